Source: an optimization exercise on an open RTL-to-GDS flow (aim: small area, a short achievable clock period and few clock cycles per item). Production flows keep margins and buffers that such runs may drop.
At most, simulation tests tie the RTL to the original design; equivalence was not proved.
The runs stand in the order in which they began. Some may have run side by side, so a run need not build on the results above it, and the first need not be the original design.
Some runs may be left out. An edit can pass the tests and still lose a function that they never use.
No functional check of the RTL was part of run 15.

==> flow/design.v <==
`timescale 1ns/1ps
module mult_serial #(parameter NA = 112, NB = 8, N = NA+NB)(
input  logic [NA-1:0] A,
input  logic [NB-1:0] B,
output logic [N-1:0]  P
);
assign P = A * B;
endmodule
`timescale 1ns/1ps
module exponentiation (
input logic clock,
input logic reset,
input logic start,
input logic [7:0] X,
input logic [3:0] Y,
output logic end_expo,
output logic [127:0] resultado
);
logic [119:0] S;
logic [7:0]   xr;
logic [3:0]   cnt;
logic         busy;
logic         load;
logic [119:0] prod;
assign load = start & ~busy;
mult_serial #(.NA(112), .NB(8)) MULT1 (.A(S[111:0]), .B(xr), .P(prod));
always_ff @(posedge clock or posedge reset) begin
    if (reset) begin
        busy     <= 1'b0;
        end_expo <= 1'b0;
        cnt      <= 4'd0;
    end else begin
        end_expo <= 1'b0;
        if (load) begin
            cnt <= Y - 4'd1;
            if (Y <= 4'd1 || X <= 8'd1) end_expo <= 1'b1;
            else                        busy     <= 1'b1;
        end else if (busy) begin
            cnt <= cnt - 4'd1;
            if (cnt == 4'd1) begin
                busy     <= 1'b0;
                end_expo <= 1'b1;
            end
        end
    end
end
always_ff @(posedge clock) begin
    if (load) begin
        xr <= X;
        S  <= (Y == 4'd0) ? 120'd1 : {112'd0, X};
    end else begin
        S  <= prod;
    end
end
assign resultado = {8'd0, S};
endmodule
==> flow/run.sh <==
#!/bin/bash
# synth_recipe.tcl (not shown) runs the flow's synth.tcl, then flattens the netlist and writes it again
# the make line also repeats each setting of config.mk as NAME=value (left out here)
make -C /OpenROAD-flow-scripts/flow DESIGN_CONFIG=/design/flow/config.mk WORK_HOME=/design/flow/orfs CLKGATE_MAP_FILE= SYNTH_SCRIPT=/design/flow/synth_recipe.tcl finish
==> flow/config.mk <==
export PLATFORM = sky130hd
export DESIGN_NAME = exponentiation
export DESIGN_NICKNAME = exponentiation
export VERILOG_FILES = /design/flow/design.v
export SDC_FILE = /design/flow/constraint.sdc
export NUM_CORES = 4
export LEC_CHECK = 0
export CAP_MARGIN = 20
export CORE_MARGIN = 2
export CORE_UTILIZATION = 40
export SLEW_MARGIN = 20
==> flow/constraint.sdc <==
create_clock -name core_clock -period 5.5 [get_ports {clock}]
set_input_delay 1.1000 -clock core_clock [delete_from_list [all_inputs] [get_ports {clock}]]
set_output_delay 1.1000 -clock core_clock [all_outputs]
set_load 0.01 [all_outputs]
==> flow_summary.toml, run 1 <==
[outcome]
outcome = "finished with violations"
violatedChecks = "setup timing"

[floorplan]
die-height_um = 289
start_util_pct = 40.3
die_area_mm2 = 0.0833
ios = 144
die_w_um = 289
core_area_mm2 = 0.0804
num_rows = 104

[layout]
stdcell_area_mm2 = 0.0427
final_layout_size_suffix_gt1_share_pct = 23.8
antennaDiodeCount = 0
layout.cells.non_filler = 5401
finalNetCount = 5148
area_delta_synth_final_pct = 31.7

[sta]
rsz0062_at_grt = "true"
max_freq_mhz = 172
setup_ws_ns = -0.325
fin_crit_ns = 5.82
tightest_slew_ns = 0.699
slew-limit-headroom_pct = 53.4
setup_viol = 50
hold_violations = 0
maxSlewViolCount = 0
timing.hold.ws_ns = 0.546
finClkSkew_ns = 0.0149
fin_crit_sh_pct = 106

[route]
postRouteAntennaNets = 0
wl_um = 103000
wl_per_cell_um = 19.0
firstDrtPassIters = 5
drt_iter0_drc = 1782
num_vias = 27900
drc_errors = 0
viasPerCell = 5.17

[clocking]
numCtsBuffers = 17
clock_sinks = 134
clk-insertion-delay-late_ns = 0.47
cts.clk_slew.worst_paths_ns = 0.07
htree_levels = 4
root_buffer = "clkbuf_16"
clk_path_buf_depth = 2
cts_tree = "done"

[yosys]
synth_edf_count = 8
netlist_instances = 3672
synth_top_family_by_area = "adder cells"
yosys.area_share.simple_pct = 24.2
async_flop_share_pct = 4.48
seq_area_frac_synth_pct = 8.62
synth_area_per_cell_um2 = 8.83
synthXorXnorAreaFrac_pct = 2.46
syn_area_mm2 = 0.0324
synth_compound_area_share_pct = 10.1
ys.flop_type = "dfxtp_1"
synth_mux_area_share_pct = 0.162
ys_types = 83
yosys.area_share.adder_pct = 46.3
yosysWarningCount = 1
ys_ff_latch = 134

[worst_setup_path]
slowest_delay_ns = 0.52
critical_path_class = "flop to flop"
reg2reg_from = "xr[5]"
crit_top_cell = "fa_1"
cp_max_fo = 6
cp-start-kind = "flop"
cp-startpoint = "xr[5]"
crit_slowest_cell = "fa_1"
r2r_slack_ns = -0.32
critPathRequiredTime_ns = 5.85
cp-end-kind = "flop"
path_cells = "buf_8 -> buf_8 -> buf_16 -> and2_1 -> fa_1 -> fa_1 -> fa_1 -> inv_2 -> fa_1 -> inv_2 -> ha_4 -> a21oi_1 -> buf_4 -> o211ai_1 -> a21oi_2 -> o211ai_1 -> nand2_1 -> a21oi_2 -> o211ai_1 -> buf_4 -> a211oi_4 -> buf_4 -> o211a_1 -> nor3b_2"
r2r_cells = 24
critPathArrivalTime_ns = 6.18
crit_end = "S[113]"
reg2reg_to = "S[113]"

[global_routing]
grt_pass1_vias = 29800
antenna_found_initial = 2
grt-ovfl-total = 0
grt_pass1_wl_um = 165000
grt_start_max_net_pins = 57
grt_util_all_layers_pct = 25.2

[job]
maxCapViolCount = 0

[hold_path]
hold_path.class = "flop to flop"

[placed_design]
placed_area_mm2 = 0.0391
port_buffers = 135
gp_congestion = 0.905
dp_hpwl_um = 78000
place_inst = 5282
layer usage:
layer / part of all wire, % / vias to the layer above / global-route usage (%)
li1: - / 12800 / -
met1: 44 / 14300 / 34.9
met2: 49 / 723 / 42.4
met3: 5.0 / 129 / 2.96
met4: 2.0 / 4 / 5.85
met5: 0.022 / - / 0
cell type report:
type / instances / area, um^2
fillers: 7354 / 37700
inverters: 494 / 1860
flip-flops and latches: 134 / 2790
well taps: 1060 / 1330
clock buffers: 25 / 559
multi-input cells: 2861 / 28800
repair buffers: 821 / 7300
clock inverters: 6 / 57.6
how the worst min path moves through the flow:
| stage | start | end | slack [ns] | cells past startpoint |
|---|---|---|---|---|
| after global routing | cnt[0] | cnt[0] | 0.56 | 1 |
| after CTS | cnt[0] | cnt[0] | 0.54 | 1 |
| after global placement | cnt[0] | cnt[0] | 0.53 | 1 |
| after detailed placement | cnt[0] | cnt[0] | 0.53 | 1 |
| after floorplan | cnt[0] | cnt[0] | 0.49 | 1 |
| final | cnt[0] | cnt[0] | 0.55 | 1 |
through the flow:
stage | utilization, % | TNS (ns) | setup WS, ns
CTS | 51.8 | -4.26 | -0.280
global placement | 48.6 | -17.87 | -0.797
finish | 53.1 | -6.95 | -0.325
global route | 53.1 | -18.35 | -0.524
floorplan | - | 0 | 0.107
detailed placement | 48.6 | -20.99 | -0.814
sequential cells by signal, indices dropped and copies added, names as in the netlist:
register	count
busy	1
end_expo	1
cnt	4
xr	8
S	120
cell families after synthesis:
kind of cell | Yosys count
DFF | 134
buffers and inverters | 684
xor gates and xnor gates | 91
muxes | 5
AOI/OAI and AO/OA | 508
adders and majority gates | 804
other | 1
and+or+nand+nor | 1445
synth_stat cells, types with 46 or more instances:
master      n  share of area [%]
nand4_1    57                1.1
inv_1     493                5.7
dfxtp_1   120                7.4
fa_1      660                 41
o21ai_0    94                1.5
a21o_1     71                1.6
clkbuf_1  158                1.8
a21oi_1   179                2.8
nor3_1     46               0.71
nor2_1    180                2.1
nand2_1   285                3.3
xnor2_1    52                1.4
and2_1    758                 15
ha_1      144                5.6
critical path, delay by kind of cell, from the launching register on:
kind	cells	cell delay, ns
buf+inv	8	1.06
simple gates	3	0.40
flops	1	0.39
fa+ha+maj	5	2.26
compound gates	8	1.57
cell usage in the layout, fill, tap and decap left out, types with 40 or more instances in the layout:
master,netlist,routed
nand4_1,57,57
buf_6,0,41
a21oi_1,179,125
fa_1,660,641
o21ai_0,94,52
xnor2_1,52,40
ha_1,144,101
a21oi_2,1,43
buf_4,12,601
dfxtp_1,120,120
and2_1,758,731
ha_4,0,43
clkdlybuf4s50_1,0,135
nor2_1,180,172
a21o_1,71,70
nand2_1,285,271
inv_1,493,480
repair_timing:
item	4_1_cts	5_1_grt
hold buffers	0	0
gates cloned	13	1
pin swaps	138	120
endpoints found under the setup margin	77	79
buffers inserted	41	38
gates resized for setup	279	188
Testbench counts, summed over its fixed seeds: cycles 2,496, items 384.
Power of run 1 is left out: the tool's default activity adds up to more than one toggle a clock period on the data nets, which glitch-free logic cannot reach.
==> inputs of run 2 (changes only) <==
==> flow/design.v (replaced) <==
`timescale 1ns/1ps
module mult_serial #(parameter W = 40, N = W + 8) (
input  logic [W-1:0] A,
input  logic [7:0]   cin,
input  logic [3:0]   one, two, neg,
input  logic         top,
output logic [N-1:0] P
);
logic [N-1:0] r [0:5];
logic [W:0]   m [0:3];
localparam logic [N-1:0] K = -((N'(1) << (W+1)) + (N'(1) << (W+3)) + (N'(1) << (W+5)) + (N'(1) << (W+7)));
always_comb begin
    for (int i = 0; i < 4; i++) begin
        m[i] = (({1'b0, A} & {(W+1){one[i]}}) | ({A, 1'b0} & {(W+1){two[i]}})) ^ {(W+1){neg[i]}};
        r[i] = '0;
        r[i][2*i +: W+2] = {~neg[i], m[i]};
        if (i > 0) r[i][2*i-2] = neg[i-1];
    end
    r[4] = '0;
    r[4][N-1:8] = A & {W{top}};
    r[4][6] = neg[3];
    r[5] = K | N'(cin);
end
function automatic logic [2*N-1:0] csa(input logic [N-1:0] x, y, z);
    logic [N-1:0] s, cy;
    s  = x ^ y ^ z;
    cy = (x & y) | (x & z) | (y & z);
    csa = {cy[N-2:0], 1'b0, s};
endfunction
logic [N-1:0] s1, c1, s2, c2, s3, c3, s4, c4;
logic [2*N-1:0] t1, t2, t3, t4;
assign t1 = csa(r[0], r[1], r[2]);
assign t2 = csa(r[3], r[4], r[5]);
assign {c1, s1} = t1;
assign {c2, s2} = t2;
assign t3 = csa(s1, c1, s2);
assign {c3, s3} = t3;
assign t4 = csa(s3, c3, c2);
assign {c4, s4} = t4;
assign P = s4 + c4;
endmodule
`timescale 1ns/1ps
module exponentiation #(parameter W = 40, NC = 3) (
input logic clock,
input logic reset,
input logic start,
input logic [7:0] X,
input logic [3:0] Y,
output logic end_expo,
output logic [127:0] resultado
);
logic [W-1:0]  C [0:NC-1];       
logic [NC-1:0] sel;              
logic [3:0]    one, two, neg;    
logic          top;
logic [7:0]    carry;
logic [3:0]    cnt;              
logic          busy;
logic          load, triv, last;
logic [W-1:0]  a;
logic [W+7:0]  r;
logic [NC-1:0] upper_zero;       
logic [8:0]    xe;
assign load = start & ~busy;
assign triv = (Y <= 4'd1) || (X <= 8'd1);
assign xe   = {X, 1'b0};
always_comb begin
    a = '0;
    for (int i = 0; i < NC; i++)
        a = a | (C[i] & {W{sel[i]}});
end
always_comb begin
    upper_zero[NC-1] = 1'b1;
    for (int i = NC-2; i >= 0; i--)
        upper_zero[i] = upper_zero[i+1] & (C[i+1] == '0);
end
assign last = |(sel & upper_zero);
mult_serial #(.W(W)) MULT1 (.A(a), .cin(carry), .one(one), .two(two), .neg(neg), .top(top), .P(r));
always_ff @(posedge clock or posedge reset) begin
    if (reset) begin
        busy     <= 1'b0;
        end_expo <= 1'b0;
        cnt      <= 4'd0;
        sel      <= '0;
    end else begin
        end_expo <= 1'b0;
        if (load) begin
            cnt <= Y - 4'd1;
            sel <= 1;
            if (triv) end_expo <= 1'b1;
            else      busy     <= 1'b1;
        end else if (busy) begin
            if (last) begin
                sel <= 1;
                cnt <= cnt - 4'd1;
                if (cnt == 4'd1) begin
                    busy     <= 1'b0;
                    end_expo <= 1'b1;
                end
            end else begin
                sel <= sel << 1;
            end
        end
    end
end
always_ff @(posedge clock) begin
    if (load) begin
        for (int i = 0; i < 4; i++) begin
            one[i] <= xe[2*i+1] ^ xe[2*i];
            two[i] <= (xe[2*i+2] & ~xe[2*i+1] & ~xe[2*i]) | (~xe[2*i+2] & xe[2*i+1] & xe[2*i]);
            neg[i] <= xe[2*i+2];
        end
        top   <= X[7];
        carry <= 8'd0;
    end else if (busy) begin
        carry <= last ? 8'd0 : r[W+7:W];
    end
end
always_ff @(posedge clock) begin
    for (int i = 0; i < NC; i++) begin
        if (load) begin
            C[i] <= '0;
            if (i == 0) C[i][7:0] <= (Y == 4'd0) ? 8'd1 : X;
        end else if (busy) begin
            if (sel[i]) C[i] <= r[W-1:0];
            if (i > 0 && sel[i-1] && last) C[i][7:0] <= r[W+7:W];
        end
    end
end
always_comb begin
    resultado = '0;
    for (int i = 0; i < NC; i++)
        resultado[i*W +: W] = C[i];
end
endmodule
==> flow_summary.toml, run 2 <==
[outcome]
outcome = "finished with violations"
violatedChecks = "setup timing"

[worst_setup_path]
slowest_delay_ns = 0.55
crit_top_cell = "buf_4"
critPathRequiredTime_ns = 5.79
cp-start-kind = "flop"
cp_max_fo = 10
critical_path_class = "flop to flop"
worst-path-buf-inv = 9
critPathArrivalTime_ns = 6.23
cp-end-kind = "flop"
crit_slowest_cell = "fa_1"
crit_family = "adder cells"

[layout]
area_delta_synth_final_pct = 40.8
largest_reg_flops = 120
largest-register = "C"
final_layout_size_suffix_gt1_share_pct = 27.5
most-common-layout-cells = "buf_4, inv_1, xnor2_1, nand2_1, a22oi_1"
finalNetCount = 2489
final_common_cell = "buf_4"
layout.cells.non_filler = 2780
antennaDiodeCount = 0
largestRegisters = "C (120), carry (8)"

[floorplan]
die_area_mm2 = 0.0406
die-height_um = 202
num_rows = 72
core_area_mm2 = 0.0386
ios = 144
die_w_um = 202
start_util_pct = 40.5

[sta]
tightest_slew_ns = 1.10
hold_violations = 0
max_freq_mhz = 168
rsz0062_at_grt = "true"
tns_ns = -6.03
setup_ws_ns = -0.437
setup_viol = 37
fin_crit_ns = 5.94
finClkSkew_ns = 0.0149
timing.hold.ws_ns = 0.477
maxSlewViolCount = 0
slew-limit-headroom_pct = 26.3
fin_crit_sh_pct = 108

[yosys]
synth_top_area_cell = "fa_1"
yosysWarningCount = 6
synth_area_leaders = "fa_1, dfxtp_1, xnor2_1, a22oi_1, ha_1"
synth_top_area_share_pct = 15.8
async_flop_share_pct = 6.04
seq_area_frac_synth_pct = 20.7
netlist_instances = 1817
syn_area_mm2 = 0.0156
synth_top_cells_by_count = "inv_1, a22oi_1, nand2_1, xnor2_1, fa_1"
synth.most_common_cell = "inv_1"
ys_types = 66
synth_area_per_cell_um2 = 8.59
ys_ff_latch = 149
synth_edf_count = 20
ys.flop_type = "dfxtp_1"

[clocking]
root_buffer = "clkbuf_16"
htree_levels = 4
numCtsBuffers = 17
clk_path_buf_depth = 2
cts_hold_buf = 0
cts.clk_slew.worst_paths_ns = 0.07
clk-insertion-delay-late_ns = 0.44
cts_tree = "done"
clock_sinks = 149

[route]
wl_per_cell_um = 20.8
wl_um = 57800
firstDrtPassIters = 5
num_vias = 15600
drc_errors = 0
viasPerCell = 5.62
drt_iter0_drc = 1296
postRouteAntennaNets = 0

[global_routing]
grt_pass1_wl_um = 89700
grt_util_all_layers_pct = 28.0
grt_pass1_vias = 15800
antenna_found_initial = 0
grt_start_max_net_pins = 36
grt-ovfl-total = 0

[hold_path]
hold_path.class = "flop to flop"

[placed_design]
port_buffers = 135
place_inst = 2716
dp_hpwl_um = 45000
gp_congestion = 1.03

[job]
maxCapViolCount = 0
-- run 2: cell count changes after synthesis, sizes merged, moves of 50 or more --
cell,before,now
nand4,58,8
nor2,180,40
fa,660,123
nand2,286,197
xnor2,52,188
and2,758,42
a22o,3,78
clkbuf,159,99
inv,494,237
a21oi,181,75
a22oi,2,201
o21ai,98,45
-- run 2: final cells by class --
class	count	area (um^2)
clock buffer	19	475
multi-input combinational	1321	12100
fill	3511	16600
sequential	149	3230
timing repair buffer	523	4450
inverter	237	890
tap	518	648
clock inverter	13	140
-- run 2: logic make-up after synthesis --
group                      share of synthesized area (%)
DFF                                                 20.7
muxes                                              0.265
other                                             0.0240
adders and majority gates                           24.0
xor gates and xnor gates                            12.1
AOI/OAI and AO/OA                                   23.7
buffers and inverters                               8.71
and+or+nand+nor                                     10.5
-- run 2: final timing paths --
check                           end  startpoint  slack (ns)  cells after the start
min in group asynchronous      busy       reset        0.95                      2
setup reg to reg            C[2][5]      sel[1]       -0.44                     27
hold reg to reg            carry[0]    carry[0]        0.48                      2
setup / recovery            C[2][5]      sel[1]       -0.44                     27
hold / removal             carry[0]    carry[0]        0.48                      2
max in group asynchronous    sel[1]       reset        4.26                      2
-- run 2: stage by stage --
step | setup slack (ns) | instance area (um^2) | util, %
after floorplan | 0.0255 | 15800 | -
after global placement | -0.651 | 20100 | 52.2
after detailed placement | -0.679 | 20100 | 52.2
after CTS | -0.353 | 21400 | 55.6
after global routing | -0.584 | 22000 | 57.0
final | -0.437 | 22000 | 57.0
-- run 2: what timing repair did --
action	4_1_cts	5_1_grt
pin swaps	46	30
setup buffers	22	10
resized for setup	119	93
endpoints found under the setup margin	80	82
-- run 2: worst register-to-register path, delay by kind of cell (launching register included) --
kind	cells	cell delay [ns]
XOR/XNOR	2	0.33
adder cells (fa/ha/maj)	4	1.80
buffers and inverters	9	1.32
flip-flops	1	0.42
AND/OR/NAND/NOR	2	0.25
AO/OA/AOI/OAI	10	1.70
-- run 2: per-layer routing --
metal | vias up | track usage, % | part of all wire, %
met5 | - | 0 | 0
met4 | 0 | 14.4 | 4.8
met3 | 130 | 3.35 | 6.1
met2 | 665 | 45.9 | 47
met1 | 7716 | 36.5 | 42
li1 | 7108 | - | -
Testbench counts for the RTL of run 2, summed over its fixed seeds: cycles 3,498, items 384.
Power of run 2 is left out for the same reason.
==> inputs of run 3 (changes only) <==
--- a/flow/design.v
+++ b/flow/design.v
@@ -57,7 +57,8 @@
 logic [3:0]    cnt;              
 logic          busy;
 logic          load, triv, last;
-logic [W-1:0]  a;
+logic [W-1:0]  a;                
+logic [W-1:0]  a_next;
 logic [W+7:0]  r;
 logic [NC-1:0] upper_zero;       
 logic [8:0]    xe;
@@ -65,16 +66,20 @@
 assign triv = (Y <= 4'd1) || (X <= 8'd1);
 assign xe   = {X, 1'b0};
 always_comb begin
-    a = '0;
-    for (int i = 0; i < NC; i++)
-        a = a | (C[i] & {W{sel[i]}});
-end
-always_comb begin
     upper_zero[NC-1] = 1'b1;
     for (int i = NC-2; i >= 0; i--)
         upper_zero[i] = upper_zero[i+1] & (C[i+1] == '0);
 end
 assign last = |(sel & upper_zero);
+always_comb begin
+    a_next = '0;
+    if (last) begin
+        a_next = sel[0] ? r[W-1:0] : C[0];
+    end else begin
+        for (int i = 0; i < NC-1; i++)
+            a_next = a_next | (C[i+1] & {W{sel[i]}});
+    end
+end
 mult_serial #(.W(W)) MULT1 (.A(a), .cin(carry), .one(one), .two(two), .neg(neg), .top(top), .P(r));
 always_ff @(posedge clock or posedge reset) begin
     if (reset) begin
@@ -112,8 +117,10 @@
         end
         top   <= X[7];
         carry <= 8'd0;
+        a     <= {{(W-8){1'b0}}, X};
     end else if (busy) begin
         carry <= last ? 8'd0 : r[W+7:W];
+        a     <= a_next;
     end
 end
 always_ff @(posedge clock) begin
==> flow_summary.toml, run 3 <==
[yosys]
ys.flop_type = "dfxtp_1"
seq_area_frac_synth_pct = 23.6
async_flop_share_pct = 4.76
synth.most_common_cell = "inv_1"
synth_top_area_cell = "dfxtp_1"
synth_area_per_cell_um2 = 8.57
syn_area_mm2 = 0.0174
synth_area_leaders = "dfxtp_1, fa_1, xnor2_1, a22oi_1, ha_1"
netlist_instances = 2036
yosysWarningCount = 6
ys_ff_latch = 189
synth_top_area_share_pct = 17.4
synth_edf_count = 28
ys_types = 67
synth_top_cells_by_count = "inv_1, xnor2_1, a22oi_1, nand2_1, dfxtp_1"

[worst_setup_path]
critical_path_class = "flop to flop"
critPathArrivalTime_ns = 5.70
cp-end-kind = "flop"
path_cells = "buf_4 -> a22oi_1 -> xnor2_1 -> ha_1 -> inv_1 -> fa_1 -> inv_1 -> fa_1 -> ha_1 -> a21oi_1 -> o21bai_1 -> or3_1 -> o211ai_1 -> buf_4 -> nand2_1 -> a31oi_1 -> xnor2_1 -> a221o_1"
crit_slowest_cell = "edfxtp_1"
cp-start-kind = "flop"
worst-path-buf-inv = 4
slowest_delay_ns = 0.64
r2r_slack_ns = 0.16
critPathRequiredTime_ns = 5.86
cp_max_fo = 27
crit_family = "adder cells"

[floorplan]
num_rows = 76
die-height_um = 213
core_area_mm2 = 0.0431
die_area_mm2 = 0.0453
die_w_um = 213
start_util_pct = 40.5
ios = 144

[route]
postRouteAntennaNets = 0
viasPerCell = 5.90
num_vias = 16200
wl_per_cell_um = 22.9
firstDrtPassIters = 6
drt_iter0_drc = 1675
wl_um = 62800
drc_errors = 0

[clocking]
root_buffer = "clkbuf_16"
htree_levels = 4
clk_path_buf_depth = 2
cts_hold_buf = 0
cts.clk_slew.worst_paths_ns = 0.08
clock_sinks = 189
numCtsBuffers = 17
cts_tree = "done"
clk-insertion-delay-late_ns = 0.48

[layout]
stdcell_area_mm2 = 0.0207
finalNetCount = 2381
antennaDiodeCount = 0
layout.cells.non_filler = 2739
largest-register = "C"
nFillCells = 4095
most-common-layout-cells = "inv_1, xnor2_1, a22oi_1, nand2_1, dfxtp_1"
largestRegisters = "C (120), a (40), carry (8)"
final_layout_size_suffix_gt1_share_pct = 9.56
final_common_cell = "inv_1"
largest_reg_flops = 120
area_delta_synth_final_pct = 18.5

[placed_design]
gp_congestion = 0.971
place_ws_ns = -0.0759
port_buffers = 135
dp_hpwl_um = 48700
placed_area_mm2 = 0.0198
place_inst = 2695

[global_routing]
grt_pass1_vias = 15800
grt_util_all_layers_pct = 28.0
grt-ovfl-total = 0
grt_pass1_wl_um = 96600
grt_start_max_net_pins = 48
antenna_found_initial = 0

[sta]
tightest_slew_ns = 0.976
maxSlewViolCount = 0
hold_violations = 0
rsz0062_at_grt = "true"
setup_viol = 0
timing.hold.ws_ns = 0.477
max_freq_mhz = 187
fin_crit_ns = 5.34
finClkSkew_ns = 0.0186
slew-limit-headroom_pct = 34.7
setup_ws_ns = 0.165
fin_crit_sh_pct = 97.0

[outcome]
outcome = "finished clean"

[hold_path]
hold_path.class = "flop to flop"

[job]
maxCapViolCount = 0
run 3: changes by cell type after synthesis, sizes merged, moves of 15 or more:
cell | previous run | this run
a21oi | 75 | 125
a22oi | 201 | 171
buf | 18 | 50
clkbuf | 99 | 132
dfxtp | 120 | 152
inv | 237 | 220
nand2 | 197 | 156
nand3 | 7 | 22
nor2 | 40 | 91
o21ai | 45 | 72
run 3: final cells by class:
type | instances | area, um^2 | share of cell area (%)
clock buffers | 17 | 425 | 2.06
clock inverters | 15 | 200 | 0.968
inverters | 223 | 837 | 4.05
multi-input cells | 1449 | 12000 | 58.0
flip-flops and latches | 189 | 4110 | 19.9
well taps | 585 | 732 | 3.54
repair buffers | 261 | 2380 | 11.5
run 3: stage by stage:
stage                     util [%]  setup TNS [ns]
after detailed placement      45.9          -0.300
after CTS                     47.4               0
after global placement        45.9               0
final                         48.0               0
after global routing          48.0          -0.100
after floorplan                  -               0
run 3: timing repair:
action	CTS	global route
setup endpoints to repair	8	55
pin swaps	0	12
resized for setup	1	33
buffers inserted	0	11
run 3: cell families after synthesis:
kind of cell               synth area share (%)
DFF                                        23.6
muxes                                     0.710
AOI/OAI and AO/OA                          24.2
buffers and inverters                      8.89
and+or+nand+nor                            10.3
other                                    0.0215
xor gates and xnor gates                   10.9
adders and majority gates                  21.4
run 3: worst paths after layout:
| kind | start | endpoint | cells after the start |
|---|---|---|---|
| worst max-delay path | two[3] | C[2][7] | 18 |
| worst min-delay path | a[12] | a[12] | 2 |
| worst max register to register | two[3] | C[2][7] | 18 |
| worst min register to register | a[12] | a[12] | 2 |
| max in group asynchronous | reset | sel[0] | 2 |
| min in group asynchronous | reset | sel[2] | 2 |
run 3: tightest hold or removal path: stages (launching register included):
cell     delay, ns
dfxtp_1       0.34
nand2_1       0.05
o21ai_0       0.06
run 3: layer usage:
layer  vias to the layer above  part of all wire (%)  GRT usage [%]
li1                       7238                     -              -
met1                      8002                    44           39.4
met4                         0                   2.5           8.22
met3                        80                   8.6           5.56
met5                         -                     0              0
met2                       836                    45           43.4
Testbench counts for the RTL of run 3, summed over its fixed seeds: cycles 3,498, items 384.
Power of run 3 is left out for the same reason.
==> inputs of run 4 (changes only) <==
==> flow/design.v (replaced) <==
`timescale 1ns/1ps
module mult_serial #(parameter W = 40, N = W + 8) (
input  logic [W-1:0] A,
input  logic [3:0]   one, two, neg,
input  logic         top,
output logic [N-1:0] S,
output logic [N-1:0] C
);
logic [N-1:0] r [0:4];
logic [W:0]   m [0:3];
always_comb begin
    for (int i = 0; i < 4; i++) begin
        m[i] = (({1'b0, A} & {(W+1){one[i]}}) | ({A, 1'b0} & {(W+1){two[i]}})) ^ {(W+1){neg[i]}};
        r[i] = '0;
        r[i][2*i +: W+1] = m[i];
        if (i > 0) begin
            r[i][W+1+2*i] = ~neg[i];
            r[i][2*i-2]   = neg[i-1];
        end
    end
    r[0][W+1] = neg[0];
    r[0][W+2] = neg[0];
    r[0][W+3] = ~neg[0];
    r[0][W+4] = 1'b1;
    r[0][W+6] = 1'b1;
    r[4] = '0;
    r[4][N-1:8] = A & {W{top}};
    r[4][6] = neg[3];
end
function automatic logic [2*N-1:0] csa(input logic [N-1:0] x, y, z);
    logic [N-1:0] s, cy;
    s  = x ^ y ^ z;
    cy = (x & y) | (x & z) | (y & z);
    csa = {cy[N-2:0], 1'b0, s};
endfunction
logic [N-1:0] s1, c1, s3, c3;
logic [2*N-1:0] t1, t3, t4;
assign t1 = csa(r[0], r[1], r[2]);
assign {c1, s1} = t1;
assign t3 = csa(s1, c1, r[3]);
assign {c3, s3} = t3;
assign t4 = csa(s3, c3, r[4]);
assign {C, S} = t4;
endmodule
`timescale 1ns/1ps
module exponentiation #(parameter W = 30, NC = 4) (
input logic clock,
input logic reset,
input logic start,
input logic [7:0] X,
input logic [3:0] Y,
output logic end_expo,
output logic [127:0] resultado
);
logic [W-1:0]  C [0:NC-1];
logic [3:0]    one, two, neg;    
logic          top;
logic [3:0]    cnt;              
logic          busy;
logic          load, triv;
logic          s1_v;
logic [NC-1:0] s1_sel;
logic [W-1:0]  a;                
logic [W+7:0]  ps, pc, ms, mc;
logic          last1;
logic [NC-1:0] upper_zero;       
logic          s2_v, s2_last, s2_final;
logic [NC-1:0] s2_sel;
logic [7:0]    t;
logic [W+7:0]  r;
logic [8:0]    xe;
logic [NC-1:0] next_sel;         
logic          next_v;
assign load = start & ~busy;
assign triv = (Y <= 4'd1) || (X <= 8'd1);
assign xe   = {X, 1'b0};
always_comb begin
    upper_zero[NC-1] = 1'b1;
    for (int i = NC-2; i >= 0; i--)
        upper_zero[i] = upper_zero[i+1] & (C[i+1] == '0) & ~(s2_v & s2_sel[i+1]);
end
assign last1 = s1_sel[NC-1] | (|(s1_sel & upper_zero) & (a[W-1:W-8] == 8'd0));
mult_serial #(.W(W)) MULT1 (.A(a), .one(one), .two(two), .neg(neg), .top(top), .S(ms), .C(mc));
assign r = ps + pc + {{W{1'b0}}, t};
always_comb begin
    a = '0;
    for (int i = 0; i < NC; i++)
        a = a | (C[i] & {W{s1_sel[i]}});
end
always_comb begin
    next_v   = 1'b0;
    next_sel = NC'(1);
    if (s1_v && !(last1 && (cnt == 4'd1 || s1_sel[0]))) begin
        next_v   = 1'b1;
        next_sel = last1 ? NC'(1) : (s1_sel << 1);
    end else if (s2_v && s2_last && !s2_final && s2_sel[0]) begin
        next_v   = 1'b1;
    end
end
always_ff @(posedge clock or posedge reset) begin
    if (reset) begin
        busy     <= 1'b0;
        end_expo <= 1'b0;
        cnt      <= 4'd0;
        s1_v     <= 1'b0;
        s2_v     <= 1'b0;
    end else begin
        end_expo <= 1'b0;
        s2_v     <= s1_v;
        if (load) begin
            cnt <= Y - 4'd1;
            if (triv) end_expo <= 1'b1;
            else begin
                busy <= 1'b1;
                s1_v <= 1'b1;
            end
        end else begin
            s1_v <= next_v;
            if (s1_v && last1) cnt <= cnt - 4'd1;
            if (s2_v && s2_final) begin
                busy     <= 1'b0;
                end_expo <= 1'b1;
            end
        end
    end
end
always_ff @(posedge clock) begin
    if (load) begin
        for (int i = 0; i < 4; i++) begin
            one[i] <= xe[2*i+1] ^ xe[2*i];
            two[i] <= (xe[2*i+2] & ~xe[2*i+1] & ~xe[2*i]) | (~xe[2*i+2] & xe[2*i+1] & xe[2*i]);
            neg[i] <= xe[2*i+2];
        end
        top    <= X[7];
        s1_sel <= NC'(1);
        t      <= 8'd0;
    end else begin
        s1_sel <= next_sel;
        if (s2_v) t <= s2_last ? 8'd0 : r[W+7:W];
    end
    ps       <= ms;
    pc       <= mc;
    s2_sel   <= s1_sel;
    s2_last  <= last1;
    s2_final <= last1 && cnt == 4'd1;
end
always_ff @(posedge clock) begin
    for (int i = 0; i < NC; i++) begin
        if (load) begin
            C[i] <= '0;
            if (i == 0) C[i][7:0] <= (Y == 4'd0) ? 8'd1 : X;
        end else if (s2_v && s2_sel[i]) begin
            C[i] <= r[W-1:0];
        end
    end
end
always_comb begin
    resultado = '0;
    for (int i = 0; i < NC; i++)
        resultado[i*W +: W] = C[i];
end
endmodule
==> flow_summary.toml, run 4 <==
[placed_design]
dp_hpwl_um = 39400
place_ws_ns = 1.76
gp_congestion = 0.914
port_buffers = 135

[floorplan]
start_util_pct = 40.6
die-height_um = 197
die_area_mm2 = 0.0387
num_rows = 70
die_w_um = 197
core_area_mm2 = 0.0366
ios = 144

[clocking]
cts_resized = 0
cts_tree = "done"
numCtsBuffers = 27
cts_hold_buf = 0
root_buffer = "clkbuf_16"
clk-insertion-delay-late_ns = 0.55
clock_sinks = 230
htree_levels = 1
clk_path_buf_depth = 3
cts.clk_slew.worst_paths_ns = 0.06
postCtsSetupBuffers = 0

[layout]
antennaDiodeCount = 0
largest-register = "C"
final_common_cell = "dfxtp_1"
final_layout_size_suffix_gt1_share_pct = 5.56
largest_reg_flops = 120
largestRegisters = "C (120), ps (38), pc (34)"
finalNetCount = 1884
area_delta_synth_final_pct = 17.8
most-common-layout-cells = "dfxtp_1, a22oi_1, nand2_1, a21oi_1, xnor2_1"

[worst_setup_path]
critical_path_class = "flop to flop"
critPathArrivalTime_ns = 4.45
cp_max_fo = 8
cp-start-kind = "flop"
critPathRequiredTime_ns = 6.00
cp-end-kind = "flop"

[sta]
max_freq_mhz = 253
tns_ns = 0
setup_viol = 0
tightest_slew_ns = 1.11
fin_crit_sh_pct = 71.9
setup_ws_ns = 1.55
finClkSkew_ns = 0.0145
rsz0062_at_grt = "false"
slew-limit-headroom_pct = 26.1
fin_crit_ns = 3.95
hold_violations = 0
maxSlewViolCount = 0

[route]
drc_errors = 0
num_vias = 12800
firstDrtPassIters = 5
drt_iter0_drc = 1182
postRouteAntennaNets = 0
viasPerCell = 5.86
wl_per_cell_um = 23.8
wl_um = 51800

[yosys]
yosysWarningCount = 5
seq_area_frac_synth_pct = 32.6
synth.most_common_cell = "dfxtp_1"
async_flop_share_pct = 3.48
ys.flop_type = "dfxtp_1"
ys_types = 74
synth_edf_count = 20
netlist_instances = 1596
ys_ff_latch = 230
synth_top_cells_by_count = "dfxtp_1, a22oi_1, nand2_1, a21oi_1, xnor2_1"
synth_top_area_cell = "dfxtp_1"
syn_area_mm2 = 0.0149
synth_top_area_share_pct = 27.2
synth_area_leaders = "dfxtp_1, fa_1, a22oi_1, xnor2_1, ha_1"
synth_area_per_cell_um2 = 9.31

[global_routing]
grt-ovfl-total = 0
gr-max-usage-layer = "met2"
grt_util_all_layers_pct = 26.6
grt_use_met2_pct = 43.1
antenna_found_initial = 0
grt_pass1_wl_um = 77800
globalRouteMet3Util_pct = 4.84
grt_pass1_vias = 12500
grt_start_max_net_pins = 54
grt_use_met1_pct = 35.5

[hold_path]
hold_path.class = "flop to flop"

[outcome]
outcome = "finished clean"

[job]
maxCapViolCount = 0
==> run 4: cell count changes after synthesis, moves of 37 or more <==
cell	delta
nor2_1	+45
a22o_1	-65
dfxtp_1	+50
xnor2_1	-49
clkbuf_1	-60
o21ai_0	-37
inv_1	-170
==> run 4: worst max-delay path, stage by stage (launching register included) <==
cell and delay, ns:
dfxtp_1 0.30, ha_1 0.30, ha_1 0.38, a21oi_1 0.40
o21bai_1 0.11, a21oi_1 0.23, o21ai_0 0.22, a2111oi_0 0.89
buf_4 0.28, o21bai_1 0.11, xor2_1 0.43, a22o_1 0.23
==> run 4: metal layers <==
metal  part of all wire [%]  routed length [um]
met4                    4.1                2100
met3                    7.7                4000
met2                     46               24000
met1                     42               21700
met5                      0                   0
==> run 4: path summary, 6_finish.rpt <==
check | start | to | slack (ns) | cells after the start
hold / removal | t[3] | t[3] | 0.48 | 2
setup reg to reg | ps[15] | C[3][26] | 1.55 | 11
min in group asynchronous | reset | s1_v | 0.82 | 2
hold reg to reg | t[3] | t[3] | 0.48 | 2
setup / recovery | ps[15] | C[3][26] | 1.55 | 11
max in group asynchronous | reset | end_expo | 4.41 | 2
==> run 4: logic make-up (layout without fill, tap and decap cells) <==
group,Yosys count,after routing,synth area share [%]
AOI/OAI and AO/OA,470,470,21.7
buffers and inverters,154,260,4.22
muxes,4,4,0.286
and+or+nand+nor,395,395,11.7
DFF,230,230,32.6
xor gates and xnor gates,165,165,9.78
adders and majority gates,177,177,19.7
other,1,8,0.0252
==> run 4: through the flow <==
stage | cells | util, % | hold slack, ns | cell area [um^2]
after global routing | 2177 | 47.8 | 0.505 | 17500
after global placement | 2128 | 45.2 | 0.440 | 16600
after floorplan | 1603 | - | 0.373 | 14900
after CTS | 2177 | 47.8 | 0.478 | 17500
final | 2177 | 47.8 | 0.476 | 17500
after detailed placement | 2131 | 45.4 | 0.463 | 16600
==> run 4: cell type report <==
type	count	area, um^2
Inverter	53	201
Tap cell	468	586
Fill cell	3479	19100
Timing Repair Buffer	161	1560
Multi-Input combinational cell	1219	9410
Clock buffer	38	788
Sequential cell	230	4840
Clock inverter	8	115
Testbench counts for the RTL of run 4, summed over its fixed seeds: cycles 5,567, items 384.
Power of run 4 is left out for the same reason.
==> inputs of run 5 (changes only) <==
--- a/flow/config.mk
+++ b/flow/config.mk
@@ -8,4 +8,5 @@
 export CAP_MARGIN = 20
 export CORE_MARGIN = 2
 export CORE_UTILIZATION = 40
+export SETUP_SLACK_MARGIN = 2.8
 export SLEW_MARGIN = 20
==> flow_summary.toml, run 5 <==
[worst_setup_path]
reg2reg_to = "C[1][26]"
crit_top_cell = "o21a_1"
cp_max_fo = 4
path_cells = "fa_1 -> ha_4 -> o21a_1 -> o21a_1 -> o211ai_2 -> o21ai_4 -> a2111oi_4 -> o21bai_2 -> xor2_2 -> buf_6 -> a22o_1"
r2r_cells = 11
worst-path-buf-inv = 1
crit_family = "compound AO/OA/AOI/OAI gates"
r2r_slack_ns = 2.24
cp-end-kind = "flop"
critPathArrivalTime_ns = 3.70
critical_path_class = "flop to flop"
crit_slowest_cell = "fa_1"
cp-start-kind = "flop"
critPathRequiredTime_ns = 5.94
slowest_delay_ns = 0.57
reg2reg_from = "ps[5]"

[global_routing]
grt-ovfl-total = 0
grt_util_all_layers_pct = 29.5
grt_start_max_net_pins = 81
grt_pass1_wl_um = 85700
grt_pass1_vias = 13500
antenna_found_initial = 1

[yosys]
synth_top_cells_by_count = "dfxtp_1, a22oi_1, nand2_1, a21oi_1, xnor2_1"
seq_area_frac_synth_pct = 32.6
synth_area_leaders = "dfxtp_1, fa_1, a22oi_1, xnor2_1, ha_1"
synth_mux_area_share_pct = 0.286
ys_ff_latch = 230
yosys.area_share.simple_pct = 11.7
netlist_instances = 1596
async_flop_share_pct = 3.48
ys_types = 74
ys.flop_type = "dfxtp_1"
synth_compound_area_share_pct = 21.7
synth_top_area_share_pct = 27.2
synth_edf_count = 20
yosysWarningCount = 5
synthXorXnorAreaFrac_pct = 9.78
synth_area_per_cell_um2 = 9.31
synth_top_area_cell = "dfxtp_1"
syn_area_mm2 = 0.0149
yosys.area_share.adder_pct = 19.7
synth.most_common_cell = "dfxtp_1"
synth_top_family_by_area = "compound AO/OA/AOI/OAI gates"

[route]
drc_errors = 0
postRouteAntennaNets = 0
firstDrtPassIters = 7
wl_um = 58400
drt_iter0_drc = 1325
viasPerCell = 6.01
wl_per_cell_um = 25.2
num_vias = 13900

[floorplan]
core_area_mm2 = 0.0366
die_area_mm2 = 0.0387
die_w_um = 197
ios = 144
num_rows = 70
die-height_um = 197
start_util_pct = 40.6

[placed_design]
port_buffers = 135
dp_hpwl_um = 39500
gp_congestion = 0.895
placed_area_mm2 = 0.0172
place_ws_ns = 1.82

[layout]
final_util_pct = 57.4
largest_reg_flops = 120
area_delta_synth_final_pct = 41.4
final_common_cell = "dfxtp_1"
largest-register = "C"
largestRegisters = "C (120), ps (38), pc (34)"
stdcell_area_mm2 = 0.0210
multi_input_area_mm2 = 0.0115
finalNetCount = 2019
final_layout_size_suffix_gt1_share_pct = 33.5
nFillCells = 3140
most-common-layout-cells = "dfxtp_1, a22oi_2, nand2_1, a21oi_1, clkdlybuf4s50_1"
seq_area_mm2 = 0.00491
antennaDiodeCount = 0

[sta]
fin_crit_sh_pct = 59.3
fin_crit_ns = 3.26
tightest_slew_ns = 1.05
slew-limit-headroom_pct = 29.7
maxSlewViolCount = 0
setup_viol = 0
tns_ns = 0
hold_violations = 0
max_freq_mhz = 307
rsz0062_at_grt = "true"
setup_ws_ns = 2.24
finClkSkew_ns = 0.0135

[clocking]
numCtsBuffers = 27
clk_path_buf_depth = 3
clock_sinks = 230
htree_levels = 1
cts_tree = "done"
clk-insertion-delay-late_ns = 0.56
root_buffer = "clkbuf_16"
cts.clk_slew.worst_paths_ns = 0.06

[hold_path]
hold_depth = 2
holdCritStartpoint = "t[3]"
hold_path.class = "flop to flop"
hold_path_end = "t[3]"

[outcome]
outcome = "finished clean"

[job]
maxCapViolCount = 0
==> run 5: timing repair <==
| item | in CTS | in global routing |
|---|---|---|
| setup endpoints to repair | 219 | 232 |
| buffers inserted | 96 | 37 |
| pin swaps | 163 | 100 |
| resized for setup | 265 | 125 |
| gates cloned | 8 | 0 |
| hold buffers | 0 | 0 |
==> run 5: area by class of cell <==
cell class / count / share of cell area (%)
clock buffers: 39 / 3.72
clock inverters: 10 / 0.423
inverters: 53 / 1.01
multi-input cells: 1224 / 54.8
flip-flops and latches: 230 / 23.4
well taps: 468 / 2.79
repair buffers: 291 / 13.9
==> run 5: through the flow <==
stage               hold slack, ns  instances
floorplan                    0.375       1603
global placement             0.439       2125
detailed placement           0.460       2125
CTS                          0.467       2278
global route                 0.484       2315
finish                       0.467       2315
==> run 5: worst reg2reg max path, stage by stage (launching register included) <==
cell and delay, ns:
dfxtp_4 0.36, fa_1 0.57, ha_4 0.23, o21a_1 0.16
o21a_1 0.21, o211ai_2 0.26, o21ai_4 0.12, a2111oi_4 0.52
o21bai_2 0.16, xor2_2 0.21, buf_6 0.15, a22o_1 0.21
==> run 5: per-layer routing <==
layer  routed length [um]  vias up  GRT usage (%)
met3                 4240      161           3.97
met2                27600      638           48.4
met4                 2760        0           12.3
met1                23700     7009           39.2
li1                     -     6106              -
met5                    0        -              0
==> run 5: cells by family (layout without fill, tap and decap cells) <==
logic type      after synthesis  after routing
compound gates              470            470
simple gates                395            400
other cells                   1              8
flops                       230            230
buf+inv                     154            393
mux                           4              4
fa+ha+maj                   177            177
xor+xnor                    165            165
==> run 5: worst max path at each step <==
| stage | start | end | slack, ns | depth (start not counted) |
|---|---|---|---|---|
| after CTS | ps[3] | C[3][17] | 2.28 | 13 |
| after detailed placement | start | C[0][7] | 1.82 | 5 |
| after floorplan | s1_sel[0] | ps[16] | 2.62 | 9 |
| after global routing | ps[3] | C[3][19] | 2.16 | 13 |
| final | ps[5] | C[1][26] | 2.24 | 11 |
| after global placement | start | C[0][0] | 1.84 | 5 |
Power of run 5 is left out for the same reason.
==> inputs of run 6 (changes only) <==
--- a/flow/config.mk
+++ b/flow/config.mk
@@ -8,5 +8,5 @@
 export CAP_MARGIN = 20
 export CORE_MARGIN = 2
 export CORE_UTILIZATION = 40
-export SETUP_SLACK_MARGIN = 2.8
+export SETUP_SLACK_MARGIN = 2.2
 export SLEW_MARGIN = 20
==> flow_summary.toml, run 6 <==
[clocking]
clk_path_buf_depth = 3
clock_sinks = 230
htree_levels = 1
cts_hold_buf = 0
cts_tree = "done"
numCtsBuffers = 27
cts.clk_slew.worst_paths_ns = 0.06
clk-insertion-delay-late_ns = 0.55
root_buffer = "clkbuf_16"

[yosys]
ys_types = 74
synth_top_area_cell = "dfxtp_1"
yosysWarningCount = 5
synth_area_per_cell_um2 = 9.31
seq_area_frac_synth_pct = 32.6
synth_edf_count = 20
synth.most_common_cell = "dfxtp_1"
synth_top_cells_by_count = "dfxtp_1, a22oi_1, nand2_1, a21oi_1, xnor2_1"
syn_area_mm2 = 0.0149
netlist_instances = 1596
synth_top_area_share_pct = 27.2
async_flop_share_pct = 3.48
synth_area_leaders = "dfxtp_1, fa_1, a22oi_1, xnor2_1, ha_1"
ys_ff_latch = 230
ys.flop_type = "dfxtp_1"

[route]
num_vias = 12900
wl_um = 52400
postRouteAntennaNets = 0
drt_iter0_drc = 1177
viasPerCell = 5.89
firstDrtPassIters = 6
wl_per_cell_um = 23.9
drc_errors = 0

[layout]
largestRegisters = "C (120), ps (38), pc (34)"
largest-register = "C"
finalNetCount = 1903
antennaDiodeCount = 0
area_delta_synth_final_pct = 21.7
largest_reg_flops = 120
final_layout_size_suffix_gt1_share_pct = 11.7
stdcell_area_mm2 = 0.0181
final_common_cell = "dfxtp_1"
most-common-layout-cells = "dfxtp_1, a22oi_1, a21oi_1, nand2_1"

[worst_setup_path]
cp_max_fo = 4
cp-end-kind = "flop"
critPathArrivalTime_ns = 3.74
r2r_slack_ns = 2.23
r2r_cells = 13
reg2reg_to = "C[0][25]"
critPathRequiredTime_ns = 5.97
critical_path_class = "flop to flop"
reg2reg_from = "pc[3]"
cp-start-kind = "flop"

[placed_design]
placed_area_mm2 = 0.0166
port_buffers = 135
gp_congestion = 0.914
place_ws_ns = 1.76
dp_hpwl_um = 39400

[sta]
rsz0062_at_grt = "true"
hold_violations = 0
setup_viol = 0
tns_ns = 0
maxSlewViolCount = 0
fin_crit_sh_pct = 59.5
max_freq_mhz = 305
slew-limit-headroom_pct = 35.4
setup_ws_ns = 2.23
finClkSkew_ns = 0.0136
fin_crit_ns = 3.27
tightest_slew_ns = 0.967

[hold_path]
hold_path_end = "t[3]"
hold_depth = 2
holdCritStartpoint = "t[3]"
hold_path.class = "flop to flop"

[floorplan]
ios = 144
die-height_um = 197
die_area_mm2 = 0.0387
core_area_mm2 = 0.0366
die_w_um = 197
num_rows = 70
start_util_pct = 40.6

[global_routing]
grt-ovfl-total = 0
grt_pass1_wl_um = 78500
grt_start_max_net_pins = 54
antenna_found_initial = 0
grt_pass1_vias = 12600
grt_util_all_layers_pct = 26.9

[job]
maxCapViolCount = 0

[outcome]
outcome = "finished clean"
==> run 6: worst max-delay path by stage <==
| stage | start | to | cells past startpoint |
|---|---|---|---|
| after global placement | ps[15] | C[3][26] | 11 |
| after detailed placement | ps[15] | C[3][26] | 11 |
| after floorplan | neg[0] | ps[12] | 7 |
| after global routing | s1_sel[0] | ps[6] | 9 |
| final | pc[3] | C[0][25] | 13 |
| after CTS | t[7] | C[2][28] | 10 |
==> run 6: logic make-up after synthesis <==
group	share of synthesized area (%)
compound gates	21.7
xor+xnor	9.78
fa+ha+maj	19.7
buf+inv	4.22
flops	32.6
mux	0.286
other cells	0.0252
simple gates	11.7
==> run 6: critical path: stages, from the launching register on <==
cell     delay [ns]
dfxtp_2        0.32
inv_2          0.03
fa_1           0.56
inv_2          0.06
ha_4           0.28
nor2b_4        0.15
o211a_4        0.19
nor3_4         0.06
or3_4          0.42
o21ai_4        0.22
a21oi_4        0.14
xnor2_1        0.47
nand2_1        0.12
a21oi_1        0.17
==> run 6: routing by layer <==
metal	global-route usage [%]	wire length, um	up-vias
met1	35.5	21600	6381
met5	0	0	-
li1	-	-	5857
met2	43.3	24300	594
met4	11.0	2170	0
met3	5.18	4260	104
==> run 6: what timing repair did <==
| action | CTS | global route |
|---|---|---|
| endpoints found under the setup margin | 105 | 111 |
| resized for setup | 48 | 54 |
| setup buffers | 10 | 9 |
| pin swaps | 9 | 17 |
| cloned | 0 | 0 |
==> run 6: cell type report <==
| type | count | area, um^2 |
|---|---|---|
| clock buffers | 38 | 788 |
| clock inverters | 8 | 115 |
| fillers | 3424 | 18500 |
| inverters | 53 | 201 |
| multi-input cells | 1219 | 9800 |
| flip-flops and latches | 230 | 4860 |
| well taps | 468 | 586 |
| repair buffers | 180 | 1720 |
==> run 6: stage by stage <==
stage	utilization [%]	cells	hold slack, ns
after floorplan	-	1603	0.373
after global placement	45.2	2128	0.440
after detailed placement	45.4	2131	0.463
after CTS	48.6	2187	0.459
after global routing	49.4	2196	0.486
final	49.4	2196	0.455
Power of run 6 is left out for the same reason.
==> inputs of run 7 (changes only) <==
==> flow/design.v: back to that of run 3 <==
--- a/flow/config.mk
+++ b/flow/config.mk
@@ -8,5 +8,5 @@
 export CAP_MARGIN = 20
 export CORE_MARGIN = 2
 export CORE_UTILIZATION = 40
-export SETUP_SLACK_MARGIN = 2.2
+export SETUP_SLACK_MARGIN = 1.2
 export SLEW_MARGIN = 20
==> flow_summary.toml, run 7 <==
[placed_design]
port_buffers = 135
gp_congestion = 0.961
placed_area_mm2 = 0.0198
dp_hpwl_um = 47000

[layout]
final_common_cell = "inv_1"
seq_area_mm2 = 0.00413
largest_reg_flops = 120
area_delta_synth_final_pct = 28.8
antennaDiodeCount = 0
stdcell_area_mm2 = 0.0225
most-common-layout-cells = "inv_1, xnor2_1, nand2_1, a22oi_1, dfxtp_1"
largestRegisters = "C (120), a (40), carry (8)"
final_layout_size_suffix_gt1_share_pct = 19.2
nFillCells = 4000
largest-register = "C"
multi_input_area_mm2 = 0.0132
finalNetCount = 2417

[global_routing]
grt_pass1_wl_um = 97500
grt_pass1_vias = 16100
antenna_found_initial = 0
grt_start_max_net_pins = 70
grt-ovfl-total = 0
grt_util_all_layers_pct = 28.2

[route]
viasPerCell = 5.89
num_vias = 16400
wl_per_cell_um = 23.3
wl_um = 64700
drc_errors = 0
drt_iter0_drc = 1653
firstDrtPassIters = 7
postRouteAntennaNets = 0

[sta]
max_freq_mhz = 191
rsz0062_at_grt = "true"
tightest_slew_ns = 1.19
fin_crit_sh_pct = 95.3
tns_ns = 0
hold_violations = 0
maxSlewViolCount = 0
finClkSkew_ns = 0.0107
slew-limit-headroom_pct = 20.6
fin_crit_ns = 5.24
setup_viol = 0

[yosys]
synth.most_common_cell = "inv_1"
synth_area_per_cell_um2 = 8.57
synth_area_leaders = "dfxtp_1, fa_1, xnor2_1, a22oi_1, ha_1"
ys_types = 67
ys_ff_latch = 189
synth_edf_count = 28
synth_top_area_cell = "dfxtp_1"
yosysWarningCount = 6
seq_area_frac_synth_pct = 23.6
ys.flop_type = "dfxtp_1"
async_flop_share_pct = 4.76
synthXorXnorAreaFrac_pct = 10.9
synth_top_family_by_area = "compound AO/OA/AOI/OAI gates"
netlist_instances = 2036
yosys.area_share.simple_pct = 10.3
yosys.area_share.adder_pct = 21.4
syn_area_mm2 = 0.0174
synth_compound_area_share_pct = 24.2
synth_top_area_share_pct = 17.4
synth_mux_area_share_pct = 0.710
synth_top_cells_by_count = "inv_1, xnor2_1, a22oi_1, nand2_1, dfxtp_1"

[clocking]
clk-insertion-delay-late_ns = 0.45
cts.clk_slew.worst_paths_ns = 0.08
htree_levels = 4
clk_path_buf_depth = 2
cts_hold_buf = 0
clock_sinks = 189
numCtsBuffers = 17
cts_tree = "done"
root_buffer = "clkbuf_16"

[worst_setup_path]
cp_max_fo = 6
crit_top_cell = "fa_1"
cp-start-kind = "flop"
cp-end-kind = "flop"
worst-path-buf-inv = 6
crit_family = "compound AO/OA/AOI/OAI gates"
critical_path_class = "flop to flop"
slowest_delay_ns = 0.60
critPathArrivalTime_ns = 5.57
path_cells = "buf_12 -> a22oi_2 -> xnor2_2 -> fa_1 -> inv_1 -> fa_1 -> fa_1 -> inv_2 -> ha_4 -> a21oi_4 -> o211ai_4 -> a311oi_4 -> o41ai_2 -> buf_4 -> a211oi_4 -> o41ai_4 -> buf_6 -> a21oi_2 -> xnor2_1 -> buf_4 -> a222oi_1 -> nor2_1"
crit_slowest_cell = "fa_1"
critPathRequiredTime_ns = 5.83

[floorplan]
die_area_mm2 = 0.0453
num_rows = 76
start_util_pct = 40.5
core_area_mm2 = 0.0431
die_w_um = 213
die-height_um = 213
ios = 144

[hold_path]
hold_path.class = "flop to flop"

[outcome]
outcome = "finished clean"

[job]
maxCapViolCount = 0
==> run 7: changes by cell type after synthesis, moves of 28 or more <==
cell and delta:
inv_1 +170, a22o_1 +65, clkbuf_1 +60, dfxtp_1 -50, xnor2_1 +49, nor2_1 -45, o21ai_0 +37, and2_1 +32
fa_1 +28
==> run 7: metrics by stage <==
stage	setup WS, ns	hold slack, ns	util (%)	cells
floorplan	0.828	0.429	-	2043
global placement	0.195	0.447	46.0	2661
detailed placement	0.146	0.458	46.0	2661
CTS	0.344	0.475	50.2	2731
global route	0.0715	0.487	52.1	2775
finish	0.259	0.460	52.1	2775
==> run 7: final timing paths <==
kind                       startpoint        to  slack, ns  depth (start not counted)
min                          carry[4]  carry[4]       0.46                          2
max                            two[0]   C[1][1]       0.26                         22
min in group asynchronous       reset    cnt[0]       0.93                          2
min reg2reg                  carry[4]  carry[4]       0.46                          2
max reg2reg                    two[0]   C[1][1]       0.26                         22
max in group asynchronous       reset    sel[0]       4.26                          2
==> run 7: layer usage <==
layer | global-route usage [%] | part of all wire (%) | vias to the layer above
met3 | 3.38 | 6.9 | 77
met2 | 44.7 | 46 | 768
met4 | 7.48 | 2.2 | 0
met5 | 0 | 0 | -
met1 | 40.5 | 45 | 8191
li1 | - | - | 7322
==> run 7: logic make-up (layout without fill, tap and decap cells) <==
group,after synthesis,after routing
compound gates,597,597
buf+inv,405,552
simple gates,390,390
fa+ha+maj,225,225
xor+xnor,217,217
flops,189,189
mux,12,12
other cells,1,8
==> run 7: final cells by class <==
type / instances / share of cell area [%]
clock buffers: 18 / 1.91
clock inverters: 14 / 0.780
inverters: 223 / 3.73
multi-input cells: 1449 / 58.8
flip-flops and latches: 189 / 18.4
well taps: 585 / 3.26
repair buffers: 297 / 13.1
==> run 7: repair_timing <==
action                     4_1_cts  5_1_grt
gates cloned                     3        5
pin swaps                       41       56
buffers inserted                35       39
setup endpoints to repair      141      149
resized for setup              149       91
==> run 7: worst min-delay path: cells and delay by family (launching register included) <==
kind / cells / cell delay [ns]
AND/OR/NAND/NOR: 1 / 0.05
AO/OA/AOI/OAI: 1 / 0.05
flip-flops: 1 / 0.32
Testbench counts for the RTL of run 7, summed over its fixed seeds: cycles 3,498, items 384.
Power of run 7 is left out for the same reason.
==> inputs of run 8 (changes only) <==
==> flow/design.v: back to that of run 4 <==
--- a/flow/config.mk
+++ b/flow/config.mk
@@ -7,6 +7,6 @@
 export LEC_CHECK = 0
 export CAP_MARGIN = 20
 export CORE_MARGIN = 2
-export CORE_UTILIZATION = 40
-export SETUP_SLACK_MARGIN = 1.2
+export CORE_UTILIZATION = 65
+export SETUP_SLACK_MARGIN = 2.2
 export SLEW_MARGIN = 20
==> flow_summary.toml, run 8 <==
[yosys]
async_flop_share_pct = 3.48
synth.most_common_cell = "dfxtp_1"
ys_ff_latch = 230
synth_edf_count = 20
yosysWarningCount = 5
synth_top_cells_by_count = "dfxtp_1, a22oi_1, nand2_1, a21oi_1, xnor2_1"
synth_area_leaders = "dfxtp_1, fa_1, a22oi_1, xnor2_1, ha_1"
synth_area_per_cell_um2 = 9.31
synth_top_area_share_pct = 27.2
ys.flop_type = "dfxtp_1"
netlist_instances = 1596
seq_area_frac_synth_pct = 32.6
syn_area_mm2 = 0.0149
ys_types = 74
synth_top_area_cell = "dfxtp_1"

[route]
firstDrtPassIters = 5
drt_iter0_drc = 1709
postRouteAntennaNets = 0
wl_um = 49500
num_vias = 13400
drc_errors = 0
wl_per_cell_um = 24.8
viasPerCell = 6.68

[floorplan]
die_w_um = 155
core_area_mm2 = 0.0225
num_rows = 55
start_util_pct = 66.0
die_area_mm2 = 0.0241
die-height_um = 155
ios = 144

[layout]
stdcell_area_mm2 = 0.0177
finalNetCount = 1888
final_util_pct = 78.8
largest_reg_flops = 120
nFillCells = 1529
final_layout_size_suffix_gt1_share_pct = 10.3
largest-register = "C"
antennaDiodeCount = 0
final_common_cell = "dfxtp_1"
largestRegisters = "C (120), ps (38), pc (34)"
area_delta_synth_final_pct = 19.3
most-common-layout-cells = "dfxtp_1, a22oi_1, nand2_1, a21oi_1"

[sta]
finClkSkew_ns = 0.0176
slew-limit-headroom_pct = 31.6
rsz0062_at_grt = "true"
tightest_slew_ns = 1.02
maxSlewViolCount = 0
tns_ns = 0
fin_crit_sh_pct = 59.6
fin_crit_ns = 3.28
setup_viol = 0
hold_violations = 0
max_freq_mhz = 305

[worst_setup_path]
path_cells = "fa_1 -> ha_2 -> a2111oi_4 -> o21a_1 -> o21ai_1 -> o21a_2 -> a221o_1 -> a21oi_2 -> xnor2_2 -> a22o_1"
critical_path_class = "flop to flop"
crit_slowest_cell = "fa_1"
slowest_delay_ns = 0.53
cp-start-kind = "flop"
critPathRequiredTime_ns = 5.93
cp_max_fo = 4
cp-end-kind = "flop"
critPathArrivalTime_ns = 3.71

[outcome]
outcome = "finished clean"

[placed_design]
placed_area_mm2 = 0.0163
dp_hpwl_um = 35600
gp_congestion = 0.965
port_buffers = 135

[clocking]
cts.clk_slew.worst_paths_ns = 0.06
clk-insertion-delay-late_ns = 0.55
clk_path_buf_depth = 3
clock_sinks = 230
cts_tree = "done"
numCtsBuffers = 26
htree_levels = 1
root_buffer = "clkbuf_16"

[global_routing]
grt_use_met2_pct = 64.0
grt_pass1_vias = 12800
globalRouteMet3Util_pct = 5.96
grt-ovfl-total = 0
antenna_found_initial = 0
grt_start_max_net_pins = 52
grt_util_all_layers_pct = 40.3
grt_pass1_wl_um = 74500
gr-max-usage-layer = "met2"
grt_use_met1_pct = 52.8

[hold_path]
hold_path.class = "flop to flop"

[job]
maxCapViolCount = 0
run 8: cell count changes after synthesis, moves of 28 or more:
| cell | delta |
|---|---|
| inv_1 | -170 |
| a22o_1 | -65 |
| clkbuf_1 | -60 |
| dfxtp_1 | +50 |
| xnor2_1 | -49 |
| nor2_1 | +45 |
| o21ai_0 | -37 |
| and2_1 | -32 |
| fa_1 | -28 |
run 8: critical path, delay by kind of cell, from the launching register on:
kind                     cells  cell delay [ns]
AO/OA/AOI/OAI                7             1.84
XOR/XNOR                     1             0.18
adder cells (fa/ha/maj)      2             0.83
flip-flops                   1             0.31
run 8: layout make-up:
class | count | area [um^2] | share of cell area, %
Clock buffer | 39 | 779 | 4.40
Clock inverter | 9 | 149 | 0.840
Inverter | 53 | 201 | 1.14
Multi-Input combinational cell | 1219 | 9780 | 55.2
Sequential cell | 230 | 4860 | 27.4
Tap cell | 285 | 357 | 2.01
Timing Repair Buffer | 166 | 1600 | 9.00
run 8: logic make-up after synthesis:
group | share of synthesized area [%]
AO/OA/AOI/OAI | 21.7
AND/OR/NAND/NOR | 11.7
flip-flops | 32.6
adder cells (fa/ha/maj) | 19.7
XOR/XNOR | 9.78
buffers and inverters | 4.22
multiplexers | 0.286
other | 0.0252
run 8: per-layer routing:
metal,wire length (um),up-vias
met5,0,-
met4,3350,0
met3,4780,188
met2,22500,954
met1,18900,6400
li1,-,5824
run 8: path summary, 6_finish.rpt:
path,start,to,slack [ns],cells past startpoint
setup / recovery,ps[7],C[1][28],2.22,10
hold / removal,s1_v,s2_v,0.48,0
setup reg to reg,ps[7],C[1][28],2.22,10
hold reg to reg,s1_v,s2_v,0.48,0
max in group asynchronous,reset,cnt[3],4.47,2
min in group asynchronous,reset,end_expo,0.80,2
run 8: timing repair:
item | 4_1_cts | 5_1_grt
endpoints found under the setup margin | 107 | 141
hold buffers | 0 | 0
gates resized for setup | 52 | 41
pin swaps | 9 | 18
setup buffers | 4 | 7
run 8: per-stage QoR:
stage,std cells,setup WS (ns),hold WS [ns]
floorplan,1603,2.48,0.373
global placement,1941,1.64,0.445
detailed placement,1942,1.69,0.461
CTS,1994,2.18,0.475
global route,2001,2.13,0.511
finish,2001,2.22,0.476
Testbench counts for the RTL of run 8, summed over its fixed seeds: cycles 5,567, items 384.
Power of run 8 is left out for the same reason.
==> inputs of run 9 (changes only) <==
==> flow/flow/run.sh (new file) <==
#!/bin/bash
# The standard layout, with every port buffered by the smallest buffer
# (sky130_fd_sc_hd__buf_1) instead of the one buffer_ports picks by itself.
set -euo pipefail
bash standard.sh BUFFER_PORTS_ARGS="-buffer_cell sky130_fd_sc_hd__buf_1" finish > standard.log 2>&1
==> flow/standard.sh (new file) <==
#!/bin/bash
# synth_recipe.tcl (not shown) runs the flow's synth.tcl, then flattens the netlist and writes it again
# the make line also repeats each setting of config.mk as NAME=value (left out here)
make -C /OpenROAD-flow-scripts/flow DESIGN_CONFIG=/design/flow/config.mk WORK_HOME=/design/flow/orfs CLKGATE_MAP_FILE= SYNTH_SCRIPT=/design/flow/synth_recipe.tcl "${@:-finish}"
removed: flow/run.sh
==> flow_summary.toml, run 9 <==
[hold_path]
hold_path.class = "flop to flop"
holdCritStartpoint = "t[2]"
hold_depth = 2

[clocking]
clk_path_buf_depth = 3
clock_sinks = 230
cts_tree = "done"
root_buffer = "clkbuf_16"
cts.clk_slew.worst_paths_ns = 0.06
clk-insertion-delay-late_ns = 0.54
numCtsBuffers = 26
cts_hold_buf = 0
htree_levels = 1

[worst_setup_path]
slowest_delay_ns = 0.54
r2r_cells = 13
cp-start-kind = "flop"
critPathRequiredTime_ns = 5.86
reg2reg_from = "t[3]"
crit_family = "simple AND/OR/NAND/NOR gates"
cp-startpoint = "t[3]"
critPathArrivalTime_ns = 3.63
worst-path-buf-inv = 2
critical_path_class = "flop to flop"
crit_slowest_cell = "fa_1"
cp_max_fo = 4
cp-end-kind = "flop"
path_cells = "inv_2 -> fa_1 -> inv_2 -> ha_4 -> nor2b_4 -> o211a_4 -> nor3_4 -> or3_4 -> a2111oi_4 -> mux2i_1 -> nand2_2 -> nand2_2 -> a21oi_2"
crit_cells = 13

[layout]
largest-register = "C"
largestRegisters = "C (120), ps (38), pc (34)"
most-common-layout-cells = "dfxtp_1, a22oi_1, a21oi_1, nand2_1"
largest_reg_flops = 120
area_delta_synth_final_pct = 13.9
final_layout_size_suffix_gt1_share_pct = 11.1
finalNetCount = 1893
final_common_cell = "dfxtp_1"
antennaDiodeCount = 0

[sta]
tightest_slew_ns = 0.958
rsz0062_at_grt = "true"
fin_crit_ns = 3.26
slew-limit-headroom_pct = 36.0
max_freq_mhz = 306
maxSlewViolCount = 0
hold_violations = 0
fin_crit_sh_pct = 59.4
setup_viol = 0
finClkSkew_ns = 0.0188
tns_ns = 0

[yosys]
ys_types = 74
yosys.area_share.adder_pct = 19.7
ys_ff_latch = 230
netlist_instances = 1596
synth_mux_area_share_pct = 0.286
ys.flop_type = "dfxtp_1"
synth_edf_count = 20
synth_area_leaders = "dfxtp_1, fa_1, a22oi_1, xnor2_1, ha_1"
synth_area_per_cell_um2 = 9.31
synthXorXnorAreaFrac_pct = 9.78
synth.most_common_cell = "dfxtp_1"
yosys.area_share.simple_pct = 11.7
async_flop_share_pct = 3.48
synth_top_area_cell = "dfxtp_1"
synth_compound_area_share_pct = 21.7
synth_top_cells_by_count = "dfxtp_1, a22oi_1, nand2_1, a21oi_1, xnor2_1"
seq_area_frac_synth_pct = 32.6
synth_top_area_share_pct = 27.2
yosysWarningCount = 5
synth_top_family_by_area = "compound AO/OA/AOI/OAI gates"
syn_area_mm2 = 0.0149

[floorplan]
num_rows = 55
ios = 144
die_w_um = 155
core_area_mm2 = 0.0225
start_util_pct = 66.0
die_area_mm2 = 0.0241
die-height_um = 155

[placed_design]
dp_hpwl_um = 35000
gp_congestion = 0.988
port_buffers = 135

[route]
firstDrtPassIters = 6
postRouteAntennaNets = 0
drc_errors = 0
num_vias = 13300
drt_iter0_drc = 1678
wl_um = 48800
wl_per_cell_um = 24.4
viasPerCell = 6.62

[global_routing]
antenna_found_initial = 0
grt-ovfl-total = 0
grt_pass1_wl_um = 73500
grt_util_all_layers_pct = 39.7
grt_start_max_net_pins = 87
grt_pass1_vias = 12600

[job]
maxCapViolCount = 0

[outcome]
outcome = "finished clean"
-- run 9: changes by cell type in the layout (fill, tap and decap cells not counted), sizes merged --
cell	delta
buf	+139
inv	-2
bufinv	+1
clkinvlp	+3
clkinv	+1
clkbuf	-5
clkdlybuf4s50	-135
nand2	+1
-- run 9: kinds of logic (layout without fill, tap and decap cells) --
kind of cell / Yosys count / in the layout
AO/OA/AOI/OAI: 470 / 470
AND/OR/NAND/NOR: 395 / 396
flip-flops: 230 / 230
multiplexers: 4 / 4
buffers and inverters: 154 / 269
XOR/XNOR: 165 / 165
adder cells (fa/ha/maj): 177 / 177
other: 1 / 8
-- run 9: worst paths after layout --
path	slack (ns)	to
worst max-delay path	2.24	C[3][17]
worst min-delay path	0.46	t[2]
worst max register to register	2.24	C[3][17]
worst min register to register	0.46	t[2]
max in group asynchronous	4.80	cnt[0]
min in group asynchronous	0.47	end_expo
-- run 9: routing by layer --
| layer | wire length, um | track usage (%) | share of wire [%] | up-vias |
|---|---|---|---|---|
| met3 | 5080 | 6.41 | 10 | 196 |
| li1 | - | - | - | 5841 |
| met1 | 18400 | 53.2 | 38 | 6379 |
| met5 | 0 | 0 | 0 | - |
| met4 | 3220 | 22.5 | 6.6 | 0 |
| met2 | 22100 | 61.7 | 45 | 852 |
-- run 9: final cells by class --
cell class                 instances  area (um^2)
sequential                       230         4860
tap                              285          357
multi-input combinational       1220         9830
inverter                          53          200
timing repair buffer             170          797
fill                            1707         5580
clock inverter                    12          170
clock buffer                      34          712
-- run 9: timing repair --
| action | CTS | global route |
|---|---|---|
| setup endpoints to repair | 115 | 112 |
| gates cloned | 0 | 1 |
| resized for setup | 51 | 53 |
| pin swaps | 10 | 23 |
| setup buffers | 4 | 11 |
-- run 9: worst register-to-register path, delay by kind of cell (launching register included) --
kind                     cells  cell delay, ns
flip-flops                   1            0.33
adder cells (fa/ha/maj)      2            0.82
buffers and inverters        2            0.09
AO/OA/AOI/OAI                3            0.67
multiplexers                 1            0.26
AND/OR/NAND/NOR              5            0.92
-- run 9: metrics by stage --
step	instances	setup WS, ns	hold slack [ns]	instance area (um^2)	util (%)
finish	2004	2.24	0.463	16900	75.2
global route	2004	2.13	0.491	16900	75.2
CTS	1991	2.15	0.467	16600	73.7
detailed placement	1941	1.83	0.453	15500	68.7
global placement	1941	1.81	0.438	15500	68.7
floorplan	1603	2.48	0.373	14900	-
Power of run 9 is left out for the same reason.
==> inputs of run 10 (changes only) <==
--- a/flow/config.mk
+++ b/flow/config.mk
@@ -8,5 +8,6 @@
 export CAP_MARGIN = 20
 export CORE_MARGIN = 2
 export CORE_UTILIZATION = 65
+export CTS_BUF_LIST = sky130_fd_sc_hd__clkbuf_4 sky130_fd_sc_hd__clkbuf_8
 export SETUP_SLACK_MARGIN = 2.2
 export SLEW_MARGIN = 20
==> flow_summary.toml, run 10 <==
[outcome]
outcome = "finished clean"

[layout]
final_common_cell = "dfxtp_1"
most-common-layout-cells = "dfxtp_1, a22oi_1, nand2_1, a21oi_1"
largestRegisters = "C (120), ps (38), pc (34)"
largest-register = "C"
area_delta_synth_final_pct = 13.4
finalNetCount = 1906
antennaDiodeCount = 0
largest_reg_flops = 120
final_layout_size_suffix_gt1_share_pct = 12.2

[yosys]
synth_area_leaders = "dfxtp_1, fa_1, a22oi_1, xnor2_1, ha_1"
synth_area_per_cell_um2 = 9.31
async_flop_share_pct = 3.48
seq_area_frac_synth_pct = 32.6
netlist_instances = 1596
ys_types = 74
syn_area_mm2 = 0.0149
synth_top_area_share_pct = 27.2
synth_top_cells_by_count = "dfxtp_1, a22oi_1, nand2_1, a21oi_1, xnor2_1"
synth.most_common_cell = "dfxtp_1"
synth_edf_count = 20
ys.flop_type = "dfxtp_1"
yosysWarningCount = 5
ys_ff_latch = 230
synth_top_area_cell = "dfxtp_1"

[route]
wl_um = 48900
drt_iter0_drc = 1665
firstDrtPassIters = 8
wl_per_cell_um = 24.1
drc_errors = 0
num_vias = 13300
postRouteAntennaNets = 0
viasPerCell = 6.55

[global_routing]
grt_start_max_net_pins = 87
grt_pass1_wl_um = 73300
grt_util_all_layers_pct = 39.8
grt_pass1_vias = 12600
grt-ovfl-total = 0
antenna_found_initial = 0

[worst_setup_path]
cp_max_fo = 4
cp-end-kind = "flop"
crit_family = "simple AND/OR/NAND/NOR gates"
crit_slowest_cell = "fa_1"
worst-path-buf-inv = 2
critPathArrivalTime_ns = 3.69
critical_path_class = "flop to flop"
cp-start-kind = "flop"
critPathRequiredTime_ns = 5.89
path_cells = "inv_2 -> fa_1 -> inv_2 -> ha_4 -> nor2b_4 -> o211a_4 -> nor3_4 -> or3_4 -> a2111oi_4 -> mux2i_1 -> nand2_2 -> nand2_1 -> a21oi_1"
crit_top_cell = "inv_2"
slowest_delay_ns = 0.54
reg2reg_from = "t[3]"
cp-startpoint = "t[3]"

[clocking]
clock_sinks = 230
root_buffer = "clkbuf_8"
clk_path_buf_depth = 3
numCtsBuffers = 41
cts_hold_buf = 0
cts_tree = "done"
clk-insertion-delay-late_ns = 0.56
cts.clk_slew.worst_paths_ns = 0.07
htree_levels = 2

[placed_design]
port_buffers = 135
dp_hpwl_um = 35000
gp_congestion = 0.988

[floorplan]
core_area_mm2 = 0.0225
start_util_pct = 66.0
die_w_um = 155
num_rows = 55
die-height_um = 155
die_area_mm2 = 0.0241
ios = 144

[sta]
tns_ns = 0
fin_crit_sh_pct = 60.0
hold_violations = 0
fin_crit_ns = 3.30
max_freq_mhz = 303
tightest_slew_ns = 0.961
maxSlewViolCount = 0
finClkSkew_ns = 0.0292
rsz0062_at_grt = "true"
slew-limit-headroom_pct = 35.8
setup_viol = 0

[hold_path]
hold_path.class = "input pin to async pin"

[job]
maxCapViolCount = 0
[run 10: worst reg2reg max path: cells and delay by family, from the launching register on]
kind / cells / cell delay (ns)
adders and majority gates: 2 / 0.82
DFF: 1 / 0.33
buffers and inverters: 2 / 0.09
and+or+nand+nor: 5 / 0.93
AOI/OAI and AO/OA: 3 / 0.69
muxes: 1 / 0.26
[run 10: timing repair]
| item | CTS | global route |
|---|---|---|
| resized for setup | 43 | 58 |
| gates cloned | 0 | 1 |
| setup endpoints to repair | 113 | 109 |
| setup buffers | 4 | 9 |
| pin swaps | 10 | 23 |
| hold endpoints to repair | 0 | 0 |
[run 10: final timing paths]
check | endpoint | slack, ns | cells after the start
worst min register to register | t[3] | 0.47 | 2
max in group asynchronous | end_expo | 4.80 | 2
worst min-delay path | s2_v | 0.46 | 2
min in group core_clock | t[3] | 0.47 | 2
worst max-delay path | C[2][17] | 2.20 | 13
worst max register to register | C[2][17] | 2.20 | 13
[run 10: stage by stage]
| step | cells | cell area (um^2) | util [%] | setup slack (ns) | hold slack (ns) |
|---|---|---|---|---|---|
| global route | 2026 | 16800 | 74.8 | 2.12 | 0.491 |
| detailed placement | 1941 | 15500 | 68.7 | 1.83 | 0.453 |
| floorplan | 1603 | 14900 | - | 2.48 | 0.373 |
| global placement | 1941 | 15500 | 68.7 | 1.81 | 0.438 |
| CTS | 2015 | 16500 | 73.4 | 2.17 | 0.467 |
| finish | 2026 | 16800 | 74.8 | 2.20 | 0.465 |
[run 10: per-layer routing]
metal / vias up / wire [um] / GRT usage (%) / share of wire (%)
met3: 176 / 5020 / 7.49 / 10
li1: 5863 / - / - / -
met4: 0 / 2820 / 20.4 / 5.8
met5: - / 0 / 0 / 0
met2: 858 / 22300 / 62.8 / 46
met1: 6379 / 18700 / 52.7 / 38
[run 10: cells by family (layout without fill, tap and decap cells)]
group / count (synthesis) / in the layout / synth area share, %
flops: 230 / 230 / 32.6
compound gates: 470 / 470 / 21.7
fa+ha+maj: 177 / 177 / 19.7
xor+xnor: 165 / 165 / 9.78
other cells: 1 / 8 / 0.0252
simple gates: 395 / 396 / 11.7
buf+inv: 154 / 291 / 4.22
mux: 4 / 4 / 0.286
[run 10: layout make-up]
type	instances	area (um^2)
multi-input combinational	1220	9810
fill	1745	5660
sequential	230	4860
timing repair buffer	168	786
clock buffer	56	708
tap	285	357
inverter	53	200
clock inverter	14	118
Power of run 10 is left out for the same reason.
==> inputs of run 11 (changes only) <==
--- a/flow/config.mk
+++ b/flow/config.mk
@@ -5,9 +5,9 @@
 export SDC_FILE = /design/flow/constraint.sdc
 export NUM_CORES = 4
 export LEC_CHECK = 0
+export ABC_AREA = 1
 export CAP_MARGIN = 20
 export CORE_MARGIN = 2
 export CORE_UTILIZATION = 65
-export CTS_BUF_LIST = sky130_fd_sc_hd__clkbuf_4 sky130_fd_sc_hd__clkbuf_8
 export SETUP_SLACK_MARGIN = 2.2
 export SLEW_MARGIN = 20
==> flow_summary.toml, run 11 <==
[route]
num_vias = 15400
drt_iter0_drc = 2133
met2_length_um = 24500
m1WireLength_um = 20700
firstDrtPassIters = 8
wl_um = 55100
met3_length_um = 6100
viasPerCell = 6.12
drc_errors = 0
postRouteAntennaNets = 0
topRoutingLayerUsed = "met4"
wl_per_cell_um = 21.8

[worst_setup_path]
critical_path_class = "flop to flop"
cp_max_fo = 13
cp-start-kind = "flop"
critPathArrivalTime_ns = 3.68
critPathRequiredTime_ns = 5.92
cp-end-kind = "flop"

[sta]
fin_crit_ns = 3.26
fin_crit_sh_pct = 59.2
finClkSkew_ns = 0.0152
rsz0062_at_grt = "true"
slew-limit-headroom_pct = 22.9
tns_ns = 0
hold_violations = 0
tightest_slew_ns = 1.16
max_freq_mhz = 307
setup_viol = 0
maxSlewViolCount = 0

[layout]
finalNetCount = 2369
final_common_cell = "nand2_1"
multi_input_area_mm2 = 0.00994
nFillCells = 1761
final_layout_size_suffix_gt1_share_pct = 8.06
seq_area_mm2 = 0.00486
largest-register = "C"
area_delta_synth_final_pct = 15.3
antennaDiodeCount = 0
largestRegisters = "C (120), ps (38), pc (34)"
most-common-layout-cells = "nand2_1, inv_1, dfxtp_1, nor2_1, buf_1"
largest_reg_flops = 120

[clocking]
clk-insertion-delay-late_ns = 0.56
cts.clk_slew.worst_paths_ns = 0.06
clk_path_buf_depth = 3
cts_tree = "done"
numCtsBuffers = 26
htree_levels = 1
clock_sinks = 230
root_buffer = "clkbuf_16"

[hold_path]
hold_path.class = "flop to flop"

[yosys]
synth_edf_count = 20
async_flop_share_pct = 3.48
yosysWarningCount = 5
seq_area_frac_synth_pct = 30.2
synth.most_common_cell = "nand2_1"
synth_top_cells_by_count = "nand2_1, inv_1, dfxtp_1, nor2_1, xor2_1"
ys_types = 48
synth_area_per_cell_um2 = 7.90
netlist_instances = 2031
ys.flop_type = "dfxtp_1"
ys_ff_latch = 230
synth_area_leaders = "dfxtp_1, fa_1, nand2_1, xor2_1, inv_1"
synth_top_area_share_pct = 25.2
syn_area_mm2 = 0.0161
synth_top_area_cell = "dfxtp_1"

[floorplan]
die-height_um = 161
die_area_mm2 = 0.0260
ios = 144
start_util_pct = 66.2
core_area_mm2 = 0.0242
die_w_um = 161
num_rows = 57

[placed_design]
dp_hpwl_um = 38900
gp_congestion = 0.989
port_buffers = 135

[global_routing]
grt_util_all_layers_pct = 41.9
antenna_found_initial = 0
grt_pass1_vias = 15200
grt_pass1_wl_um = 84400
grt_start_max_net_pins = 114
grt-ovfl-total = 0

[job]
maxCapViolCount = 0

[outcome]
outcome = "finished clean"
[run 11: worst max-delay path, cell delays in order (launching register included)]
cell and delay [ns]:
dfxtp_4 0.49, inv_2 0.19, o21ai_0 0.36, a221oi_4 0.07
buf_12 0.17, o22ai_1 0.17, xor2_1 0.24, fa_1 0.49
fa_1 0.52, fa_1 0.42
[run 11: worst paths after layout]
kind | end | slack (ns) | depth (start not counted) | start
max | ps[16] | 2.24 | 9 | s1_sel[0]
max in group asynchronous | cnt[3] | 4.78 | 2 | reset
min in group asynchronous | end_expo | 0.47 | 2 | reset
min reg2reg | s2_v | 0.46 | 0 | s1_v
max reg2reg | ps[16] | 2.24 | 9 | s1_sel[0]
min | s2_v | 0.46 | 0 | s1_v
[run 11: timing repair]
| action | 4_1_cts | 5_1_grt |
|---|---|---|
| hold buffers | 0 | 0 |
| pin swaps | 7 | 0 |
| gates cloned | 0 | 1 |
| setup endpoints to repair | 64 | 58 |
| buffers inserted | 36 | 12 |
| resized for setup | 32 | 26 |
[run 11: metal layers]
metal | track usage [%] | up-vias
met5 | 0 | -
met4 | 25.6 | 0
met3 | 7.42 | 221
met2 | 65.8 | 1075
met1 | 54.1 | 7207
li1 | - | 6935
[run 11: metrics by stage]
step           utilization (%)  cell area (um^2)  cells  hold slack, ns  worst slack (ns)
6_report                  76.4             18500   2521           0.461              2.24
5_1_grt                   76.4             18500   2521           0.467              2.16
4_1_cts                   75.5             18300   2507           0.454              2.19
3_5_place_dp              68.7             16700   2423           0.437              1.59
3_3_place_gp              68.7             16700   2422           0.421              1.69
2_1_floorplan                -             16100   2038           0.351              2.42
[run 11: layout make-up]
type,count,area share (%)
clock buffer,35,3.97
timing repair buffer,200,6.93
inverter,297,6.11
clock inverter,13,0.858
multi-input combinational,1421,53.7
timing repair inverter,1,0.0405
sequential,230,26.2
tap,324,2.19
[run 11: logic make-up after synthesis]
kind of cell             Yosys count  share of synthesized area, %
buffers and inverters            387                          9.80
flip-flops                       230                          30.2
XOR/XNOR                         141                          7.69
AND/OR/NAND/NOR                  713                          18.4
adder cells (fa/ha/maj)          177                          18.2
multiplexers                       2                         0.125
AO/OA/AOI/OAI                    380                          15.5
other                              1                        0.0234
Power of run 11 is not shown: the default activity estimate is doubtful for this run.
==> inputs of run 12 (changes only) <==
--- a/flow/config.mk
+++ b/flow/config.mk
@@ -5,9 +5,8 @@
 export SDC_FILE = /design/flow/constraint.sdc
 export NUM_CORES = 4
 export LEC_CHECK = 0
-export ABC_AREA = 1
 export CAP_MARGIN = 20
 export CORE_MARGIN = 2
 export CORE_UTILIZATION = 65
-export SETUP_SLACK_MARGIN = 2.2
+export SETUP_SLACK_MARGIN = 2.4
 export SLEW_MARGIN = 20
==> flow_summary.toml, run 12 <==
[clocking]
cts.clk_slew.worst_paths_ns = 0.06
clk-insertion-delay-late_ns = 0.54
root_buffer = "clkbuf_16"
clk_path_buf_depth = 3
htree_levels = 1
clock_sinks = 230
cts_tree = "done"
cts_hold_buf = 0
numCtsBuffers = 26

[yosys]
seq_area_frac_synth_pct = 32.6
synth_area_per_cell_um2 = 9.31
syn_area_mm2 = 0.0149
ys.flop_type = "dfxtp_1"
synth_top_area_cell = "dfxtp_1"
ys_ff_latch = 230
synth_area_leaders = "dfxtp_1, fa_1, a22oi_1, xnor2_1, ha_1"
ys_types = 74
yosysWarningCount = 5
async_flop_share_pct = 3.48
netlist_instances = 1596
synth_top_cells_by_count = "dfxtp_1, a22oi_1, nand2_1, a21oi_1, xnor2_1"
synth_top_area_share_pct = 27.2
synth_edf_count = 20
synth.most_common_cell = "dfxtp_1"

[layout]
final_layout_size_suffix_gt1_share_pct = 18.1
largest-register = "C"
area_delta_synth_final_pct = 20.6
largestRegisters = "C (120), ps (38), pc (34)"
most-common-layout-cells = "dfxtp_1, buf_1, nand2_1, a21oi_1, nor2_1"
stdcell_area_mm2 = 0.0179
layout.cells.non_filler = 2038
finalNetCount = 1927
final_common_cell = "dfxtp_1"
largest_reg_flops = 120
antennaDiodeCount = 0

[floorplan]
die_area_mm2 = 0.0241
num_rows = 55
ios = 144
die_w_um = 155
die-height_um = 155
start_util_pct = 66.0
core_area_mm2 = 0.0225

[global_routing]
grt-ovfl-total = 0
grt_util_all_layers_pct = 40.8
grt_pass1_wl_um = 75300
antenna_found_initial = 0
grt_pass1_vias = 12900
grt_start_max_net_pins = 87

[sta]
fin_crit_sh_pct = 59.5
tns_ns = 0
max_freq_mhz = 306
rsz0062_at_grt = "true"
hold_violations = 0
tightest_slew_ns = 1.04
maxSlewViolCount = 0
slew-limit-headroom_pct = 30.8
setup_viol = 0
finClkSkew_ns = 0.0289
fin_crit_ns = 3.27

[route]
drc_errors = 0
firstDrtPassIters = 6
drt_iter0_drc = 1619
num_vias = 13500
wl_um = 51100
postRouteAntennaNets = 0
viasPerCell = 6.61
wl_per_cell_um = 25.1

[placed_design]
place_inst = 1941
placed_area_mm2 = 0.0155
port_buffers = 135
gp_congestion = 0.988
dp_hpwl_um = 35000

[worst_setup_path]
cp-end-kind = "flop"
critPathRequiredTime_ns = 5.86
critical_path_class = "flop to flop"
critPathArrivalTime_ns = 3.63
cp-start-kind = "flop"
cp_max_fo = 4

[hold_path]
hold_path.class = "input pin to async pin"

[outcome]
outcome = "finished clean"

[job]
maxCapViolCount = 0
-- run 12: cell count changes after synthesis, moves of 90 or more --
| cell | before | now |
|---|---|---|
| inv_1 | 286 | 50 |
| nand2_1 | 403 | 167 |
| a22oi_1 | 0 | 176 |
| xnor2_1 | 10 | 139 |
| o22ai_1 | 125 | 2 |
| xor2_1 | 131 | 25 |
| a21oi_1 | 54 | 145 |
| nand3_1 | 98 | 8 |
-- run 12: timing repair --
item / CTS / global route
pin swaps: 43 / 72
gates resized for setup: 114 / 135
gates cloned: 0 / 1
setup buffers: 24 / 26
setup endpoints to repair: 144 / 143
-- run 12: final timing paths --
| kind | slack, ns | from | endpoint | cells past startpoint |
|---|---|---|---|---|
| worst min register to register | 0.46 | t[3] | t[3] | 2 |
| min in group core_clock | 0.46 | t[3] | t[3] | 2 |
| worst max-delay path | 2.23 | ps[6] | C[3][17] | 11 |
| worst max register to register | 2.23 | ps[6] | C[3][17] | 11 |
| worst min-delay path | 0.46 | reset | end_expo | 2 |
| max in group asynchronous | 4.81 | reset | cnt[0] | 2 |
-- run 12: worst max-delay path: stages, from the launching register on --
cell       delay [ns]
dfxtp_1          0.32
fa_1             0.52
ha_4             0.32
and2_4           0.16
a221o_1          0.22
nor3_4           0.07
or3_4            0.44
a2111oi_4        0.42
mux2i_1          0.26
nand2_2          0.16
nand2_2          0.12
a21oi_2          0.08
-- run 12: per-stage QoR --
step / util (%) / setup slack, ns / hold slack [ns]
global route: 79.6 / 2.15 / 0.478
finish: 79.6 / 2.23 / 0.459
global placement: 68.7 / 1.81 / 0.438
detailed placement: 68.7 / 1.83 / 0.453
floorplan: - / 2.48 / 0.373
CTS: 75.8 / 2.18 / 0.462
-- run 12: kinds of logic (layout without fill, tap and decap cells) --
group	after synthesis	after routing	share of synthesized area (%)
AOI/OAI and AO/OA	470	470	21.7
xor gates and xnor gates	165	165	9.78
other	1	8	0.0252
buffers and inverters	154	303	4.22
muxes	4	4	0.286
DFF	230	230	32.6
adders and majority gates	177	177	19.7
and+or+nand+nor	395	396	11.7
-- run 12: routing by layer --
layer / GRT usage, % / share of wire, % / up-vias
met2: 63.7 / 45 / 915
met5: 0 / 0 / -
met4: 23.8 / 7.0 / 0
li1: - / - / 5901
met1: 53.6 / 37 / 6446
met3: 7.47 / 10 / 217
-- run 12: layout make-up --
cell class | count | area (um^2)
inverters | 53 | 208
repair buffers | 204 | 1110
clock inverters | 12 | 170
flip-flops and latches | 230 | 4860
well taps | 285 | 357
multi-input cells | 1220 | 10500
fillers | 1517 | 4580
clock buffers | 34 | 712
Power of run 12 is left out: the tool's default activity adds up to more than one toggle a clock period on the data nets, which glitch-free logic cannot reach.
==> inputs of run 13 (changes only) <==
--- a/flow/config.mk
+++ b/flow/config.mk
@@ -8,5 +8,5 @@
 export CAP_MARGIN = 20
 export CORE_MARGIN = 2
 export CORE_UTILIZATION = 65
-export SETUP_SLACK_MARGIN = 2.4
+export SETUP_SLACK_MARGIN = 1.8
 export SLEW_MARGIN = 20
==> flow_summary.toml, run 13 <==
[yosys]
synth_edf_count = 20
yosys.area_share.simple_pct = 11.7
synth_mux_area_share_pct = 0.286
synth_area_per_cell_um2 = 9.31
synth_top_cells_by_count = "dfxtp_1, a22oi_1, nand2_1, a21oi_1, xnor2_1"
ys_ff_latch = 230
synth.most_common_cell = "dfxtp_1"
syn_area_mm2 = 0.0149
ys_types = 74
async_flop_share_pct = 3.48
synth_top_area_share_pct = 27.2
yosysWarningCount = 5
seq_area_frac_synth_pct = 32.6
synth_top_family_by_area = "compound AO/OA/AOI/OAI gates"
yosys.area_share.adder_pct = 19.7
synth_top_area_cell = "dfxtp_1"
synth_compound_area_share_pct = 21.7
synth_area_leaders = "dfxtp_1, fa_1, a22oi_1, xnor2_1, ha_1"
ys.flop_type = "dfxtp_1"
netlist_instances = 1596
synthXorXnorAreaFrac_pct = 9.78

[layout]
nFillCells = 1771
largest-register = "C"
final_common_cell = "dfxtp_1"
area_delta_synth_final_pct = 10.4
most-common-layout-cells = "dfxtp_1, a22oi_1, nand2_1, a21oi_1, xnor2_1"
antennaDiodeCount = 0
stdcell_area_mm2 = 0.0164
largestRegisters = "C (120), ps (38), pc (34)"
final_layout_size_suffix_gt1_share_pct = 5.75
finalNetCount = 1877
multi_input_area_mm2 = 0.00945
seq_area_mm2 = 0.00485
largest_reg_flops = 120

[sta]
rsz0062_at_grt = "false"
hold_violations = 0
finClkSkew_ns = 0.0176
fin_crit_ns = 3.63
tightest_slew_ns = 0.956
slew-limit-headroom_pct = 36.1
setup_viol = 0
fin_crit_sh_pct = 65.9
max_freq_mhz = 276
tns_ns = 0
maxSlewViolCount = 0

[floorplan]
start_util_pct = 66.0
core_area_mm2 = 0.0225
num_rows = 55
ios = 144
die_w_um = 155
die-height_um = 155
die_area_mm2 = 0.0241

[route]
wl_per_cell_um = 24.1
num_vias = 13100
firstDrtPassIters = 7
viasPerCell = 6.61
drc_errors = 0
wl_um = 47900
postRouteAntennaNets = 0
drt_iter0_drc = 1653

[global_routing]
grt_start_max_net_pins = 87
grt_pass1_vias = 12500
grt-ovfl-total = 0
antenna_found_initial = 1
grt_pass1_wl_um = 72900
grt_util_all_layers_pct = 39.4

[outcome]
outcome = "finished clean"

[placed_design]
port_buffers = 135
dp_hpwl_um = 35000
placed_area_mm2 = 0.0155
gp_congestion = 0.988

[clocking]
clk-insertion-delay-late_ns = 0.54
cts_tree = "done"
cts.clk_slew.worst_paths_ns = 0.06
root_buffer = "clkbuf_16"
numCtsBuffers = 26
clk_path_buf_depth = 3
htree_levels = 1
clock_sinks = 230
postCtsSetupBuffers = 0

[worst_setup_path]
critical_path_class = "flop to flop"
cp_max_fo = 22
r2r_cells = 8
crit_top_cell = "fa_1"
critPathArrivalTime_ns = 4.03
critPathRequiredTime_ns = 5.90
slowest_delay_ns = 0.65
cp-end-kind = "flop"
r2r_slack_ns = 1.87
reg2reg_from = "s1_sel[0]"
cp-start-kind = "flop"
reg2reg_to = "ps[27]"
path_cells = "buf_4 -> a22oi_1 -> nand2_1 -> a22oi_1 -> xnor2_1 -> fa_1 -> fa_1 -> fa_1"
crit_slowest_cell = "dfxtp_1"

[job]
maxCapViolCount = 0

[hold_path]
hold_path.class = "input pin to async pin"
## run 13: cell types whose count changed in the layout (fill, tap and decap cells not counted), moves of 11 or more
cell     before  now
a22oi_1     108  174
a22oi_2      68    2
buf_4        54   19
nand2_1     134  163
nand2_4      22    0
xnor2_1     124  138
buf_6        12    0
a21oi_1     134  145
## run 13: cells by family (layout without fill, tap and decap cells)
group / count (synthesis) / count (layout)
AOI/OAI and AO/OA: 470 / 470
and+or+nand+nor: 395 / 395
DFF: 230 / 230
adders and majority gates: 177 / 177
xor gates and xnor gates: 165 / 165
buffers and inverters: 154 / 254
muxes: 4 / 4
other: 1 / 8
## run 13: worst max-delay path by stage
stage	slack (ns)	endpoint	from	cells after the start
finish	1.87	ps[27]	s1_sel[0]	8
global route	1.80	C[3][14]	ps[3]	12
CTS	1.83	ps[27]	s1_sel[2]	7
detailed placement	1.83	ps[31]	s1_sel[3]	8
global placement	1.81	ps[31]	s1_sel[3]	8
floorplan	2.48	ps[12]	neg[0]	7
## run 13: stage by stage
step | util [%] | setup WS, ns | std cells | hold WS, ns
6_report | 72.9 | 1.87 | 1988 | 0.463
3_5_place_dp | 68.7 | 1.83 | 1941 | 0.453
4_1_cts | 72.6 | 1.83 | 1987 | 0.467
5_1_grt | 72.9 | 1.80 | 1988 | 0.500
3_3_place_gp | 68.7 | 1.81 | 1941 | 0.438
2_1_floorplan | - | 2.48 | 1603 | 0.373
## run 13: worst max-delay path, delay by kind of cell, from the launching register on
kind	cells	cell delay (ns)
buffers and inverters	1	0.38
and+or+nand+nor	1	0.41
adders and majority gates	3	1.50
DFF	1	0.65
AOI/OAI and AO/OA	2	0.33
xor gates and xnor gates	1	0.19
## run 13: timing repair
item,4_1_cts,5_1_grt
hold buffers,0,0
pin swaps,0,0
setup endpoints to repair,2,41
resized for setup,1,10
cloned,0,0
## run 13: layer usage
| layer | up-vias | part of all wire, % | wire length [um] | track usage (%) |
|---|---|---|---|---|
| met5 | - | 0 | 0 | 0 |
| met4 | 0 | 6.4 | 3050 | 20.6 |
| met3 | 180 | 10 | 4900 | 5.99 |
| met2 | 867 | 45 | 21600 | 61.9 |
| met1 | 6303 | 38 | 18400 | 53.2 |
| li1 | 5799 | - | - | - |
## run 13: layout make-up
| class | count | area share (%) |
|---|---|---|
| Multi-Input combinational cell | 1219 | 57.6 |
| Sequential cell | 230 | 29.6 |
| Clock buffer | 34 | 4.34 |
| Timing Repair Buffer | 155 | 4.05 |
| Tap cell | 285 | 2.17 |
| Inverter | 53 | 1.22 |
| Clock inverter | 12 | 1.04 |
Power of run 13 is left out for the same reason.
==> inputs of run 14 (changes only) <==
--- a/flow/config.mk
+++ b/flow/config.mk
@@ -8,5 +8,5 @@
 export CAP_MARGIN = 20
 export CORE_MARGIN = 2
 export CORE_UTILIZATION = 65
-export SETUP_SLACK_MARGIN = 1.8
+export SETUP_SLACK_MARGIN = 2.0
 export SLEW_MARGIN = 20
==> flow_summary.toml, run 14 <==
[floorplan]
die_area_mm2 = 0.0241
core_area_mm2 = 0.0225
start_util_pct = 66.0
die_w_um = 155
die-height_um = 155
ios = 144
num_rows = 55

[route]
firstDrtPassIters = 6
num_vias = 13100
wl_per_cell_um = 24.2
viasPerCell = 6.59
wl_um = 48200
drc_errors = 0
drt_iter0_drc = 1617
postRouteAntennaNets = 0

[yosys]
synth_top_cells_by_count = "dfxtp_1, a22oi_1, nand2_1, a21oi_1, xnor2_1"
syn_area_mm2 = 0.0149
ys.flop_type = "dfxtp_1"
synth_top_area_share_pct = 27.2
yosysWarningCount = 5
ys_types = 74
synth_edf_count = 20
synth_top_area_cell = "dfxtp_1"
synth_area_per_cell_um2 = 9.31
ys_ff_latch = 230
seq_area_frac_synth_pct = 32.6
async_flop_share_pct = 3.48
synth_area_leaders = "dfxtp_1, fa_1, a22oi_1, xnor2_1, ha_1"
synth.most_common_cell = "dfxtp_1"
netlist_instances = 1596

[worst_setup_path]
cp-end-kind = "flop"
reg2reg_to = "ps[23]"
cp-startpoint = "s1_sel[1]"
cp-start-kind = "flop"
reg2reg_from = "s1_sel[1]"
r2r_cells = 8
critPathRequiredTime_ns = 5.90
critical_path_class = "flop to flop"
r2r_slack_ns = 2.03
cp_max_fo = 20
critPathArrivalTime_ns = 3.87

[clocking]
cts.clk_slew.worst_paths_ns = 0.06
root_buffer = "clkbuf_16"
clk-insertion-delay-late_ns = 0.54
clk_path_buf_depth = 3
numCtsBuffers = 26
htree_levels = 1
clock_sinks = 230
cts_tree = "done"

[outcome]
outcome = "finished clean"

[sta]
hold_violations = 0
timing.hold.ws_ns = 0.452
rsz0062_at_grt = "true"
tns_ns = 0
max_freq_mhz = 288
slew-limit-headroom_pct = 33.2
fin_crit_sh_pct = 63.1
tightest_slew_ns = 0.998
setup_viol = 0
finClkSkew_ns = 0.0234
fin_crit_ns = 3.47
maxSlewViolCount = 0

[placed_design]
dp_hpwl_um = 35000
port_buffers = 135
gp_congestion = 0.988
placed_area_mm2 = 0.0155

[global_routing]
grt-ovfl-total = 0
grt_pass1_wl_um = 73000
grt_util_all_layers_pct = 39.5
grt_pass1_vias = 12500
grt_start_max_net_pins = 87
antenna_found_initial = 1

[layout]
most-common-layout-cells = "dfxtp_1, a22oi_1, nand2_1, a21oi_1, nor2_1"
stdcell_area_mm2 = 0.0166
largest-register = "C"
final_common_cell = "dfxtp_1"
finalNetCount = 1879
area_delta_synth_final_pct = 11.7
largest_reg_flops = 120
largestRegisters = "C (120), ps (38), pc (34)"
final_layout_size_suffix_gt1_share_pct = 7.51

[hold_path]
hold_path.class = "flop to flop"
hold_depth = 2
hold_path_end = "t[3]"
holdCritStartpoint = "t[3]"

[job]
maxCapViolCount = 0
## run 14: how the worst max path moves through the flow
stage,end,depth (start not counted)
final,ps[23],8
after global routing,C[3][10],12
after CTS,C[3][10],12
after detailed placement,ps[31],8
after floorplan,ps[12],7
after global placement,ps[31],8
## run 14: critical path, cell delays in order (launching register included)
cell     delay, ns
dfxtp_2       0.47
buf_4         0.26
a22oi_1       0.43
nand2_2       0.27
a22oi_1       0.29
xnor2_1       0.17
fa_1          0.49
fa_1          0.52
fa_1          0.42
## run 14: kinds of logic (layout without fill, tap and decap cells)
logic type	Yosys count	count (layout)	synth area share, %
compound gates	470	470	21.7
xor+xnor	165	165	9.78
fa+ha+maj	177	177	19.7
buf+inv	154	256	4.22
flops	230	230	32.6
mux	4	4	0.286
other cells	1	9	0.0252
simple gates	395	395	11.7
## run 14: layer usage
layer  track usage, %  share of wire (%)
met1             53.2                 38
met2             61.8                 45
met3             6.07                 10
met4             21.0                6.1
met5                0                  0
## run 14: final cells by class
class | count | area, um^2
clock inverter | 12 | 170
inverter | 53 | 200
multi-input combinational | 1219 | 9610
timing repair buffer | 157 | 692
fill | 1752 | 5910
antenna | 1 | 2.50
clock buffer | 34 | 712
sequential | 230 | 4850
tap | 285 | 357
## run 14: what timing repair did
| item | in CTS | in global routing |
|---|---|---|
| endpoints found under the setup margin | 56 | 60 |
| pin swaps | 0 | 8 |
| resized for setup | 13 | 30 |
| hold buffers | 0 | 0 |
| buffers inserted | 0 | 2 |
| gates cloned | 0 | 0 |
## run 14: metrics by stage
step                setup slack (ns)  instances  utilization [%]
floorplan                       2.48       1603                -
global placement                1.81       1941             68.7
detailed placement              1.83       1941             68.7
CTS                             2.01       1987             72.8
global route                    1.92       1990             73.7
finish                          2.03       1991             73.7
Power of run 14 is left out for the same reason.
==> inputs of run 15 (changes only) <==
--- a/flow/design.v
+++ b/flow/design.v
@@ -43,7 +43,7 @@
 assign {C, S} = t4;
 endmodule
 `timescale 1ns/1ps
-module exponentiation #(parameter W = 30, NC = 4) (
+module exponentiation #(parameter W = 32, NC = 4) (
 input logic clock,
 input logic reset,
 input logic start,
--- a/flow/config.mk
+++ b/flow/config.mk
@@ -8,5 +8,5 @@
 export CAP_MARGIN = 20
 export CORE_MARGIN = 2
 export CORE_UTILIZATION = 65
-export SETUP_SLACK_MARGIN = 2.0
+export SETUP_SLACK_MARGIN = 2.2
 export SLEW_MARGIN = 20
==> flow_summary.toml, run 15 <==
[layout]
largest_reg_flops = 128
largest-register = "C"
finalNetCount = 1982
area_delta_synth_final_pct = 12.0
final_layout_size_suffix_gt1_share_pct = 7.50
largestRegisters = "C (128), ps (40), pc (36)"
most-common-layout-cells = "dfxtp_1, nand2_1, a22oi_1, buf_1"
final_common_cell = "dfxtp_1"
antennaDiodeCount = 0

[route]
wl_per_cell_um = 24.1
viasPerCell = 6.70
drc_errors = 0
num_vias = 14200
wl_um = 51100
postRouteAntennaNets = 0
drt_iter0_drc = 1917
firstDrtPassIters = 7

[global_routing]
grt_start_max_net_pins = 67
grt_pass1_wl_um = 77700
grt_pass1_vias = 13400
antenna_found_initial = 0
grt-ovfl-total = 0
grt_util_all_layers_pct = 39.0

[worst_setup_path]
r2r_cells = 8
critPathRequiredTime_ns = 5.91
critical_path_class = "flop to flop"
cp_max_fo = 34
cp-end-kind = "flop"
critPathArrivalTime_ns = 3.79
cp-start-kind = "flop"

[yosys]
ys_types = 75
synth_top_cells_by_count = "dfxtp_1, nand2_1, a22oi_1, a21oi_1, xnor2_1"
synth_top_area_share_pct = 27.3
syn_area_mm2 = 0.0157
synth_edf_count = 20
seq_area_frac_synth_pct = 32.3
synth_top_area_cell = "dfxtp_1"
yosysWarningCount = 5
synth_area_leaders = "dfxtp_1, fa_1, a22oi_1, xnor2_1, ha_1"
ys_ff_latch = 242
ys.flop_type = "dfxtp_1"
async_flop_share_pct = 3.31
synth.most_common_cell = "dfxtp_1"
netlist_instances = 1686
synth_area_per_cell_um2 = 9.32

[floorplan]
die_w_um = 160
die_area_mm2 = 0.0254
core_area_mm2 = 0.0236
start_util_pct = 66.6
die-height_um = 160
num_rows = 56
ios = 144

[sta]
finClkSkew_ns = 0.0130
fin_crit_sh_pct = 61.3
hold_violations = 0
tns_ns = 0
max_freq_mhz = 296
slew-limit-headroom_pct = 20.7
maxSlewViolCount = 0
setup_viol = 0
rsz0062_at_grt = "true"
tightest_slew_ns = 1.19
fin_crit_ns = 3.37

[job]
maxCapViolCount = 0

[clocking]
root_buffer = "clkbuf_16"
clock_sinks = 242
cts.clk_slew.worst_paths_ns = 0.06
cts_tree = "done"
clk_path_buf_depth = 3
clk-insertion-delay-late_ns = 0.55
htree_levels = 1
numCtsBuffers = 28

[hold_path]
hold_path.class = "input pin to async pin"

[outcome]
outcome = "finished clean"

[placed_design]
port_buffers = 143
dp_hpwl_um = 37300
gp_congestion = 0.979
-- run 15: changes by cell type after synthesis, sizes merged, moves of 10 or more --
cell    before  now
a22oi      176  188
nor2       136   66
buf         29   19
nand2      170  210
clkbuf      72   88
dfxtp      202  214
nand3        8   34
-- run 15: worst max-delay path: stages, from the launching register on --
cell and delay (ns):
dfxtp_1 0.29, buf_4 0.25, a22oi_1 0.44, nand2_1 0.33
a22oi_1 0.31, xnor2_1 0.13, fa_1 0.60, fa_1 0.43
fa_1 0.44
-- run 15: final timing paths --
| check | endpoint | slack, ns | start |
|---|---|---|---|
| worst max-delay path | ps[21] | 2.13 | s1_sel[2] |
| worst min-delay path | end_expo | 0.47 | reset |
| worst max register to register | ps[21] | 2.13 | s1_sel[2] |
| worst min register to register | busy | 0.47 | busy |
| max in group asynchronous | cnt[0] | 4.79 | reset |
| min in group core_clock | busy | 0.47 | busy |
-- run 15: repair_timing --
action | 4_1_cts | 5_1_grt
resized for setup | 17 | 37
setup endpoints to repair | 104 | 80
buffers inserted | 1 | 1
hold buffers | 0 | 0
pin swaps | 0 | 4
-- run 15: cells by family after synthesis --
group | Yosys count | synth area share, %
AO/OA/AOI/OAI | 508 | 22.3
AND/OR/NAND/NOR | 424 | 12.4
flip-flops | 242 | 32.3
adder cells (fa/ha/maj) | 187 | 19.7
XOR/XNOR | 162 | 9.03
buffers and inverters | 156 | 3.77
multiplexers | 7 | 0.478
-- run 15: area by class of cell --
| cell class | instances | area [um^2] |
|---|---|---|
| Tap cell | 319 | 399 |
| Timing Repair Buffer | 171 | 807 |
| Inverter | 49 | 189 |
| Clock inverter | 10 | 66.3 |
| Multi-Input combinational cell | 1288 | 10300 |
| Clock buffer | 41 | 811 |
| Sequential cell | 242 | 5090 |
| Fill cell | 1781 | 6000 |
-- run 15: stage by stage --
step	hold slack (ns)	cell area (um^2)	setup WS (ns)	utilization (%)	std cells
5_1_grt	0.485	17600	2.07	74.6	2120
3_3_place_gp	0.450	16400	1.89	69.4	2060
2_1_floorplan	0.326	15700	2.27	-	1686
6_report	0.467	17600	2.13	74.6	2120
3_5_place_dp	0.457	16500	1.81	69.7	2064
4_1_cts	0.470	17400	2.18	73.7	2116
-- run 15: layer usage --
layer / vias up / global-route usage [%] / share of wire (%)
li1: 6252 / - / -
met1: 6793 / 51.7 / 38
met2: 947 / 61.2 / 45
met5: - / 0 / 0
met4: 0 / 21.5 / 6.9
met3: 217 / 6.46 / 10
Power of run 15 is left out for the same reason.
==> inputs of run 16 (changes only) <==
--- a/flow/design.v
+++ b/flow/design.v
@@ -43,7 +43,7 @@
 assign {C, S} = t4;
 endmodule
 `timescale 1ns/1ps
-module exponentiation #(parameter W = 32, NC = 4) (
+module exponentiation #(parameter W = 30, NC = 4) (
 input logic clock,
 input logic reset,
 input logic start,
--- a/flow/config.mk
+++ b/flow/config.mk
@@ -8,5 +8,7 @@
 export CAP_MARGIN = 20
 export CORE_MARGIN = 2
 export CORE_UTILIZATION = 65
+export GPL_ROUTABILITY_DRIVEN = 0
+export GPL_TIMING_DRIVEN = 0
 export SETUP_SLACK_MARGIN = 2.2
 export SLEW_MARGIN = 20
==> flow_summary.toml, run 16 <==
[clocking]
htree_levels = 1
cts.clk_slew.worst_paths_ns = 0.06
clk-insertion-delay-late_ns = 0.56
numCtsBuffers = 25
clk_path_buf_depth = 3
clock_sinks = 230
cts_hold_buf = 0
root_buffer = "clkbuf_16"
cts_tree = "done"

[yosys]
ys_ff_latch = 230
synth.most_common_cell = "dfxtp_1"
synth_area_leaders = "dfxtp_1, fa_1, a22oi_1, xnor2_1, ha_1"
yosysWarningCount = 5
async_flop_share_pct = 3.48
ys.flop_type = "dfxtp_1"
ys_types = 74
synth_top_area_cell = "dfxtp_1"
synth_area_per_cell_um2 = 9.31
synth_edf_count = 20
syn_area_mm2 = 0.0149
netlist_instances = 1596
synth_top_cells_by_count = "dfxtp_1, a22oi_1, nand2_1, a21oi_1, xnor2_1"
synth_top_area_share_pct = 27.2
seq_area_frac_synth_pct = 32.6

[worst_setup_path]
cp_max_fo = 4
cp-start-kind = "flop"
worst-path-buf-inv = 1
path_cells = "fa_1 -> ha_4 -> and2_4 -> a221o_1 -> nor3_4 -> or3_4 -> o21ai_4 -> a21oi_4 -> buf_12 -> o2111ai_4 -> and3_1 -> a211o_1"
cp-end-kind = "flop"
critical_path_class = "flop to flop"
crit_slowest_cell = "fa_1"
critPathRequiredTime_ns = 5.94
slowest_delay_ns = 0.58
critPathArrivalTime_ns = 3.77
crit_family = "compound AO/OA/AOI/OAI gates"

[sta]
setup_ws_ns = 2.16
tightest_slew_ns = 0.916
fin_crit_ns = 3.34
slew-limit-headroom_pct = 38.7
finClkSkew_ns = 0.0141
setup_viol = 0
maxSlewViolCount = 0
timing.hold.ws_ns = 0.410
hold_violations = 0
rsz0062_at_grt = "true"
fin_crit_sh_pct = 60.7
tns_ns = 0
max_freq_mhz = 300

[route]
viasPerCell = 6.58
firstDrtPassIters = 7
wl_um = 50800
num_vias = 13800
wl_per_cell_um = 24.3
postRouteAntennaNets = 0
drc_errors = 0
drt_iter0_drc = 2021

[global_routing]
grt_util_all_layers_pct = 41.2
gr-max-usage-layer = "met2"
globalRouteMet3Util_pct = 9.28
grt_use_met2_pct = 62.0
grt_pass1_vias = 12900
grt_pass1_wl_um = 75400
antenna_found_initial = 0
grt_use_met1_pct = 55.5
grt_start_max_net_pins = 22
grt-ovfl-total = 0

[outcome]
outcome = "finished clean"

[floorplan]
start_util_pct = 66.0
num_rows = 55
core_area_mm2 = 0.0225
die-height_um = 155
die_w_um = 155
die_area_mm2 = 0.0241
ios = 144

[layout]
final_common_cell = "dfxtp_1"
area_delta_synth_final_pct = 18.7
final_layout_size_suffix_gt1_share_pct = 14.3
largest_reg_flops = 120
antennaDiodeCount = 0
most-common-layout-cells = "dfxtp_1, buf_1, nand2_1, a21oi_1, nor2_1"
finalNetCount = 1978
largest-register = "C"
largestRegisters = "C (120), ps (38), pc (34)"

[job]
maxCapViolCount = 0

[hold_path]
hold_path.class = "flop to flop"

[placed_design]
place_ws_ns = 1.31
port_buffers = 135
dp_hpwl_um = 38700
run 16: cell types whose count changed in the layout (fill, tap and decap cells not counted), moves of 11 or more:
cell | before | now
nand2_4 | 0 | 18
nand3_1 | 34 | 8
nand2_1 | 193 | 140
a22oi_1 | 181 | 114
nor2_1 | 66 | 135
a22oi_2 | 7 | 62
clkbuf_1 | 8 | 61
buf_4 | 19 | 30
dfxtp_1 | 212 | 197
xnor2_1 | 142 | 130
run 16: final cells by class:
class	instances	area [um^2]
plain buffers	101	482
clock buffers	38	756
clock inverters	8	85.1
fillers	1567	4870
inverters	53	199
multi-input cells	1219	10200
flip-flops and latches	230	4850
well taps	285	357
repair buffers	156	701
run 16: what timing repair did:
action / CTS / global route
gates resized for setup: 103 / 114
endpoints found under the setup margin: 104 / 109
pin swaps: 27 / 52
buffers inserted: 9 / 12
run 16: worst register-to-register path, cell delays in order (launching register included):
cell	delay [ns]
dfxtp_2	0.32
fa_1	0.58
ha_4	0.22
and2_4	0.14
a221o_1	0.40
nor3_4	0.23
or3_4	0.23
o21ai_4	0.09
a21oi_4	0.24
buf_12	0.16
o2111ai_4	0.14
and3_1	0.21
a211o_1	0.25
run 16: logic make-up (layout without fill, tap and decap cells):
family | count (synthesis) | count (layout) | share of synthesized area (%)
fa+ha+maj | 177 | 177 | 19.7
simple gates | 395 | 395 | 11.7
flops | 230 | 230 | 32.6
other cells | 1 | 8 | 0.0252
mux | 4 | 4 | 0.286
xor+xnor | 165 | 165 | 9.78
compound gates | 470 | 470 | 21.7
buf+inv | 154 | 356 | 4.22
run 16: final timing paths:
kind	startpoint	end	slack, ns	cells past startpoint
min in group asynchronous	reset	cnt[2]	0.45	2
worst min register to register	s1_sel[0]	s2_sel[0]	0.41	0
worst max register to register	ps[6]	t[5]	2.16	12
max in group asynchronous	reset	s2_v	4.82	2
worst max-delay path	ps[6]	t[5]	2.16	12
worst min-delay path	s1_sel[0]	s2_sel[0]	0.41	0
run 16: layer usage:
layer	wire length [um]	vias to the layer above	part of all wire, %
li1	-	6025	-
met1	19300	6592	38
met2	22500	928	44
met3	5730	209	11
met4	3300	0	6.5
met5	0	-	0
run 16: through the flow:
| stage | instances | area (um^2) | utilization (%) |
|---|---|---|---|
| after floorplan | 1603 | 14900 | - |
| after global placement | 2023 | 15700 | 70.0 |
| after detailed placement | 2023 | 15700 | 70.0 |
| after CTS | 2078 | 17100 | 76.0 |
| after global routing | 2090 | 17600 | 78.3 |
| final | 2090 | 17600 | 78.3 |
Testbench counts for the RTL of run 16, summed over its fixed seeds: cycles 5,567, items 384.
Power of run 16 is left out for the same reason.
==> inputs of run 17 (changes only) <==
==> flow/flow/run.sh (replaced) <==
#!/bin/bash
# The standard layout, with every port buffered by the smallest buffer
# (sky130_fd_sc_hd__buf_1), and adders left to abc instead of being mapped
# to full/half-adder cells before it.
set -euo pipefail
bash standard.sh ADDER_MAP_FILE= BUFFER_PORTS_ARGS="-buffer_cell sky130_fd_sc_hd__buf_1" finish > standard.log 2>&1
--- a/flow/config.mk
+++ b/flow/config.mk
@@ -8,7 +8,5 @@
 export CAP_MARGIN = 20
 export CORE_MARGIN = 2
 export CORE_UTILIZATION = 65
-export GPL_ROUTABILITY_DRIVEN = 0
-export GPL_TIMING_DRIVEN = 0
 export SETUP_SLACK_MARGIN = 2.2
 export SLEW_MARGIN = 20
==> flow_summary.toml, run 17 <==
[outcome]
outcome = "finished clean"

[route]
drt_iter0_drc = 1615
postRouteAntennaNets = 0
viasPerCell = 6.33
wl_per_cell_um = 20.8
num_vias = 15700
wl_um = 51600
drc_errors = 0
firstDrtPassIters = 6

[layout]
largest_reg_flops = 120
final_util_pct = 72.6
final_layout_size_suffix_gt1_share_pct = 5.86
final_common_cell = "nand2_1"
finalNetCount = 2148
area_delta_synth_final_pct = 10.0
largestRegisters = "C (120), ps (38), pc (34)"
antennaDiodeCount = 0
nFillCells = 2125
largest-register = "C"
stdcell_area_mm2 = 0.0182
most-common-layout-cells = "nand2_1, xnor2_1, dfxtp_1, a22oi_1, nor2_1"

[placed_design]
port_buffers = 135
gp_congestion = 1.00
dp_hpwl_um = 36900
placed_area_mm2 = 0.0170

[yosys]
synth.most_common_cell = "nand2_1"
ys_ff_latch = 230
syn_area_mm2 = 0.0165
ys_types = 74
ys.flop_type = "dfxtp_1"
synth_area_leaders = "dfxtp_1, xnor2_1, a22oi_1, nand2_1, maj3_1"
synth_area_per_cell_um2 = 7.93
synth_edf_count = 20
netlist_instances = 2082
synth_top_cells_by_count = "nand2_1, xnor2_1, dfxtp_1, a22oi_1, nor2_1"
seq_area_frac_synth_pct = 29.3
synth_top_area_cell = "dfxtp_1"
async_flop_share_pct = 3.48
yosysWarningCount = 5
synth_top_area_share_pct = 24.5

[worst_setup_path]
cp-start-kind = "flop"
reg2reg_to = "ps[27]"
critPathArrivalTime_ns = 3.70
crit_top_cell = "xnor2_1"
critical_path_class = "flop to flop"
cp-end-kind = "flop"
critPathRequiredTime_ns = 5.96
cp_max_fo = 22
slowest_delay_ns = 0.62
r2r_slack_ns = 2.26
r2r_cells = 10
path_cells = "buf_4 -> a22oi_1 -> nand2_1 -> a22oi_1 -> xnor2_1 -> maj3_1 -> xnor2_1 -> xnor2_1 -> xor2_1 -> xnor2_1"
reg2reg_from = "s1_sel[1]"
crit_slowest_cell = "dfxtp_2"
cp-startpoint = "s1_sel[1]"

[floorplan]
die_area_mm2 = 0.0267
die_w_um = 163
core_area_mm2 = 0.0250
ios = 144
die-height_um = 163
num_rows = 58
start_util_pct = 66.0

[global_routing]
antenna_found_initial = 0
grt_pass1_wl_um = 79700
grt-ovfl-total = 0
grt_start_max_net_pins = 77
grt_pass1_vias = 14500
grt_util_all_layers_pct = 37.6

[sta]
fin_crit_sh_pct = 58.9
hold_violations = 0
tightest_slew_ns = 1.10
slew-limit-headroom_pct = 26.2
fin_crit_ns = 3.24
maxSlewViolCount = 0
max_freq_mhz = 309
tns_ns = 0
finClkSkew_ns = 0.0170
timing.hold.ws_ns = 0.467
setup_viol = 0
rsz0062_at_grt = "true"

[clocking]
clk_path_buf_depth = 3
root_buffer = "clkbuf_16"
numCtsBuffers = 26
htree_levels = 1
clk-insertion-delay-late_ns = 0.54
cts.clk_slew.worst_paths_ns = 0.06
clock_sinks = 230
cts_tree = "done"

[job]
maxCapViolCount = 0

[hold_path]
hold_path.class = "input pin to async pin"
==> run 17: critical path: cells and delay by family, from the launching register on <==
kind | cells | cell delay (ns)
xor gates and xnor gates | 5 | 0.98
AOI/OAI and AO/OA | 2 | 0.30
DFF | 1 | 0.62
buffers and inverters | 1 | 0.28
adders and majority gates | 1 | 0.42
and+or+nand+nor | 1 | 0.52
==> run 17: what timing repair did <==
item,CTS,global route
resized for setup,14,43
setup endpoints to repair,55,83
setup buffers,1,2
hold buffers,0,0
pin swaps,4,11
==> run 17: cell families (layout without fill, tap and decap cells) <==
logic type,after synthesis,count (layout),share of synthesized area [%]
xor gates and xnor gates,433,433,23.2
adders and majority gates,92,92,5.58
and+or+nand+nor,622,622,16.2
muxes,9,9,0.599
AOI/OAI and AO/OA,531,531,21.1
other,1,8,0.0227
DFF,230,230,29.3
buffers and inverters,164,227,3.94
==> run 17: layer usage <==
| layer | share of wire (%) | wire (um) | vias up | global-route usage [%] |
|---|---|---|---|---|
| li1 | - | - | 7360 | - |
| met1 | 40 | 20700 | 7447 | 48.7 |
| met3 | 7.5 | 3890 | 154 | 4.82 |
| met4 | 5.3 | 2730 | 0 | 17.1 |
| met5 | 0 | 0 | - | 0 |
| met2 | 47 | 24300 | 756 | 62.7 |
==> run 17: how the worst max path moves through the flow <==
stage	to	cells past startpoint	slack, ns
floorplan	t[1]	11	2.37
global placement	t[4]	11	2.06
detailed placement	C[0][28]	11	1.95
CTS	C[0][9]	12	2.20
global route	cnt[3]	11	2.16
finish	ps[27]	10	2.26
==> run 17: stage by stage <==
step                setup slack (ns)  cells
floorplan                       2.37   2089
global placement                2.06   2432
finish                          2.26   2482
CTS                             2.20   2480
detailed placement              1.95   2432
global route                    2.16   2482
==> run 17: final cells by class <==
type	instances	area (um^2)	share of cell area [%]
flip-flops and latches	230	4860	26.7
repair buffers	159	687	3.78
well taps	330	413	2.27
multi-input cells	1695	11300	62.2
clock inverters	6	55.1	0.303
inverters	21	81.3	0.448
clock buffers	41	778	4.28
Power of run 17 is left out for the same reason.

[what the ideal ports hide]
No port has a modelled driver above. Below, the same layouts with a new extraction and two added sets of constraints.
Step 1: set_driving_cell puts a clkbuf_16 on clock and a buf_2 on each other input, an assumption about the parent block.
Step 2 also shifts input and output timing later by t, the mid clock arrival at the registers, as if the neighbouring blocks saw the same clock.
Three values: ideal, step 1, step 2; two values: the first two.
run	t (ns)	setup WS [ns]	worst data-port slew with drivers (ns)
run 1	0.532	-0.325 / -0.325 / -0.325	0.05
run 2	0.484	-0.437 / -0.437 / -0.437	0.04
run 3	0.521	0.165 / 0.165 / 0.165	0.03
run 4	0.599	1.547 / 1.547 / 1.547	0.04
run 5	0.602	2.238 / 2.238 / 2.238	0.07
run 6	0.594	2.226 / 2.226 / 1.944	0.04
run 7	0.504	0.259 / 0.259 / 0.259	0.04
run 8	0.599	2.223 / 2.223 / 1.764	0.05
run 9	0.578	2.235 / 2.235 / 1.910	0.03
run 10	0.587	2.200 / 2.200 / 1.918	0.04
run 11	0.605	2.243 / 2.243 / 2.243	0.03
run 12	0.579	2.227 / 2.227 / 1.950	0.04
run 13	0.580	1.875 / 1.875 / 1.875	0.03
run 14	0.581	2.031 / 2.031 / 1.913	0.03
run 15	0.595	2.127 / 2.127 / 2.127	0.03
run 16	0.601	2.163 / 2.163 / 2.163	0.03
run 17	0.588	2.263 / 2.263 / 2.143	0.03
The setup slack of run 8, which loses most, moves by 0.000 ns with the drivers and by -0.459 ns with both steps.
